Context: an optimization exercise on an open-source flow, tuned for small area. The choices shown serve that exercise and are no tape-out recipe. Only simulation tests tie the RTL to the original design; equivalence was not proved. The runs stand in the order in which they began. Some may have run side by side, so a run need not build on the results above it, and the first need not be the original design. The series may have gaps, and a smaller design here may also do less where the tests do not look. Power figures rest on the tool's default switching activity, not on a simulated workload.

### design.v
`timescale 1ns / 1ps
module CRC32_64bKEEP(
  input             i_clk       ,
  input             i_rst       ,
  input             i_en        ,
  input  [7 :0]     i_data      ,
  input  [7 :0]     i_data_1    ,
  input  [7 :0]     i_data_2    ,
  input  [7 :0]     i_data_3    ,
  input  [7 :0]     i_data_4    ,
  input  [7 :0]     i_data_5    ,
  input  [7 :0]     i_data_6    ,
  input  [7 :0]     i_data_7    ,
  output [31:0]     o_crc_8     , 
  output [31:0]     o_crc_1     , 
  output [31:0]     o_crc_2     , 
  output [31:0]     o_crc_3     , 
  output [31:0]     o_crc_4     , 
  output [31:0]     o_crc_5     , 
  output [31:0]     o_crc_6     , 
  output [31:0]     o_crc_7       
);
    wire [7 :0] d[0:7];
    wire [31:0] c[0:7];
    wire [31:0] newcrc[0:7];
    reg  [31:0] ro_crc[0:7];
    assign o_crc_8 = ro_crc[7];
    assign o_crc_1 = ro_crc[0];
    assign o_crc_2 = ro_crc[1];
    assign o_crc_3 = ro_crc[2];
    assign o_crc_4 = ro_crc[3];
    assign o_crc_5 = ro_crc[4];
    assign o_crc_6 = ro_crc[5];
    assign o_crc_7 = ro_crc[6];
    assign d[0] = {i_data[0],i_data[1],i_data[2],i_data[3],i_data[4],i_data[5],i_data[6],i_data[7]}; 
    assign d[1] = {i_data_1[0],i_data_1[1],i_data_1[2],i_data_1[3],i_data_1[4],i_data_1[5],i_data_1[6],i_data_1[7]};
    assign d[2] = {i_data_2[0],i_data_2[1],i_data_2[2],i_data_2[3],i_data_2[4],i_data_2[5],i_data_2[6],i_data_2[7]};
    assign d[3] = {i_data_3[0],i_data_3[1],i_data_3[2],i_data_3[3],i_data_3[4],i_data_3[5],i_data_3[6],i_data_3[7]};
    assign d[4] = {i_data_4[0],i_data_4[1],i_data_4[2],i_data_4[3],i_data_4[4],i_data_4[5],i_data_4[6],i_data_4[7]};
    assign d[5] = {i_data_5[0],i_data_5[1],i_data_5[2],i_data_5[3],i_data_5[4],i_data_5[5],i_data_5[6],i_data_5[7]};
    assign d[6] = {i_data_6[0],i_data_6[1],i_data_6[2],i_data_6[3],i_data_6[4],i_data_6[5],i_data_6[6],i_data_6[7]};
    assign d[7] = {i_data_7[0],i_data_7[1],i_data_7[2],i_data_7[3],i_data_7[4],i_data_7[5],i_data_7[6],i_data_7[7]};
    assign c[0]  = 32'hffffffff;
genvar i ;
generate for(i = 0 ; i < 8 ; i = i + 1)
begin
    assign newcrc[i][0]  = i_en ? d[i][6] ^ d[i][0] ^ c[i][24] ^ c[i][30] : 'd0;
    assign newcrc[i][1]  = i_en ? d[i][7] ^ d[i][6] ^ d[i][1] ^ d[i][0] ^ c[i][24] ^ c[i][25] ^ c[i][30] ^ c[i][31]: 'd0;
    assign newcrc[i][2]  = i_en ? d[i][7] ^ d[i][6] ^ d[i][2] ^ d[i][1] ^ d[i][0] ^ c[i][24] ^ c[i][25] ^ c[i][26] ^ c[i][30] ^ c[i][31]: 'd0;
    assign newcrc[i][3]  = i_en ? d[i][7] ^ d[i][3] ^ d[i][2] ^ d[i][1] ^ c[i][25] ^ c[i][26] ^ c[i][27] ^ c[i][31]: 'd0;
    assign newcrc[i][4]  = i_en ? d[i][6] ^ d[i][4] ^ d[i][3] ^ d[i][2] ^ d[i][0] ^ c[i][24] ^ c[i][26] ^ c[i][27] ^ c[i][28] ^ c[i][30]: 'd0;
    assign newcrc[i][5]  = i_en ? d[i][7] ^ d[i][6] ^ d[i][5] ^ d[i][4] ^ d[i][3] ^ d[i][1] ^ d[i][0] ^ c[i][24] ^ c[i][25] ^ c[i][27] ^ c[i][28] ^ c[i][29] ^ c[i][30] ^ c[i][31]: 'd0;
    assign newcrc[i][6]  = i_en ? d[i][7] ^ d[i][6] ^ d[i][5] ^ d[i][4] ^ d[i][2] ^ d[i][1] ^ c[i][25] ^ c[i][26] ^ c[i][28] ^ c[i][29] ^ c[i][30] ^ c[i][31]: 'd0;
    assign newcrc[i][7]  = i_en ? d[i][7] ^ d[i][5] ^ d[i][3] ^ d[i][2] ^ d[i][0] ^ c[i][24] ^ c[i][26] ^ c[i][27] ^ c[i][29] ^ c[i][31]: 'd0;
    assign newcrc[i][8]  = i_en ? d[i][4] ^ d[i][3] ^ d[i][1] ^ d[i][0] ^ c[i][0] ^ c[i][24] ^ c[i][25] ^ c[i][27] ^ c[i][28]: 'd0;
    assign newcrc[i][9]  = i_en ? d[i][5] ^ d[i][4] ^ d[i][2] ^ d[i][1] ^ c[i][1] ^ c[i][25] ^ c[i][26] ^ c[i][28] ^ c[i][29]: 'd0;
    assign newcrc[i][10] = i_en ? d[i][5] ^ d[i][3] ^ d[i][2] ^ d[i][0] ^ c[i][2] ^ c[i][24] ^ c[i][26] ^ c[i][27] ^ c[i][29]: 'd0;
    assign newcrc[i][11] = i_en ? d[i][4] ^ d[i][3] ^ d[i][1] ^ d[i][0] ^ c[i][3] ^ c[i][24] ^ c[i][25] ^ c[i][27] ^ c[i][28]: 'd0;
    assign newcrc[i][12] = i_en ? d[i][6] ^ d[i][5] ^ d[i][4] ^ d[i][2] ^ d[i][1] ^ d[i][0] ^ c[i][4] ^ c[i][24] ^ c[i][25] ^ c[i][26] ^ c[i][28] ^ c[i][29] ^ c[i][30]: 'd0;
    assign newcrc[i][13] = i_en ? d[i][7] ^ d[i][6] ^ d[i][5] ^ d[i][3] ^ d[i][2] ^ d[i][1] ^ c[i][5] ^ c[i][25] ^ c[i][26] ^ c[i][27] ^ c[i][29] ^ c[i][30] ^ c[i][31]: 'd0;
    assign newcrc[i][14] = i_en ? d[i][7] ^ d[i][6] ^ d[i][4] ^ d[i][3] ^ d[i][2] ^ c[i][6] ^ c[i][26] ^ c[i][27] ^ c[i][28] ^ c[i][30] ^ c[i][31]: 'd0;
    assign newcrc[i][15] = i_en ? d[i][7] ^ d[i][5] ^ d[i][4] ^ d[i][3] ^ c[i][7] ^ c[i][27] ^ c[i][28] ^ c[i][29] ^ c[i][31]: 'd0;
    assign newcrc[i][16] = i_en ? d[i][5] ^ d[i][4] ^ d[i][0] ^ c[i][8] ^ c[i][24] ^ c[i][28] ^ c[i][29]: 'd0;
    assign newcrc[i][17] = i_en ? d[i][6] ^ d[i][5] ^ d[i][1] ^ c[i][9] ^ c[i][25] ^ c[i][29] ^ c[i][30]: 'd0;
    assign newcrc[i][18] = i_en ? d[i][7] ^ d[i][6] ^ d[i][2] ^ c[i][10] ^ c[i][26] ^ c[i][30] ^ c[i][31]: 'd0;
    assign newcrc[i][19] = i_en ? d[i][7] ^ d[i][3] ^ c[i][11] ^ c[i][27] ^ c[i][31]: 'd0;
    assign newcrc[i][20] = i_en ? d[i][4] ^ c[i][12] ^ c[i][28]: 'd0;
    assign newcrc[i][21] = i_en ? d[i][5] ^ c[i][13] ^ c[i][29]: 'd0;
    assign newcrc[i][22] = i_en ? d[i][0] ^ c[i][14] ^ c[i][24]: 'd0;
    assign newcrc[i][23] = i_en ? d[i][6] ^ d[i][1] ^ d[i][0] ^ c[i][15] ^ c[i][24] ^ c[i][25] ^ c[i][30]: 'd0;
    assign newcrc[i][24] = i_en ? d[i][7] ^ d[i][2] ^ d[i][1] ^ c[i][16] ^ c[i][25] ^ c[i][26] ^ c[i][31]: 'd0;
    assign newcrc[i][25] = i_en ? d[i][3] ^ d[i][2] ^ c[i][17] ^ c[i][26] ^ c[i][27]: 'd0;
    assign newcrc[i][26] = i_en ? d[i][6] ^ d[i][4] ^ d[i][3] ^ d[i][0] ^ c[i][18] ^ c[i][24] ^ c[i][27] ^ c[i][28] ^ c[i][30]: 'd0;
    assign newcrc[i][27] = i_en ? d[i][7] ^ d[i][5] ^ d[i][4] ^ d[i][1] ^ c[i][19] ^ c[i][25] ^ c[i][28] ^ c[i][29] ^ c[i][31]: 'd0;
    assign newcrc[i][28] = i_en ? d[i][6] ^ d[i][5] ^ d[i][2] ^ c[i][20] ^ c[i][26] ^ c[i][29] ^ c[i][30]: 'd0;
    assign newcrc[i][29] = i_en ? d[i][7] ^ d[i][6] ^ d[i][3] ^ c[i][21] ^ c[i][27] ^ c[i][30] ^ c[i][31]: 'd0;
    assign newcrc[i][30] = i_en ? d[i][7] ^ d[i][4] ^ c[i][22] ^ c[i][28] ^ c[i][31]: 'd0;
    assign newcrc[i][31] = i_en ? d[i][5] ^ c[i][23] ^ c[i][29]: 'd0;
    if(i > 0) begin
        assign c[i] = newcrc[i - 1];
    end
always@(posedge i_clk)
begin
  if(i_rst)
    ro_crc[i] <= 'd0;
  else 
    ro_crc[i] <= ~{
                  newcrc[i][0],newcrc[i][1],newcrc[i][2],newcrc[i][3],newcrc[i][4],newcrc[i][5],newcrc[i][6],newcrc[i][7],
                  newcrc[i][8],newcrc[i][9],newcrc[i][10],newcrc[i][11],newcrc[i][12],newcrc[i][13],newcrc[i][14],newcrc[i][15],
                  newcrc[i][16],newcrc[i][17],newcrc[i][18],newcrc[i][19],newcrc[i][20],newcrc[i][21],newcrc[i][22],newcrc[i][23],
                  newcrc[i][24],newcrc[i][25],newcrc[i][26],newcrc[i][27],newcrc[i][28],newcrc[i][29],newcrc[i][30],newcrc[i][31]
                  };
end
end
endgenerate
endmodule
`timescale 1ns / 1ps
module Hash_locating#(
    parameter       P_OUTPORT_WIDTH = 4     ,
    parameter       P_TABLE_DEPTH   = 16    ,
    parameter       P_MYTOR_ADDR    = 0     
)(
    input                           i_clk               ,
    input                           i_rst               ,
    input  [47:0]                   i_update_dest_mac   ,
    input  [P_OUTPORT_WIDTH - 1:0]  i_update_outport    ,
    input                           i_update_flag       ,
    input                           i_update_valid      ,
    input                           i_seek_valid        ,
    input  [47:0]                   i_seek_dest_mac     ,
    input  [2 :0]                   i_seek_id           ,
    output [P_OUTPORT_WIDTH - 1:0]  o_seek_outport      ,
    output [2 + 1 :0]               o_seek_id           ,
    output                          o_seek_flag         ,
    output                          o_seek_valid        
);
reg                             ri_seek_valid    ;
reg  [47:0]                     ri_seek_dest_mac ;
reg  [2 :0]                     ri_seek_id       ;
reg  [P_OUTPORT_WIDTH - 1:0]    ro_seek_outport ;
reg  [2 :0]                     ro_seek_id      ;
reg                             ro_seek_flag    ;
reg                             ro_seek_valid   ;
reg  [4*(48 + 1 + P_OUTPORT_WIDTH) - 1 : 0] mac_addr_table  [P_TABLE_DEPTH - 1 : 0];
reg  [2 : 0] mac_addr_num  [P_TABLE_DEPTH - 1 : 0];
integer i;
reg  [47:0]                     ri_update_dest_mac ;
reg  [P_OUTPORT_WIDTH - 1:0]    ri_update_outport  ;
reg                             ri_update_valid    ;
reg                             ri_update_flag     ; 
wire [31:0]     w_crc32_result  ;
wire [3 :0]     w_hash_addr     ;
wire [47:0]     w_crc_mac       ;
assign w_hash_addr = w_crc32_result[3 :0]   ;
assign w_crc_mac =  i_update_valid ? i_update_dest_mac : 
                    i_seek_valid ? i_seek_dest_mac : 'd0;
assign o_seek_outport  = ro_seek_outport ;
assign o_seek_id       = {ro_seek_id,ro_seek_flag};
assign o_seek_flag     = ro_seek_flag    ;
assign o_seek_valid    = ro_seek_valid   ;
CRC32_64bKEEP CRC32_64bKEEP_u0(
  .i_clk            (i_clk              ),
  .i_rst            (i_rst              ),
  .i_en             (i_update_valid || i_seek_valid),
  .i_data           (w_crc_mac[47:40]   ),
  .i_data_1         (w_crc_mac[39:32]   ),
  .i_data_2         (w_crc_mac[31:24]   ),
  .i_data_3         (w_crc_mac[23:16]   ),
  .i_data_4         (w_crc_mac[15: 8]   ),
  .i_data_5         (w_crc_mac[7 : 0]   ),
  .i_data_6         (8'd0),
  .i_data_7         (8'd0),
  .o_crc_8          (), 
  .o_crc_1          (), 
  .o_crc_2          (), 
  .o_crc_3          (), 
  .o_crc_4          (), 
  .o_crc_5          (), 
  .o_crc_6          (w_crc32_result             ), 
  .o_crc_7          ()  
);
always @(posedge i_clk) begin
    if(i_rst)
        ri_update_valid    <= 'd0;
    else if(i_update_valid)begin
        ri_update_dest_mac <= i_update_dest_mac     ;
        ri_update_outport  <= i_update_outport      ;
        ri_update_valid    <= i_update_valid        ;
        ri_update_flag     <= i_update_flag         ;
    end
    else begin
        ri_update_dest_mac <= ri_update_dest_mac    ;
        ri_update_outport  <= ri_update_outport     ;
        ri_update_valid    <= 0       ;
        ri_update_flag     <= ri_update_flag        ;
    end
end
always @(posedge i_clk) begin
    if(i_rst)begin
        for(i = 0; i < P_TABLE_DEPTH; i = i + 1)
            mac_addr_num[i] <= 'd0;
    end
    else if(ri_update_valid)
        mac_addr_num[w_hash_addr] <= mac_addr_num[w_hash_addr] + 1'd1;
    else
        mac_addr_num[w_hash_addr] <= mac_addr_num[w_hash_addr];
end
always @(posedge i_clk) begin
    if(i_rst)begin
        for(i = 0; i < P_TABLE_DEPTH; i = i + 1)
            mac_addr_table[i] <= 'd0;
    end
    else if(ri_update_valid)begin
        case(mac_addr_num[w_hash_addr])
            0 : mac_addr_table[w_hash_addr][0 +: (48 + 1 + P_OUTPORT_WIDTH)] <= {ri_update_outport,ri_update_flag,ri_update_dest_mac};
            1 : mac_addr_table[w_hash_addr][1*(48 + 1 + P_OUTPORT_WIDTH) +: (48 + 1 + P_OUTPORT_WIDTH)] <= {ri_update_outport,ri_update_flag,ri_update_dest_mac};
            2 : mac_addr_table[w_hash_addr][2*(48 + 1 + P_OUTPORT_WIDTH) +: (48 + 1 + P_OUTPORT_WIDTH)] <= {ri_update_outport,ri_update_flag,ri_update_dest_mac};
            3 : mac_addr_table[w_hash_addr][3*(48 + 1 + P_OUTPORT_WIDTH) +: (48 + 1 + P_OUTPORT_WIDTH)] <= {ri_update_outport,ri_update_flag,ri_update_dest_mac};
            default : mac_addr_table[w_hash_addr] <=  mac_addr_table[w_hash_addr];
        endcase
    end
    else
        mac_addr_table[w_hash_addr] <= mac_addr_table[w_hash_addr];
end
always @(posedge i_clk) begin
    if(i_rst)
        ri_seek_valid    <= 'd0;
    else if(i_seek_valid)begin
        ri_seek_valid    <= i_seek_valid   ;
        ri_seek_dest_mac <= i_seek_dest_mac;
        ri_seek_id       <= i_seek_id      ;        
    end
    else begin
        ri_seek_valid    <= 0               ;
        ri_seek_dest_mac <= ri_seek_dest_mac;
        ri_seek_id       <= ri_seek_id      ;   
    end
end
always @(posedge i_clk) begin
    if(i_rst)begin
        ro_seek_flag    <= 'd0;
        ro_seek_outport <= 'd0;
        ro_seek_id      <= 'd0;
        ro_seek_valid   <= 'd0;
    end
    else if(ri_seek_valid)begin
        if(mac_addr_table[w_hash_addr][0 +: 48] == ri_seek_dest_mac)begin
            ro_seek_flag    <= mac_addr_table[w_hash_addr][48 +: 1];
            ro_seek_outport <= mac_addr_table[w_hash_addr][48 + 1 +: P_OUTPORT_WIDTH];
            ro_seek_id      <= ri_seek_id;
            ro_seek_valid   <= 'd1;
        end
        else if(mac_addr_table[w_hash_addr][1 * (48 + 1 + P_OUTPORT_WIDTH)  +: 48] == ri_seek_dest_mac)begin
            ro_seek_flag    <= mac_addr_table[w_hash_addr][1 * (48 + 1 + P_OUTPORT_WIDTH) + 48 +: 1];
            ro_seek_outport <= mac_addr_table[w_hash_addr][1 * (48 + 1 + P_OUTPORT_WIDTH) + 48 + 1 +: P_OUTPORT_WIDTH];
            ro_seek_id      <= ri_seek_id;
            ro_seek_valid   <= 'd1;
        end
        else if(mac_addr_table[w_hash_addr][2 * (48 + 1 + P_OUTPORT_WIDTH)  +: 48] == ri_seek_dest_mac)begin
            ro_seek_flag    <= mac_addr_table[w_hash_addr][2 * (48 + 1 + P_OUTPORT_WIDTH) + 48 +: 1];
            ro_seek_outport <= mac_addr_table[w_hash_addr][2 * (48 + 1 + P_OUTPORT_WIDTH) + 48 + 1 +: P_OUTPORT_WIDTH];
            ro_seek_id      <= ri_seek_id;
            ro_seek_valid   <= 'd1;
        end
        else if(mac_addr_table[w_hash_addr][3 * (48 + 1 + P_OUTPORT_WIDTH)  +: 48] == ri_seek_dest_mac)begin
            ro_seek_flag    <= mac_addr_table[w_hash_addr][3 * (48 + 1 + P_OUTPORT_WIDTH) + 48 +: 1];
            ro_seek_outport <= mac_addr_table[w_hash_addr][3 * (48 + 1 + P_OUTPORT_WIDTH) + 48 + 1 +: P_OUTPORT_WIDTH];
            ro_seek_id      <= ri_seek_id;
            ro_seek_valid   <= 'd1;
        end
        else begin
            ro_seek_flag    <= 'd0;
            ro_seek_outport <= 'd0;
            ro_seek_id      <= 'd0;
            ro_seek_valid   <= 'd0;
        end
    end
    else begin
        ro_seek_flag    <= 'd0;
        ro_seek_outport <= 'd0;
        ro_seek_id      <= 'd0;
        ro_seek_valid   <= 'd0;
    end
end
endmodule
### run.sh
#!/bin/bash
# synth_recipe.tcl (not shown) runs the flow's synth.tcl, then flattens the netlist and writes it again
# the make line also repeats each setting of config.mk as NAME=value (left out here)
make -C /OpenROAD-flow-scripts/flow DESIGN_CONFIG=/design/flow/config.mk WORK_HOME=/design/flow/orfs CLKGATE_MAP_FILE= SYNTH_SCRIPT=/design/flow/synth_recipe.tcl finish
### config.mk
export PLATFORM = sky130hd
export DESIGN_NAME = Hash_locating
export DESIGN_NICKNAME = Hash_locating
export VERILOG_FILES = /design/flow/design.v
export SDC_FILE = /design/flow/constraint.sdc
export NUM_CORES = 4
export LEC_CHECK = 0
export CAP_MARGIN = 20
export CORE_MARGIN = 2
export CORE_UTILIZATION = 45
export PLACE_DENSITY = 0.6
export SLEW_MARGIN = 20
### constraint.sdc
create_clock -name core_clock -period 10.0 [get_ports {i_clk}]
set_input_delay 2.0000 -clock core_clock [delete_from_list [all_inputs] [get_ports {i_clk}]]
set_output_delay 2.0000 -clock core_clock [all_outputs]
set_load 0.01 [all_outputs]
==> results.yml, run 1 <==
status:
  status: "no timing/DRC/antenna violations"
detailed_routing:
  via_per_inst: 6.257
  drcViolationCount: 0
  route.layer.met1.wl_mm: 184.2
  highest_layer: "met5"
  wl_mm: 535.3
  ant_nets: 0
  vias: 94570
  drt_iter0_markers: 13000
  wl_met2_mm: 244.5
  wl_per_cell_microns: 35.42
  wl_met3_mm: 64.36
  drtPass1Iterations: 6
logic_synthesis:
  ys.flop_type: "edfxtp_1"
  ys_ff_latch: 3559
  syn_area_sq_um: 155800
  avgSynthCellArea_sq_um: 14.98
  seq_area_frac_synth: 0.6849
  synth_nets: 10520
  synthArstFlopShare: 0
  synthDistinctLibCells: 51
  yosysWarnings: 3
  syn_inst: 10410
  synth-edff-count: 3544
sta:
  whs_ns: 0.4588
  layout_setup_ws_ns: 3.269
  final_max_slew_viol_count: 0
  max_freq_mhz: 148.6
  rsz0062_at_grt: "no"
  finalClockSkew_ns: 0.05676
  period_minus_slack_ns: 6.731
  fin_crit_sh: 0.6731
  hold_viol: 0
  worst_pin_slew_ns: 1.311
  setup_tns_ns: 0
  setup_viol: 0
  slew_headroom: 0.1262
pwr:
  p_leak_nw: 58.64
  powerDensity_nw_per_um2: 276.2
  ir_drop_mv: 0.2097
cts:
  clock-sinks: 3559
  numCtsBuffers: 367
  cts_tree: "yes"
  htree_levels: 5
  ctsResizeCount: 0
  cts_root_buf: "clkbuf_16"
  post_cts_buffers: 0
  cts.clk_slew.worst_paths_ns: 0.07
  cts_buffer_depth: 4
  holdBufCountCts: 0
  clock_latency_ns: 0.98
placed_design:
  dp_hpwl_mm: 291.4
  io_buffers: 117
  gp_congestion: 0.9032
  pre_cts_ws_ns: 3.341
  placed_cells: 14440
setup_path:
  crit_cells: 12
  r2r-end: "ro_seek_id[0]"
  critPathArrivalTime_ns: 7.63
  crit_type: "reg2reg"
  r2r-start: "w_hash_addr[0]"
  startpoint: "w_hash_addr[0]"
  reg2reg_slack_ns: 3.27
  end_kind: "flip-flop"
  worst_r2r_path_depth: 12
  slowest_delay_ns: 1.03
  crit_path_start_kind: "flip-flop"
  critPathMaxFanout: 81
  slowest_stage: "nor4_1"
  crit_buf_inv: 3
  path_cells: "buf_12 > buf_4 > mux4_2 > mux4_2 > xnor2_1 > nand4_1 > nor4_1 > nand3_1 > nand3_1 > o21bai_1 > inv_1 > and2_1"
  required_ns: 10.90
  crit_family: "simple AND/OR/NAND/NOR gates"
floorplan:
  coreArea_sq_um: 345400
  die_y_microns: 592.5
  dieArea_sq_um: 351000
  rows: 216
  die_w_microns: 592.5
  num_io_pins: 118
  start_util: 0.4512
min_path:
  hold_class: "reg2reg"
  whs_endpoint: "ro_seek_id[0]"
  holdCritStartpoint: "ri_seek_id[0]"
  hold_depth: 1
final_layout:
  drive_gt1_frac: 0.1987
  stdcell_count: 15110
  fin_util: 0.5039
  syn_to_final_growth_pct: 11.70
  nets: 10350
  n_fill_cell: 28700
flow_run:
  maxCapViolCount: 0
grt:
  grt_start_max_net_pins: 122
  grt_pass1_wl_mm: 735.0
  antenna_found_initial: 11
  overflow: 0
  gr-usage-all-layers: 0.3027
  grt_pass1_vias: 94510
-- logic make-up (layout without fill, tap and decap cells) --
family                     count (synthesis)  in the layout  synth area share
AOI/OAI and AO/OA                        576            576           0.02611
xor gates and xnor gates                 456            456           0.02777
adders and majority gates                  5              5         0.0004015
buffers and inverters                    953           1070           0.02612
DFF                                     3559           3559            0.6849
muxes                                    953            953            0.1372
other                                      0             14                 0
and+or+nand+nor                         3903           3903           0.09752
-- stage by stage --
step           power, W  instance area, sq um
2_1_floorplan   0.02941                155800
3_3_place_gp    0.03435                162000
3_5_place_dp    0.03455                162000
4_1_cts         0.04780                173500
5_1_grt         0.04949                174000
6_report        0.04808                174100
-- metal layers --
| metal | GRT usage | up-vias |
|---|---|---|
| met3 | 0.07979 | 1243 |
| met5 | 0.002570 | - |
| met2 | 0.4651 | 5976 |
| met4 | 0.2053 | 8 |
| li1 | - | 37940 |
| met1 | 0.3777 | 49400 |
-- state kept, by name, indices dropped and copies added, names as in the netlist --
name,count
ri_seek_valid,1
ro_seek_flag,1
ro_seek_id,3
mac_addr_num,48
ri_seek_id,3
ri_update_valid,1
ri_update_outport,4
w_hash_addr,4
ro_seek_valid,1
ro_seek_outport,4
ri_update_dest_mac,48
ri_update_flag,1
mac_addr_table,3392
ri_seek_dest_mac,48
-- Yosys cell counts, drive strengths merged, types with 12 or more instances --
library cell	number	area, sq um
xnor2	370	3301
dfxtp	15	300.3
o22ai	15	93.84
a21o	16	120.1
edfxtp	3544	106400
clkbuf	530	1992
nor4	12	75.07
nand2	218	818.3
xor2	71	685.7
a21oi	217	1326
nand2b	70	437.9
nor2b	65	414.1
buf	413	2041
a22oi	295	2291
mux4	946	21310
nand4	48	300.3
nor2	3467	13010
xnor3	14	315.3
o21ai	12	60.06
-- how the worst max path moves through the flow --
stage / end
detailed placement: ro_seek_id[0]
global route: ro_seek_id[1]
floorplan: mac_addr_table[10][159]
global placement: ro_seek_id[1]
CTS: ro_seek_id[0]
finish: ro_seek_id[0]
-- power by group --
group	total, W	leakage, nW	switching, W	internal [W]
Sequential	0.0188	36.8	0.000520	0.0182
Combinational	0.0159	16.2	0.0103	0.00563
Clock	0.0134	5.59	0.00579	0.00762
-- layout by cell type (no fill, tap or decap), types with 15 or more instances in the layout --
| cell | instances |
|---|---|
| nand4_1 | 48 |
| a21oi_1 | 19 |
| mux4_2 | 946 |
| edfxtp_1 | 3544 |
| nand2_4 | 64 |
| nor2_1 | 3465 |
| a21o_1 | 16 |
| nor2b_1 | 60 |
| clkbuf_16 | 378 |
| clkinv_1 | 84 |
| buf_4 | 274 |
| o22ai_1 | 15 |
| xnor2_1 | 362 |
| bufinv_16 | 28 |
| a22oi_1 | 285 |
| nand2b_4 | 64 |
| nand2_1 | 154 |
| a21oi_2 | 198 |
| clkinv_2 | 57 |
| clkdlybuf4s50_1 | 115 |
| clkbuf_1 | 84 |
| xor2_1 | 64 |
-- layout make-up --
class / count / area, sq um / share of cell area
tap: 4578 / 5728 / 0.03291
inverter: 10 / 37.54 / 0.0002157
sequential: 3559 / 106700 / 0.6132
clock inverter: 189 / 1655 / 0.009510
timing repair buffer: 407 / 3518 / 0.02021
antenna: 14 / 35.03 / 0.0002013
clock buffer: 464 / 9802 / 0.05631
multi-input combinational: 5893 / 46540 / 0.2674
==> run 2: changes to the inputs <==
==> design.v (replaced) <==
`timescale 1ns / 1ps
module CRC32_64bKEEP(
  input  [47:0] i_mac ,
  output [3 :0] o_hash
);
  assign o_hash[0] = ^(i_mac & 48'h1b48df01d104) ^ 1'b1;
  assign o_hash[1] = ^(i_mac & 48'h3690be03a209) ^ 1'b1;
  assign o_hash[2] = ^(i_mac & 48'h6d207d074413);
  assign o_hash[3] = ^(i_mac & 48'hda40fa0e8826);
endmodule
`timescale 1ns / 1ps
module Hash_locating#(
    parameter       P_OUTPORT_WIDTH = 4     ,
    parameter       P_TABLE_DEPTH   = 16    ,
    parameter       P_MYTOR_ADDR    = 0
)(
    input                           i_clk               ,
    input                           i_rst               ,
    input  [47:0]                   i_update_dest_mac   ,
    input  [P_OUTPORT_WIDTH - 1:0]  i_update_outport    ,
    input                           i_update_flag       ,
    input                           i_update_valid      ,
    input                           i_seek_valid        ,
    input  [47:0]                   i_seek_dest_mac     ,
    input  [2 :0]                   i_seek_id           ,
    output [P_OUTPORT_WIDTH - 1:0]  o_seek_outport      ,
    output [2 + 1 :0]               o_seek_id           ,
    output                          o_seek_flag         ,
    output                          o_seek_valid
);
localparam W  = 44;                      
localparam PW = P_OUTPORT_WIDTH + 1;     
localparam SW = W + PW;                  
wire [3:0] w_hash_upd, w_hash_seek;
CRC32_64bKEEP crc_upd (.i_mac(i_update_dest_mac), .o_hash(w_hash_upd ));
CRC32_64bKEEP crc_seek(.i_mac(i_seek_dest_mac  ), .o_hash(w_hash_seek));
wire [3:0] w_bucket = i_update_valid ? w_hash_upd : w_hash_seek;
reg            ri_update_valid;
reg  [15:0]    ri_bsel;          
reg  [SW-1:0]  ri_update_entry;  
reg  [W-1:0]   ri_seek_key;      
reg  [2:0]     ri_seek_id;
reg            ri_seek_hit_ok;   
reg            ri_seek_zero;     
always @(posedge i_clk) begin
    ri_update_valid <= !i_rst && i_update_valid;
    ri_seek_hit_ok  <= !i_rst && i_seek_valid &&
                       (!i_update_valid || w_hash_upd == w_hash_seek);
    ri_seek_zero    <= !i_rst && i_seek_valid && i_seek_dest_mac == 48'd0;
    ri_bsel         <= 16'd1 << w_bucket;
    ri_update_entry <= {i_update_outport, i_update_flag,
                        i_update_dest_mac[47:12], i_update_dest_mac[7:0]};
    ri_seek_key     <= {i_seek_dest_mac[47:12], i_seek_dest_mac[7:0]};
    ri_seek_id      <= i_seek_id;
end
reg  [2:0]    r_num   [0:15];    
reg           r_full  [0:15];    
reg           r_wr_n  [0:15];    
wire [4*SW-1:0] w_bucket_data [0:15];
genvar gb, gs;
generate for (gb = 0; gb < 16; gb = gb + 1) begin : g_bucket
    wire w_upd = ri_update_valid && ri_bsel[gb];
    always @(posedge i_clk) begin
        if (i_rst) begin
            r_num[gb]  <= 3'd0;
            r_full[gb] <= 1'b0;
            r_wr_n[gb] <= 1'b1;
        end else if (w_upd) begin
            r_num[gb]  <= r_num[gb] + 3'd1;
            r_wr_n[gb] <= !(r_num[gb] + 3'd1 >= 3'd4);
            if (r_num[gb] == 3'd3)
                r_full[gb] <= 1'b1;
        end
    end
    for (gs = 0; gs < 4; gs = gs + 1) begin : g_slot
        reg  [SW-1:0] r_slot;
        wire w_at   = (r_num[gb][1:0] == gs);
        wire w_we   = w_upd && w_at && !r_num[gb][2];
        wire w_hold = !(w_upd && w_at && r_wr_n[gb]);
        always @(posedge i_clk)
            r_slot <= (r_slot & {SW{w_hold}}) | (ri_update_entry & {SW{w_we}});
        assign w_bucket_data[gb][gs*SW +: SW] = r_slot;
    end
end endgenerate
reg [4*SW-1:0] w_rd;
reg [2:0]      w_rd_num;
reg            w_rd_full;
integer k;
always @(*) begin
    w_rd      = {4*SW{1'b0}};
    w_rd_num  = 3'd0;
    w_rd_full = 1'b0;
    for (k = 0; k < 16; k = k + 1) begin
        w_rd      = w_rd      | ({4*SW{ri_bsel[k]}} & w_bucket_data[k]);
        w_rd_num  = w_rd_num  | ({3{ri_bsel[k]}} & r_num[k]);
        w_rd_full = w_rd_full | (ri_bsel[k] & r_full[k]);
    end
end
wire [3:0] w_valid, w_match;
wire [PW-1:0] w_pay [0:3];
generate for (gs = 0; gs < 4; gs = gs + 1) begin : g_cmp
    assign w_valid[gs] = w_rd_full || w_rd_num[2] || (w_rd_num[1:0] > gs);
    assign w_match[gs] = w_valid[gs] ? (w_rd[gs*SW +: W] == ri_seek_key) && ri_seek_hit_ok
                                     : ri_seek_zero;
    assign w_pay[gs]   = w_valid[gs] ? w_rd[gs*SW + W +: PW] : {PW{1'b0}};
end endgenerate
wire          w_hit = |w_match;
wire [PW-1:0] w_hit_pay = w_match[0] ? w_pay[0] :
                          w_match[1] ? w_pay[1] :
                          w_match[2] ? w_pay[2] :
                          w_match[3] ? w_pay[3] : {PW{1'b0}};
reg                          ro_seek_valid;
reg  [2:0]                   ro_seek_id;
reg  [PW-1:0]                ro_pay;
always @(posedge i_clk) begin
    if (i_rst || !w_hit) begin
        ro_seek_valid <= 1'b0;
        ro_seek_id    <= 3'd0;
        ro_pay        <= {PW{1'b0}};
    end else begin
        ro_seek_valid <= 1'b1;
        ro_seek_id    <= ri_seek_id;
        ro_pay        <= w_hit_pay;
    end
end
assign o_seek_outport = ro_pay[PW-1:1];
assign o_seek_flag    = ro_pay[0];
assign o_seek_id      = {ro_seek_id, ro_pay[0]};
assign o_seek_valid   = ro_seek_valid;
endmodule
==> config.mk (replaced) <==
export PLATFORM = sky130hd
export DESIGN_NAME = Hash_locating
export DESIGN_NICKNAME = Hash_locating
export VERILOG_FILES = /design/flow/design.v
export SDC_FILE = /design/flow/constraint.sdc
export NUM_CORES = 4
export LEC_CHECK = 0
export CAP_MARGIN = 10
export CORE_MARGIN = 2
export CORE_UTILIZATION = 65
export CTS_BUF_LIST = sky130_fd_sc_hd__clkbuf_16
export CTS_CLUSTER_DIAMETER = 80
export CTS_CLUSTER_SIZE = 25
export PLACE_DENSITY = 0.75
export SLEW_MARGIN = 10
==> results.yml, run 2 <==
setup_path:
  end_kind: "flip-flop"
  startpoint: "ri_bsel[6]"
  required_ns: 10.80
  crit_buf_inv: 2
  r2r-end: "ro_pay[2]"
  worst_r2r_path_depth: 12
  slowest_stage: "nor4_1"
  crit_path_start_kind: "flip-flop"
  crit_type: "reg2reg"
  r2r-start: "ri_bsel[6]"
  slowest_delay_ns: 1.03
  critPathArrivalTime_ns: 6.72
  crit_family: "simple AND/OR/NAND/NOR gates"
  reg2reg_slack_ns: 4.08
  critPathMaxFanout: 32
  path_cells: "buf_4 > buf_4 > a22o_1 > a221oi_1 > nand4_1 > xor2_1 > nor4_1 > nand4_1 > nor3_1 > nor3_1 > a21o_1 > a21oi_2"
cts:
  post_cts_buffers: 0
  clock-sinks: 3340
  holdBufCountCts: 0
  ctsResizeCount: 0
  numCtsBuffers: 154
  cts_tree: "yes"
  htree_levels: 4
  clock_latency_ns: 0.90
  cts_root_buf: "clkbuf_16"
  cts_buffer_depth: 3
  cts.clk_slew.worst_paths_ns: 0.10
logic_synthesis:
  synth-edff-count: 0
  synth_compound_gate_area_share: 0.3465
  synth_top_family_by_area: "compound AO/OA/AOI/OAI gates"
  synth.mux.area_fraction: 0.0001724
  syn_inst: 10700
  synthDistinctLibCells: 52
  syn_area_sq_um: 123400
  avgSynthCellArea_sq_um: 11.53
  synthArstFlopShare: 0
  yosys.area.top_type: "dfxtp_1"
  ys_ff_latch: 3340
  synth.most_common_cell: "a22o_1"
  yosys-top-cells-area: "dfxtp_1 (54%), a22o_1 (28%), a221oi_1 (4.7%)"
  synth_nets: 10900
  yosysWarnings: 4
  ys.flop_type: "dfxtp_1"
  synth_top_area_share: 0.5418
  seq_area_frac_synth: 0.5418
  synth_common_cells: "a22o_1 (3901), dfxtp_1 (3340), clkbuf_1 (944)"
  synthSimpleGateAreaFrac: 0.02836
  synth_xor_area_frac: 0.02001
  synth_fa_ha_area_frac: 0.009327
pwr:
  p_leak_nw: 49.19
  powerDensity_nw_per_um2: 248.4
  ir_drop_mv: 0.2385
final_layout:
  syn_to_final_growth_pct: 4.021
  layout_common_cells: "a22o_1 (3901), dfxtp_1 (3272), a221oi_1 (664)"
  largest_register_ffs: 3136
  stdcell_count: 12390
  drive_gt1_frac: 0.07176
  top_regs: "g_bucket.g_slot.r_slot: 3136 flops, ri_update_entry: 49 flops, r_num: 48 flops"
  n_fill_cell: 13820
  stdcell_area_sq_um: 128400
  top_register: "g_bucket.g_slot.r_slot"
  nets: 10060
  final_common_cell: "a22o_1"
floorplan:
  rows: 159
  start_util: 0.6558
  dieArea_sq_um: 193400
  coreArea_sq_um: 188200
  die_y_microns: 439.7
  num_io_pins: 118
  die_w_microns: 439.7
sta:
  fin_crit_sh: 0.5921
  hold_viol: 0
  setup_tns_ns: 0
  slew_headroom: -0.04620
  finalClockSkew_ns: 0.04744
  setup_viol: 0
  layout_setup_ws_ns: 4.079
  whs_ns: 0.4250
  max_freq_mhz: 168.9
  worst_pin_slew_ns: 1.567
  rsz0062_at_grt: "no"
  final_max_slew_viol_count: 16
  period_minus_slack_ns: 5.921
detailed_routing:
  wl_mm: 523.2
  drt_iter0_markers: 19360
  wl_per_cell_microns: 42.22
  vias: 105100
  via_per_inst: 8.480
  drtPass1Iterations: 12
  ant_nets: 0
  drcViolationCount: 0
min_path:
  holdCritStartpoint: "ri_seek_id[0]"
  whs_endpoint: "ro_seek_id[0]"
  hold_depth: 2
  hold_class: "reg2reg"
status:
  so.violations: "capacitance limit, slew limit"
  status: "failed layout checks"
grt:
  gr-usage-all-layers: 0.5185
  antenna_found_initial: 22
  grt_pass1_vias: 99560
  grt_pass1_wl_mm: 731.8
  grt_start_max_net_pins: 97
  overflow: 0
placed_design:
  io_buffers: 117
  gp_congestion: 0.9827
  placed_cells: 12200
  detailed_place.area_sq_um: 124200
  pre_cts_ws_ns: 4.725
  dp_hpwl_mm: 249.7
flow_run:
  maxCapViolCount: 3
## run 2: worst max-delay path by stage
| stage | endpoint | slack [ns] | cells past startpoint |
|---|---|---|---|
| 6_report | ro_pay[2] | 4.08 | 12 |
| 5_1_grt | ro_pay[2] | 4.28 | 12 |
| 4_1_cts | ro_pay[2] | 4.67 | 12 |
| 3_5_place_dp | ro_pay[2] | 4.73 | 12 |
| 3_3_place_gp | ri_bsel[1] | 4.65 | 10 |
| 2_1_floorplan | ri_bsel[0] | 6.38 | 9 |
## run 2: cell families (layout without fill, tap and decap cells)
kind of cell    after synthesis  after routing
xor+xnor                    282            282
other cells                   0             15
compound gates             4864           4864
simple gates                655            655
buf+inv                    1467            645
fa+ha+maj                    92             92
flops                      3340           3340
mux                           2              2
## run 2: cell type report
type,instances,area (sq um),area share
diodes,15,37.54,0.0002924
clock buffers,157,3929,0.03060
clock inverters,21,170.2,0.001326
inverters,76,285.3,0.002222
multi-input cells,5895,50400,0.3926
flip-flops and latches,3340,66990,0.5218
well taps,2495,3122,0.02432
repair buffers,391,3436,0.02676
## run 2: layer usage
layer  share of wire  wire (microns)  GRT usage
met1            0.34          177400     0.6534
met2            0.39          206100     0.7266
met3            0.17           88600     0.1806
met4           0.097           50920     0.3951
met5         0.00021             108          0
## run 2: power breakdown
group          leakage, nW  total, W  switching [W]  internal [W]
Clock                 2.03   0.00719        0.00432       0.00287
Sequential            27.2    0.0172        0.00178        0.0154
Combinational         20.0   0.00754        0.00498       0.00256
Total                 49.2    0.0319         0.0111        0.0208
## run 2: metrics by stage
step                      power [W]  utilization
final                       0.03189       0.6821
after global placement      0.02409       0.6600
after CTS                   0.03109       0.6818
after floorplan             0.02147            -
after detailed placement    0.02425       0.6601
after global routing        0.03225       0.6820
## run 2: worst register-to-register path: cells and delay by family (launching register included)
| kind | cells | cell delay, ns |
|---|---|---|
| simple gates | 5 | 2.83 |
| buf+inv | 2 | 1.11 |
| compound gates | 4 | 1.06 |
| flops | 1 | 0.73 |
| xor+xnor | 1 | 0.11 |
==> run 3: changes to the inputs <==
--- a/design.v
+++ b/design.v
@@ -35,80 +35,107 @@
 CRC32_64bKEEP crc_upd (.i_mac(i_update_dest_mac), .o_hash(w_hash_upd ));
 CRC32_64bKEEP crc_seek(.i_mac(i_seek_dest_mac  ), .o_hash(w_hash_seek));
 wire [3:0] w_bucket = i_update_valid ? w_hash_upd : w_hash_seek;
+reg            r_phase;
 reg            ri_update_valid;
 reg  [15:0]    ri_bsel;          
-reg  [SW-1:0]  ri_update_entry;  
+reg  [SW-1:0]  ri_update_wr_n;   
 reg  [W-1:0]   ri_seek_key;      
 reg  [2:0]     ri_seek_id;
 reg            ri_seek_hit_ok;   
 reg            ri_seek_zero;     
+wire [SW-1:0] w_entry = {i_update_outport, i_update_flag,
+                         i_update_dest_mac[47:12], i_update_dest_mac[7:0]};
+wire [W-1:0]  w_key   = {i_seek_dest_mac[47:12], i_seek_dest_mac[7:0]};
+always @(posedge i_clk) begin
+    if (i_rst)
+        r_phase <= 1'b0;
+    else
+        r_phase <= !r_phase;
+end
 always @(posedge i_clk) begin
     ri_update_valid <= !i_rst && i_update_valid;
     ri_seek_hit_ok  <= !i_rst && i_seek_valid &&
                        (!i_update_valid || w_hash_upd == w_hash_seek);
     ri_seek_zero    <= !i_rst && i_seek_valid && i_seek_dest_mac == 48'd0;
     ri_bsel         <= 16'd1 << w_bucket;
-    ri_update_entry <= {i_update_outport, i_update_flag,
-                        i_update_dest_mac[47:12], i_update_dest_mac[7:0]};
-    ri_seek_key     <= {i_seek_dest_mac[47:12], i_seek_dest_mac[7:0]};
+    ri_update_wr_n  <= ~(w_entry ^ {SW{r_phase}});
+    ri_seek_key     <= ~(w_key   ^ {W{r_phase}});
     ri_seek_id      <= i_seek_id;
 end
 reg  [2:0]    r_num   [0:15];    
 reg           r_full  [0:15];    
-reg           r_wr_n  [0:15];    
 wire [4*SW-1:0] w_bucket_data [0:15];
-genvar gb, gs;
+genvar gb, gs, gi;
 generate for (gb = 0; gb < 16; gb = gb + 1) begin : g_bucket
     wire w_upd = ri_update_valid && ri_bsel[gb];
     always @(posedge i_clk) begin
         if (i_rst) begin
             r_num[gb]  <= 3'd0;
             r_full[gb] <= 1'b0;
-            r_wr_n[gb] <= 1'b1;
         end else if (w_upd) begin
             r_num[gb]  <= r_num[gb] + 3'd1;
-            r_wr_n[gb] <= !(r_num[gb] + 3'd1 >= 3'd4);
             if (r_num[gb] == 3'd3)
                 r_full[gb] <= 1'b1;
         end
     end
     for (gs = 0; gs < 4; gs = gs + 1) begin : g_slot
         reg  [SW-1:0] r_slot;
-        wire w_at   = (r_num[gb][1:0] == gs);
-        wire w_we   = w_upd && w_at && !r_num[gb][2];
-        wire w_hold = !(w_upd && w_at && r_wr_n[gb]);
+        wire [SW-1:0] w_next;
+        wire w_we = w_upd && r_num[gb] == gs;
+        for (gi = 0; gi < SW; gi = gi + 1) begin : g_bit
+            Hash_hold_cell u_cell (
+                .i_q     (r_slot[gi]),
+                .i_we    (w_we),
+                .i_wr_n  (ri_update_wr_n[gi]),
+                .i_hold  (!w_we),
+                .o_next  (w_next[gi])
+            );
+        end
         always @(posedge i_clk)
-            r_slot <= (r_slot & {SW{w_hold}}) | (ri_update_entry & {SW{w_we}});
+            r_slot <= w_next;
         assign w_bucket_data[gb][gs*SW +: SW] = r_slot;
     end
 end endgenerate
-reg [4*SW-1:0] w_rd;
-reg [2:0]      w_rd_num;
-reg            w_rd_full;
-integer k;
-always @(*) begin
-    w_rd      = {4*SW{1'b0}};
-    w_rd_num  = 3'd0;
-    w_rd_full = 1'b0;
-    for (k = 0; k < 16; k = k + 1) begin
-        w_rd      = w_rd      | ({4*SW{ri_bsel[k]}} & w_bucket_data[k]);
-        w_rd_num  = w_rd_num  | ({3{ri_bsel[k]}} & r_num[k]);
-        w_rd_full = w_rd_full | (ri_bsel[k] & r_full[k]);
+localparam RW = 4*SW + 4;        
+wire [RW-1:0]   w_rd_all;
+wire [4*SW-1:0] w_rd      = w_rd_all[4*SW-1:0];
+wire [2:0]      w_rd_num  = w_rd_all[4*SW +: 3];
+wire            w_rd_full = w_rd_all[4*SW + 3];
+generate for (gi = 0; gi < RW; gi = gi + 1) begin : g_rd
+    wire [15:0] w_in;
+    for (gb = 0; gb < 16; gb = gb + 1) begin : g_in
+        if (gi < 4*SW)
+            assign w_in[gb] = w_bucket_data[gb][gi];
+        else if (gi < 4*SW + 3)
+            assign w_in[gb] = r_num[gb][gi - 4*SW];
+        else
+            assign w_in[gb] = r_full[gb];
     end
-end
+    wire [5:0] w_grp_n;
+    for (gs = 0; gs < 5; gs = gs + 1) begin : g_grp
+        Hash_aoi222 u_aoi (
+            .i_a0(ri_bsel[3*gs]),   .i_b0(w_in[3*gs]),
+            .i_a1(ri_bsel[3*gs+1]), .i_b1(w_in[3*gs+1]),
+            .i_a2(ri_bsel[3*gs+2]), .i_b2(w_in[3*gs+2]),
+            .o_y_n(w_grp_n[gs])
+        );
+    end
+    assign w_grp_n[5] = !(ri_bsel[15] && w_in[15]);
+    assign w_rd_all[gi] = !(&w_grp_n);
+end endgenerate
 wire [3:0] w_valid, w_match;
-wire [PW-1:0] w_pay [0:3];
 generate for (gs = 0; gs < 4; gs = gs + 1) begin : g_cmp
     assign w_valid[gs] = w_rd_full || w_rd_num[2] || (w_rd_num[1:0] > gs);
     assign w_match[gs] = w_valid[gs] ? (w_rd[gs*SW +: W] == ri_seek_key) && ri_seek_hit_ok
                                      : ri_seek_zero;
-    assign w_pay[gs]   = w_valid[gs] ? w_rd[gs*SW + W +: PW] : {PW{1'b0}};
 end endgenerate
 wire          w_hit = |w_match;
-wire [PW-1:0] w_hit_pay = w_match[0] ? w_pay[0] :
-                          w_match[1] ? w_pay[1] :
-                          w_match[2] ? w_pay[2] :
-                          w_match[3] ? w_pay[3] : {PW{1'b0}};
+wire [1:0]    w_first = w_match[0] ? 2'd0 :
+                        w_match[1] ? 2'd1 :
+                        w_match[2] ? 2'd2 : 2'd3;
+wire [PW-1:0] w_first_pay   = w_rd[w_first*SW + W +: PW];
+wire          w_first_valid = w_valid[w_first];
+wire [PW-1:0] w_hit_pay     = w_first_valid ? w_first_pay ^ {PW{r_phase}} : {PW{1'b0}};
 reg                          ro_seek_valid;
 reg  [2:0]                   ro_seek_id;
 reg  [PW-1:0]                ro_pay;
@@ -128,3 +155,20 @@
 assign o_seek_id      = {ro_seek_id, ro_pay[0]};
 assign o_seek_valid   = ro_seek_valid;
 endmodule
+module Hash_hold_cell(
+    input  i_q    ,
+    input  i_we   ,
+    input  i_wr_n ,
+    input  i_hold ,
+    output o_next
+);
+assign o_next = !((i_q || i_we) && (i_wr_n || i_hold));
+endmodule
+module Hash_aoi222(
+    input  i_a0, input i_b0,
+    input  i_a1, input i_b1,
+    input  i_a2, input i_b2,
+    output o_y_n
+);
+assign o_y_n = !(i_a0 && i_b0 || i_a1 && i_b1 || i_a2 && i_b2);
+endmodule
--- a/config.mk
+++ b/config.mk
@@ -7,9 +7,11 @@
 export LEC_CHECK = 0
 export CAP_MARGIN = 10
 export CORE_MARGIN = 2
-export CORE_UTILIZATION = 65
+export CORE_UTILIZATION = 55
 export CTS_BUF_LIST = sky130_fd_sc_hd__clkbuf_16
 export CTS_CLUSTER_DIAMETER = 80
 export CTS_CLUSTER_SIZE = 25
-export PLACE_DENSITY = 0.75
+export PLACE_DENSITY = 0.65
 export SLEW_MARGIN = 10
+export SYNTH_HIERARCHICAL = 1
+export SYNTH_MINIMUM_KEEP_SIZE = 0
==> results.yml, run 3 <==
floorplan:
  die_y_microns: 444.5
  dieArea_sq_um: 197600
  num_io_pins: 118
  rows: 161
  die_w_microns: 444.5
  start_util: 0.5541
  coreArea_sq_um: 192600
status:
  status: "no timing/DRC/antenna violations"
detailed_routing:
  ant_nets: 0
  drcViolationCount: 0
  drt_iter0_markers: 17620
  wl_mm: 446.8
  vias: 96620
  wl_per_cell_microns: 36.86
  drtPass1Iterations: 13
  via_per_inst: 7.972
grt:
  grt_start_max_net_pins: 121
  grt_pass1_wl_mm: 638.6
  grt_pass1_vias: 91800
  overflow: 0
  antenna_found_initial: 23
  gr-usage-all-layers: 0.4327
setup_path:
  slowest_delay_ns: 1.07
  path_cells: "buf_4 > buf_4 > a222oi_1 > nand3_1 > a211oi_1 > xnor2_1 > nor4_1 > nand4_1 > nor3_1 > buf_4 > a311oi_1 > a21oi_1 > o21ai_1 > a21oi_1"
  crit_type: "reg2reg"
  crit_cells: 14
  end_kind: "flip-flop"
  r2r-end: "ro_pay[4]"
  crit_path_start_kind: "flip-flop"
  crit_buf_inv: 3
  path_common_cell: "buf_4"
  startpoint: "ri_bsel[7]"
  crit_family: "simple AND/OR/NAND/NOR gates"
  slowest_stage: "nor4_1"
  r2r-start: "ri_bsel[7]"
  crit_path_end: "ro_pay[4]"
  critPathArrivalTime_ns: 7.02
  reg2reg_slack_ns: 3.77
  required_ns: 10.79
  worst_r2r_path_depth: 14
  critPathMaxFanout: 38
logic_synthesis:
  yosys.area.top_type: "dfxtp_1"
  syn_inst: 9099
  synth.most_common_cell: "dfxtp_1"
  seq_area_frac_synth: 0.6237
  yosys-top-cells-area: "dfxtp_1 (62%), o22ai_1 (18%), a222oi_1 (9.4%)"
  avgSynthCellArea_sq_um: 11.73
  synth_nets: 9287
  yosysWarnings: 9
  synthDistinctLibCells: 45
  synth_top_area_share: 0.6237
  ys.flop_type: "dfxtp_1"
  synthArstFlopShare: 0
  synth-edff-count: 0
  syn_area_sq_um: 106700
  ys_ff_latch: 3325
  synth_common_cells: "dfxtp_1 (3325), o22ai_1 (3137), a222oi_1 (1000)"
cts:
  cts_buffer_depth: 3
  clock_latency_ns: 0.88
  cts_tree: "yes"
  numCtsBuffers: 154
  ctsResizeCount: 0
  holdBufCountCts: 0
  post_cts_buffers: 0
  htree_levels: 4
  cts.clk_slew.worst_paths_ns: 0.10
  cts_root_buf: "clkbuf_16"
  clock-sinks: 3325
sta:
  period_minus_slack_ns: 6.230
  final_max_slew_viol_count: 0
  setup_viol: 0
  slew_headroom: 0.03144
  rsz0062_at_grt: "no"
  worst_pin_slew_ns: 1.451
  finalClockSkew_ns: 0.04517
  hold_viol: 0
  max_freq_mhz: 160.5
  fin_crit_sh: 0.6230
  setup_tns_ns: 0
final_layout:
  top_register: "g_bucket.g_slot.r_slot"
  regArea_sq_um: 66760
  multi_input_area_sq_um: 39520
  nets: 9729
  layout_common_cells: "dfxtp_1 (3257), o22ai_1 (3137), a222oi_1 (1000)"
  largest_register_ffs: 3136
  drive_gt1_frac: 0.06774
  top_regs: "g_bucket.g_slot.r_slot: 3136 flops, ri_update_wr_n: 49 flops, r_num: 48 flops"
  final_common_cell: "dfxtp_1"
  n_fill_cell: 15850
  syn_to_final_growth_pct: 10.11
placed_design:
  dp_hpwl_mm: 248.3
  io_buffers: 117
  gp_congestion: 0.9501
pwr:
  finalPower_w: 0.04432
  ir_drop_mv: 0.2728
  powerDensity_nw_per_um2: 377.1
  p_leak_nw: 44.59
flow_run:
  maxCapViolCount: 0
min_path:
  hold_class: "reg2reg"
-- run 3: per-stage QoR --
stage	util	std cells	setup slack, ns	area [sq um]	hold slack [ns]
finish	0.6102	12120	3.770	117500	0.4462
global route	0.6101	12110	4.103	117500	0.4571
CTS	0.6100	12110	4.290	117500	0.4488
detailed placement	0.5875	11910	4.350	113100	0.4299
global placement	0.5875	11910	4.317	113100	0.4184
floorplan	-	9099	2.596	106700	0.4057
-- run 3: how the worst min path moves through the flow --
stage,from,to,slack [ns],depth (start not counted)
after floorplan,ri_seek_id[0],ro_seek_id[0],0.41,1
after global routing,g_bucket[7].g_slot[2].r_slot[19],g_bucket[7].g_slot[2].r_slot[19],0.46,1
after detailed placement,ri_seek_id[1],ro_seek_id[1],0.43,1
after CTS,g_bucket[10].g_slot[1].r_slot[32],g_bucket[10].g_slot[1].r_slot[32],0.45,1
after global placement,ri_seek_id[1],ro_seek_id[1],0.42,1
final,g_bucket[8].g_slot[0].r_slot[28],g_bucket[8].g_slot[0].r_slot[28],0.45,1
-- run 3: logic make-up (layout without fill, tap and decap cells) --
family	Yosys count	count (layout)	share of synthesized area
buf+inv	208	690	0.007984
compound gates	4412	4412	0.2958
flops	3325	3325	0.6237
other cells	0	13	0
mux	5	5	0.0005276
xor+xnor	362	362	0.03194
simple gates	707	707	0.03066
fa+ha+maj	80	80	0.009380
-- run 3: layer usage --
layer | up-vias | track usage | share of wire
met2 | 7320 | 0.6223 | 0.42
met1 | 48050 | 0.5472 | 0.36
met4 | 18 | 0.3149 | 0.084
met5 | - | 0 | 0.00027
li1 | 39760 | - | -
met3 | 1468 | 0.1363 | 0.14
-- run 3: final cells by class --
| class | count | area share |
|---|---|---|
| clock inverters | 33 | 0.002257 |
| flip-flops and latches | 3325 | 0.5681 |
| clock buffers | 163 | 0.03471 |
| repair buffers | 359 | 0.02709 |
| inverters | 135 | 0.004312 |
| well taps | 2526 | 0.02690 |
| diodes | 13 | 0.0002768 |
| multi-input cells | 5566 | 0.3363 |
-- run 3: per-module statistics from Yosys, one instance, submodules excluded --
module / cells inside / flops+latches / copies in the design
Hash_aoi222: 1 / 0 / 1000
Hash_locating: 4889 / 3325 / 1
CRC32_64bKEEP: 37 / 0 / 2
Hash_hold_cell: 1 / 0 / 3136
-- run 3: worst reg2reg max path: cells and delay by family, from the launching register on --
kind	cells	cell delay, ns
AO/OA/AOI/OAI	6	1.45
XOR/XNOR	1	0.16
buffers and inverters	3	1.42
flip-flops	1	0.87
AND/OR/NAND/NOR	4	2.27
-- run 3: where the power goes --
group,internal (W),switching (W)
sequential,0.0158,0.00240
combinational,0.00729,0.0116
clock,0.00299,0.00424
total,0.0261,0.0182
==> run 4: changes to the inputs <==
--- a/config.mk
+++ b/config.mk
@@ -5,13 +5,13 @@
 export SDC_FILE = /design/flow/constraint.sdc
 export NUM_CORES = 4
 export LEC_CHECK = 0
-export CAP_MARGIN = 10
+export CAP_MARGIN = 20
 export CORE_MARGIN = 2
 export CORE_UTILIZATION = 55
 export CTS_BUF_LIST = sky130_fd_sc_hd__clkbuf_16
 export CTS_CLUSTER_DIAMETER = 80
 export CTS_CLUSTER_SIZE = 25
 export PLACE_DENSITY = 0.65
-export SLEW_MARGIN = 10
+export SLEW_MARGIN = 20
 export SYNTH_HIERARCHICAL = 1
 export SYNTH_MINIMUM_KEEP_SIZE = 0
==> results.yml, run 4 <==
logic_synthesis:
  seq_area_frac_synth: 0.6237
  synth_nets: 9287
  syn_inst: 9099
  synthArstFlopShare: 0
  ys_ff_latch: 3325
  synth_common_cells: "dfxtp_1 (3325), o22ai_1 (3137), a222oi_1 (1000)"
  synth.most_common_cell: "dfxtp_1"
  synth-edff-count: 0
  yosysWarnings: 9
  avgSynthCellArea_sq_um: 11.73
  synth_top_area_share: 0.6237
  syn_area_sq_um: 106700
  ys.flop_type: "dfxtp_1"
  yosys.area.top_type: "dfxtp_1"
  yosys-top-cells-area: "dfxtp_1 (62%), o22ai_1 (18%), a222oi_1 (9.4%)"
  synthDistinctLibCells: 45
pwr:
  ir_drop_mv: 0.3422
  powerDensity_nw_per_um2: 376.9
  p_leak_nw: 44.66
  finalPower_w: 0.04437
detailed_routing:
  vias: 96790
  wl_mm: 447.6
  drcViolationCount: 0
  wl_per_cell_microns: 36.91
  ant_nets: 0
  via_per_inst: 7.981
  drtPass1Iterations: 10
  drt_iter0_markers: 17450
setup_path:
  critPathMaxFanout: 38
  r2r-start: "ri_bsel[7]"
  worst_r2r_path_depth: 14
  required_ns: 10.78
  reg2reg_slack_ns: 3.90
  critPathArrivalTime_ns: 6.88
  crit_path_start_kind: "flip-flop"
  crit_type: "reg2reg"
  crit_path_end: "ro_pay[4]"
  startpoint: "ri_bsel[7]"
  r2r-end: "ro_pay[4]"
  end_kind: "flip-flop"
cts:
  holdBufCountCts: 0
  clock-sinks: 3325
  ctsResizeCount: 0
  numCtsBuffers: 153
  cts_buffer_depth: 3
  clock_latency_ns: 0.88
  cts_root_buf: "clkbuf_16"
  post_cts_buffers: 0
  cts.clk_slew.worst_paths_ns: 0.10
  htree_levels: 4
  cts_tree: "yes"
final_layout:
  final_common_cell: "dfxtp_1"
  nets: 9737
  top_register: "g_bucket.g_slot.r_slot"
  top_regs: "g_bucket.g_slot.r_slot: 3136 flops, ri_update_wr_n: 49 flops, r_num: 48 flops"
  layout_common_cells: "dfxtp_1 (3254), o22ai_1 (3137), a222oi_1 (1000)"
  drive_gt1_frac: 0.06894
  syn_to_final_growth_pct: 10.31
  largest_register_ffs: 3136
sta:
  setup_viol: 0
  worst_pin_slew_ns: 1.301
  finalClockSkew_ns: 0.03800
  max_freq_mhz: 164.0
  hold_viol: 0
  slew_headroom: 0.1312
  whs_ns: 0.4464
  rsz0062_at_grt: "no"
  period_minus_slack_ns: 6.096
  fin_crit_sh: 0.6096
  setup_tns_ns: 0
  final_max_slew_viol_count: 0
status:
  status: "no timing/DRC/antenna violations"
placed_design:
  io_buffers: 117
  dp_hpwl_mm: 248.4
  gp_congestion: 0.9501
floorplan:
  die_w_microns: 444.5
  dieArea_sq_um: 197600
  rows: 161
  coreArea_sq_um: 192600
  die_y_microns: 444.5
  num_io_pins: 118
  start_util: 0.5541
flow_run:
  maxCapViolCount: 0
grt:
  grt_pass1_vias: 92190
  antenna_found_initial: 20
  overflow: 0
  gr-usage-all-layers: 0.4337
  grt_start_max_net_pins: 121
  grt_pass1_wl_mm: 640.4
min_path:
  hold_class: "reg2reg"
run 4: changes by cell type in the layout (fill, tap and decap cells not counted), moves of 4 or more:
cell	change
inv_1	-4
inv_4	+5
inv_2	-7
buf_12	+8
run 4: worst min path at each step:
stage,startpoint,endpoint,slack (ns),cells after the start
floorplan,ri_seek_id[0],ro_seek_id[0],0.41,1
global placement,ri_seek_id[1],ro_seek_id[1],0.42,1
detailed placement,ri_seek_id[1],ro_seek_id[1],0.43,1
CTS,g_bucket[12].g_slot[1].r_slot[29],g_bucket[12].g_slot[1].r_slot[29],0.45,1
global route,g_bucket[13].g_slot[0].r_slot[45],g_bucket[13].g_slot[0].r_slot[45],0.46,1
finish,g_bucket[12].g_slot[1].r_slot[43],g_bucket[12].g_slot[1].r_slot[43],0.45,1
run 4: worst max-delay path, stage by stage (launching register included):
cell and delay, ns:
dfxtp_4 0.87, buf_4 0.61, buf_4 0.55, a222oi_1 0.14, nand3_1 0.21, a211oi_2 0.07, xnor2_1 0.16, nor4_1 0.84
nand4_1 0.54, nor3_1 0.70, buf_4 0.23, a311oi_1 0.05, a21oi_1 0.44, o21ai_1 0.33, a21oi_1 0.25
run 4: Yosys stat by module (local to each module, per instance):
module,times used,cell area [sq um]
Hash_hold_cell,3136,6.256
Hash_locating,1,76200
Hash_aoi222,1000,10.01
CRC32_64bKEEP,2,442.9
run 4: through the flow:
step / worst slack [ns] / area (sq um) / util / instances
2_1_floorplan: 2.596 / 106700 / - / 9099
5_1_grt: 4.043 / 117700 / 0.6111 / 12120
6_report: 3.904 / 117700 / 0.6113 / 12130
3_5_place_dp: 4.298 / 113200 / 0.5876 / 11910
3_3_place_gp: 4.317 / 113100 / 0.5875 / 11910
4_1_cts: 4.241 / 117500 / 0.6102 / 12110
run 4: layout make-up:
| type | count | area, sq um |
|---|---|---|
| clock buffers | 162 | 4054 |
| well taps | 2526 | 3161 |
| clock inverters | 32 | 285.3 |
| fillers | 15720 | 74860 |
| multi-input cells | 5566 | 39530 |
| diodes | 13 | 32.53 |
| inverters | 135 | 520.5 |
| repair buffers | 368 | 3371 |
| flip-flops and latches | 3325 | 66770 |
run 4: kinds of logic (layout without fill, tap and decap cells):
logic type | count (synthesis) | count (layout) | share of synthesized area
compound gates | 4412 | 4412 | 0.2958
xor+xnor | 362 | 362 | 0.03194
fa+ha+maj | 80 | 80 | 0.009380
buf+inv | 208 | 697 | 0.007984
flops | 3325 | 3325 | 0.6237
mux | 5 | 5 | 0.0005276
other cells | 0 | 13 | 0
simple gates | 707 | 707 | 0.03066
run 4: layer usage:
layer | vias up | wire length [microns] | global-route usage
met3 | 1470 | 62230 | 0.1295
met2 | 7402 | 186200 | 0.6243
li1 | 39740 | - | -
met5 | - | 74 | 0
met1 | 48160 | 162800 | 0.5531
met4 | 12 | 36320 | 0.3142
run 4: power by group:
group,internal [W],switching [W]
sequential,0.0158,0.00236
combinational,0.00730,0.0116
clock,0.00301,0.00423
==> run 5: changes to the inputs <==
==> flow/run.sh (new file) <==
#!/bin/bash
# The standard layout (standard.sh: ORFS from the standard synthesis to the
# final DEF), with one change: the input and output ports are buffered with
# the smallest buffer, sky130_fd_sc_hd__buf_1, instead of the cell
# buffer_ports picks by default. make's full output goes to standard.log here;
# each ORFS step also keeps its own log under orfs/logs/.
set -uo pipefail
export BUFFER_PORTS_ARGS="-buffer_cell sky130_fd_sc_hd__buf_1"
bash standard.sh > standard.log 2>&1
==> standard.sh (new file) <==
#!/bin/bash
# synth_recipe.tcl (not shown) runs the flow's synth.tcl, then flattens the netlist and writes it again
# the make line also repeats each setting of config.mk as NAME=value (left out here)
make -C /OpenROAD-flow-scripts/flow DESIGN_CONFIG=/design/flow/config.mk WORK_HOME=/design/flow/orfs CLKGATE_MAP_FILE= SYNTH_SCRIPT=/design/flow/synth_recipe.tcl "${@:-finish}"
removed: run.sh
==> results.yml, run 5 <==
sta:
  finalClockSkew_ns: 0.03367
  setup_viol: 0
  max_freq_mhz: 169.1
  fin_crit_sh: 0.5915
  worst_pin_slew_ns: 1.362
  slew_headroom: 0.09095
  rsz0062_at_grt: "no"
  period_minus_slack_ns: 5.915
  hold_viol: 0
  final_max_slew_viol_count: 0
  setup_tns_ns: 0
  layout_setup_ws_ns: 4.085
final_layout:
  layout_common_cells: "dfxtp_1 (3255), o22ai_1 (3137), a222oi_1 (1000)"
  largest_register_ffs: 3136
  regArea_sq_um: 66760
  drive_gt1_frac: 0.06950
  final_common_cell: "dfxtp_1"
  syn_to_final_growth_pct: 9.471
  n_fill_cell: 15810
  stdcell_area_sq_um: 116800
  top_regs: "g_bucket.g_slot.r_slot: 3136 flops, ri_update_wr_n: 49 flops, r_num: 48 flops"
  top_register: "g_bucket.g_slot.r_slot"
  nets: 9756
  multi_input_area_sq_um: 39530
flow_run:
  maxCapViolCount: 0
grt:
  gr-usage-all-layers: 0.4407
  overflow: 0
  grt_pass1_vias: 92610
  grt_start_max_net_pins: 106
  grt_pass1_wl_mm: 647.4
  antenna_found_initial: 11
detailed_routing:
  vias: 97780
  wl_mm: 456.2
  ant_nets: 0
  drcViolationCount: 0
  drt_iter0_markers: 19010
  wl_per_cell_microns: 37.59
  highest_layer: "met5"
  via_per_inst: 8.058
  route.layer.met1.wl_mm: 165.0
  wl_met2_mm: 186.8
  wl_met3_mm: 65.17
  drtPass1Iterations: 10
pwr:
  ir_drop_mv: 0.3225
  p_leak_nw: 44.38
  powerDensity_nw_per_um2: 378.0
setup_path:
  critPathArrivalTime_ns: 6.65
  r2r-start: "ri_bsel[7]"
  crit_buf_inv: 2
  critPathMaxFanout: 60
  crit_type: "reg2reg"
  slowest_delay_ns: 1.14
  crit_family: "simple AND/OR/NAND/NOR gates"
  required_ns: 10.73
  crit_path_end: "ro_pay[0]"
  worst_r2r_path_depth: 13
  startpoint: "ri_bsel[7]"
  r2r-end: "ro_pay[0]"
  end_kind: "flip-flop"
  crit_path_start_kind: "flip-flop"
  crit_cells: 13
  path_cells: "buf_4 > buf_4 > a222oi_1 > nand3_1 > a211oi_1 > xor2_1 > nand4_1 > or4_1 > o31ai_4 > nand2_2 > a2111oi_0 > or4_1 > a21oi_1"
  reg2reg_slack_ns: 4.08
  slowest_stage: "dfxtp_4"
logic_synthesis:
  ys_ff_latch: 3325
  synth_nets: 9287
  synth.most_common_cell: "dfxtp_1"
  synth_compound_gate_area_share: 0.2958
  avgSynthCellArea_sq_um: 11.73
  synthArstFlopShare: 0
  syn_inst: 9099
  ys.flop_type: "dfxtp_1"
  synth_fa_ha_area_frac: 0.009380
  yosys-top-cells-area: "dfxtp_1 (62%), o22ai_1 (18%), a222oi_1 (9.4%)"
  synthSimpleGateAreaFrac: 0.03066
  synthDistinctLibCells: 45
  synth_common_cells: "dfxtp_1 (3325), o22ai_1 (3137), a222oi_1 (1000)"
  yosys.area.top_type: "dfxtp_1"
  yosysWarnings: 9
  synth.mux.area_fraction: 0.0005276
  synth_xor_area_frac: 0.03194
  seq_area_frac_synth: 0.6237
  synth-edff-count: 0
  synth_top_area_share: 0.6237
  syn_area_sq_um: 106700
  synth_top_family_by_area: "compound AO/OA/AOI/OAI gates"
cts:
  htree_levels: 4
  holdBufCountCts: 0
  clock_latency_ns: 0.88
  ctsResizeCount: 0
  cts_buffer_depth: 3
  clock-sinks: 3325
  cts.clk_slew.worst_paths_ns: 0.10
  post_cts_buffers: 0
  cts_root_buf: "clkbuf_16"
  numCtsBuffers: 153
  cts_tree: "yes"
placed_design:
  gp_congestion: 0.9556
  detailed_place.area_sq_um: 112600
  io_buffers: 117
  dp_hpwl_mm: 248.6
  pre_cts_ws_ns: 4.467
floorplan:
  die_w_microns: 444.5
  coreArea_sq_um: 192600
  die_y_microns: 444.5
  num_io_pins: 118
  start_util: 0.5541
  dieArea_sq_um: 197600
  rows: 161
min_path:
  hold_depth: 1
  hold_class: "reg2reg"
status:
  status: "no timing/DRC/antenna violations"
==> run 5: cell counts after synthesis <==
Identical to the previous run, type by type.
==> run 5: per-stage QoR <==
stage | std cells | hold slack (ns) | utilization | total power [W]
finish | 12140 | 0.4472 | 0.6066 | 0.04416
global placement | 11940 | 0.4083 | 0.5843 | 0.03590
floorplan | 9099 | 0.4057 | - | 0.02932
CTS | 12120 | 0.4483 | 0.6062 | 0.04302
global route | 12120 | 0.4566 | 0.6065 | 0.04527
detailed placement | 11940 | 0.4147 | 0.5845 | 0.03617
==> run 5: cell families after synthesis <==
group / count (synthesis)
adders and majority gates: 80
AOI/OAI and AO/OA: 4412
xor gates and xnor gates: 362
DFF: 3325
and+or+nand+nor: 707
muxes: 5
buffers and inverters: 208
==> run 5: routing by layer <==
layer | up-vias | track usage
met5 | - | 0.009768
met4 | 9 | 0.3226
met3 | 1613 | 0.1277
met2 | 7786 | 0.6288
met1 | 48560 | 0.5670
li1 | 39810 | -
==> run 5: area by class of cell <==
cell class,count,share of cell area
clock buffers,160,0.03427
repair buffers,387,0.02275
diodes,12,0.0002570
clock inverters,24,0.001478
flip-flops and latches,3325,0.5714
inverters,135,0.004391
multi-input cells,5566,0.3384
well taps,2526,0.02705
==> run 5: how the worst min path moves through the flow <==
stage	startpoint	to	slack (ns)
6_report	g_bucket[13].g_slot[2].r_slot[46]	g_bucket[13].g_slot[2].r_slot[46]	0.45
5_1_grt	g_bucket[13].g_slot[0].r_slot[35]	g_bucket[13].g_slot[0].r_slot[35]	0.46
4_1_cts	g_bucket[9].g_slot[2].r_slot[14]	g_bucket[9].g_slot[2].r_slot[14]	0.45
3_5_place_dp	ri_seek_id[2]	ro_seek_id[2]	0.41
3_3_place_gp	ri_seek_id[2]	ro_seek_id[2]	0.41
2_1_floorplan	ri_seek_id[0]	ro_seek_id[0]	0.41
==> run 5: per-module statistics from Yosys, one instance, submodules excluded <==
| module | flip-flops and latches | area [sq um] | copies in the design |
|---|---|---|---|
| Hash_locating | 3325 | 76200 | 1 |
| Hash_aoi222 | 0 | 10.01 | 1000 |
| CRC32_64bKEEP | 0 | 442.9 | 2 |
| Hash_hold_cell | 0 | 6.256 | 3136 |
==> run 5: report_power, final <==
group / leakage, nW / internal (W) / switching (W)
clock network: 2.11 / 0.00292 / 0.00421
registers: 27.9 / 0.0158 / 0.00230
logic: 14.3 / 0.00725 / 0.0116
==> run 6: changes to the inputs <==
==> flow/run.sh (replaced) <==
#!/bin/bash
# The standard layout (standard.sh: ORFS from the standard synthesis to the
# final DEF), with two changes:
#  - the input and output ports are buffered with the smallest buffer,
#    sky130_fd_sc_hd__buf_1, instead of the cell buffer_ports picks by default;
#  - after global routing, ORFS's power recovery (repair_timing
#    -recover_power) may downsize cells on paths with positive slack.
# make's full output goes to standard.log here; each ORFS step also keeps its
# own log under orfs/logs/.
set -uo pipefail
export BUFFER_PORTS_ARGS="-buffer_cell sky130_fd_sc_hd__buf_1"
export RECOVER_POWER=100
bash standard.sh > standard.log 2>&1
--- a/config.mk
+++ b/config.mk
@@ -5,13 +5,13 @@
 export SDC_FILE = /design/flow/constraint.sdc
 export NUM_CORES = 4
 export LEC_CHECK = 0
-export CAP_MARGIN = 20
+export CAP_MARGIN = 10
 export CORE_MARGIN = 2
 export CORE_UTILIZATION = 55
 export CTS_BUF_LIST = sky130_fd_sc_hd__clkbuf_16
 export CTS_CLUSTER_DIAMETER = 80
 export CTS_CLUSTER_SIZE = 25
 export PLACE_DENSITY = 0.65
-export SLEW_MARGIN = 20
+export SLEW_MARGIN = 10
 export SYNTH_HIERARCHICAL = 1
 export SYNTH_MINIMUM_KEEP_SIZE = 0
==> results.yml, run 6 <==
status:
  status: "failed layout checks"
  so.violations: "capacitance limit, slew limit"
detailed_routing:
  drcViolationCount: 0
  drt_iter0_markers: 18550
  via_per_inst: 8.042
  ant_nets: 0
  vias: 97590
  wl_mm: 455.7
  wl_per_cell_microns: 37.55
  drtPass1Iterations: 9
grt:
  antenna_found_initial: 15
  grt_start_max_net_pins: 106
  gr-usage-all-layers: 0.4402
  overflow: 0
  grt_pass1_wl_mm: 646.4
  grt_pass1_vias: 92700
sta:
  whs_ns: 0.4457
  finalClockSkew_ns: 0.04201
  period_minus_slack_ns: 8.153
  final_max_slew_viol_count: 4295
  setup_viol: 0
  rsz0062_at_grt: "no"
  max_freq_mhz: 122.7
  worst_pin_slew_ns: 4.098
  hold_viol: 0
  setup_tns_ns: 0
  fin_crit_sh: 0.8153
  slew_headroom: -1.732
floorplan:
  dieArea_sq_um: 197600
  start_util: 0.5541
  die_w_microns: 444.5
  coreArea_sq_um: 192600
  num_io_pins: 118
  rows: 161
  die_y_microns: 444.5
pwr:
  power_leader: "combinational cells"
  finalPower_w: 0.04415
  power.combinational.total_w: 0.0189
  internal_power_w: 0.02603
  p_comb_frac: 0.427
  p_leak_nw: 43.94
  ir_drop_mv: 0.2829
  powerDensity_nw_per_um2: 379.7
  p_clk_w: 0.00713
  switching_power_w: 0.01812
  p_seq_frac: 0.411
  swShare: 0.4104
  clkPwrFrac: 0.161
  seq_power_w: 0.0182
final_layout:
  drive_gt1_frac: 0.05011
  final_common_cell: "dfxtp_1"
  n_fill_cell: 15900
  top_regs: "g_bucket.g_slot.r_slot: 3136 flops, ri_update_wr_n: 49 flops, r_num: 48 flops"
  stdcell_area_sq_um: 116300
  syn_to_final_growth_pct: 8.954
  largest_register_ffs: 3136
  fin_util: 0.6038
  layout_common_cells: "dfxtp_1 (3261), o22ai_1 (3137), a222oi_1 (1000)"
  top_register: "g_bucket.g_slot.r_slot"
  nets: 9753
cts:
  cts_root_buf: "clkbuf_16"
  ctsResizeCount: 0
  htree_levels: 4
  cts_tree: "yes"
  holdBufCountCts: 0
  cts.clk_slew.worst_paths_ns: 0.10
  post_cts_buffers: 0
  cts_buffer_depth: 3
  numCtsBuffers: 153
  clock-sinks: 3325
  clock_latency_ns: 0.89
setup_path:
  reg2reg_slack_ns: 1.85
  critPathArrivalTime_ns: 8.90
  crit_path_start_kind: "flip-flop"
  critPathMaxFanout: 50
  crit_buf_inv: 3
  required_ns: 10.75
  r2r-end: "g_bucket[5].g_slot[2].r_slot[25]"
  path_cells: "clkbuf_1 > nand2_1 > nor2_1 > nand2_2 > clkbuf_1 > inv_1 > o22ai_1"
  worst_r2r_path_depth: 7
  end_kind: "flip-flop"
  r2r-start: "ri_update_valid"
  crit_cells: 7
  slowest_stage: "clkbuf_1"
  crit_type: "reg2reg"
  path_common_cell: "clkbuf_1"
  slowest_delay_ns: 2.54
  startpoint: "ri_update_valid"
  crit_family: "buffers and inverters"
  crit_path_end: "g_bucket[5].g_slot[2].r_slot[25]"
flow_run:
  maxCapViolCount: 101
logic_synthesis:
  ys.flop_type: "dfxtp_1"
  synth-edff-count: 0
  syn_inst: 9099
  ys_ff_latch: 3325
  yosys-top-cells-area: "dfxtp_1 (62%), o22ai_1 (18%), a222oi_1 (9.4%)"
  synth.most_common_cell: "dfxtp_1"
  seq_area_frac_synth: 0.6237
  synthArstFlopShare: 0
  synthDistinctLibCells: 45
  avgSynthCellArea_sq_um: 11.73
  yosys.area.top_type: "dfxtp_1"
  syn_area_sq_um: 106700
  yosysWarnings: 9
  synth_nets: 9287
  synth_common_cells: "dfxtp_1 (3325), o22ai_1 (3137), a222oi_1 (1000)"
  synth_top_area_share: 0.6237
min_path:
  hold_depth: 1
  holdCritStartpoint: "g_bucket[4].g_slot[3].r_slot[30]"
  hold_class: "reg2reg"
  whs_endpoint: "g_bucket[4].g_slot[3].r_slot[30]"
placed_design:
  detailed_place.area_sq_um: 112500
  dp_hpwl_mm: 248.4
  io_buffers: 117
  gp_congestion: 0.9556
==> run 6: kinds of logic (layout without fill, tap and decap cells) <==
group | count (synthesis) | in the layout | share of synthesized area
buffers and inverters | 208 | 708 | 0.007984
other | 0 | 11 | 0
adder cells (fa/ha/maj) | 80 | 80 | 0.009380
flip-flops | 3325 | 3325 | 0.6237
AO/OA/AOI/OAI | 4412 | 4412 | 0.2958
multiplexers | 5 | 5 | 0.0005276
XOR/XNOR | 362 | 362 | 0.03194
AND/OR/NAND/NOR | 707 | 707 | 0.03066
==> run 6: metrics by stage <==
| step | cells | setup WS (ns) |
|---|---|---|
| after floorplan | 9099 | 2.596 |
| after global placement | 11940 | 4.392 |
| after detailed placement | 11940 | 4.484 |
| after CTS | 12130 | 4.413 |
| after global routing | 12130 | 2.096 |
| final | 12140 | 1.847 |
==> run 6: how the worst max path moves through the flow <==
| stage | start | to | slack (ns) | depth (start not counted) |
|---|---|---|---|---|
| 2_1_floorplan | ri_bsel[10] | g_bucket[10].g_slot[3].r_slot[0] | 2.60 | 3 |
| 3_3_place_gp | ri_bsel[7] | ro_pay[4] | 4.39 | 13 |
| 3_5_place_dp | ri_bsel[7] | ro_pay[1] | 4.48 | 13 |
| 4_1_cts | ri_bsel[7] | ro_pay[2] | 4.41 | 13 |
==> run 6: per-module statistics from Yosys (local to each module, per instance) <==
module | cells | flip-flops and latches
Hash_locating | 4889 | 3325
Hash_hold_cell | 1 | 0
Hash_aoi222 | 1 | 0
CRC32_64bKEEP | 37 | 0
==> run 6: power groups by stage <==
stage	sequential (W)	combinational (W)	clock [W]
4_1_cts	0.0180	0.0179	0.00710
3_5_place_dp	0.0183	0.0179	0
3_3_place_gp	0.0182	0.0177	0
2_1_floorplan	0.0183	0.0110	0
==> run 6: layout make-up <==
| class | instances | area (sq um) | share of cell area |
|---|---|---|---|
| timing repair buffer | 384 | 2213 | 0.01904 |
| clock inverter | 30 | 211.5 | 0.001819 |
| antenna | 11 | 27.53 | 0.0002367 |
| sequential | 3325 | 66740 | 0.5740 |
| tap | 2526 | 3161 | 0.02718 |
| multi-input combinational | 5566 | 39430 | 0.3391 |
| inverter | 135 | 506.7 | 0.004358 |
| clock buffer | 159 | 3979 | 0.03422 |
==> run 6: per-layer routing <==
metal | part of all wire | vias up | GRT usage
met5 | 0.00013 | - | 0
li1 | - | 39780 | -
met4 | 0.085 | 10 | 0.3176
met1 | 0.36 | 48440 | 0.5625
met3 | 0.15 | 1639 | 0.1348
met2 | 0.41 | 7724 | 0.6305
==> run 7: changes to the inputs <==
--- a/design.v
+++ b/design.v
@@ -73,7 +73,9 @@
             r_num[gb]  <= 3'd0;
             r_full[gb] <= 1'b0;
         end else if (w_upd) begin
-            r_num[gb]  <= r_num[gb] + 3'd1;
+            r_num[gb]  <= {r_num[gb][2] ^ (r_num[gb][1] & r_num[gb][0]),
+                           r_num[gb][1] ^ r_num[gb][0],
+                           !r_num[gb][0]};
             if (r_num[gb] == 3'd3)
                 r_full[gb] <= 1'b1;
         end
==> flow/run.sh (replaced) <==
#!/bin/bash
set -uo pipefail
export BUFFER_PORTS_ARGS="-buffer_cell sky130_fd_sc_hd__buf_1"
export CTS_ARGS="-sink_clustering_enable -repair_clock_nets -dont_use_dummy_load -sink_clustering_size 25 -sink_clustering_max_diameter 80 -buf_list sky130_fd_sc_hd__clkbuf_16"
bash standard.sh > standard.log 2>&1
--- a/config.mk
+++ b/config.mk
@@ -5,13 +5,13 @@
 export SDC_FILE = /design/flow/constraint.sdc
 export NUM_CORES = 4
 export LEC_CHECK = 0
-export CAP_MARGIN = 10
+export CAP_MARGIN = 20
 export CORE_MARGIN = 2
 export CORE_UTILIZATION = 55
 export CTS_BUF_LIST = sky130_fd_sc_hd__clkbuf_16
 export CTS_CLUSTER_DIAMETER = 80
 export CTS_CLUSTER_SIZE = 25
 export PLACE_DENSITY = 0.65
-export SLEW_MARGIN = 10
+export SLEW_MARGIN = 20
 export SYNTH_HIERARCHICAL = 1
 export SYNTH_MINIMUM_KEEP_SIZE = 0
==> results.yml, run 7 <==
floorplan:
  dieArea_sq_um: 198900
  die_y_microns: 445.9
  rows: 162
  num_io_pins: 118
  die_w_microns: 445.9
  coreArea_sq_um: 194600
  start_util: 0.5520
setup_path:
  crit_type: "reg2reg"
  critPathArrivalTime_ns: 7.30
  required_ns: 10.72
  crit_path_start_kind: "flip-flop"
  end_kind: "flip-flop"
  critPathMaxFanout: 51
placed_design:
  gp_congestion: 0.9605
  pre_cts_ws_ns: 4.226
  io_buffers: 117
  dp_hpwl_mm: 267.8
detailed_routing:
  drtPass1Iterations: 12
  wl_mm: 465.3
  wl_per_cell_microns: 38.09
  drcViolationCount: 0
  ant_nets: 0
  via_per_inst: 8.095
  drt_iter0_markers: 18980
  vias: 98880
sta:
  final_max_slew_viol_count: 0
  layout_setup_ws_ns: 3.418
  worst_pin_slew_ns: 1.321
  finalClockSkew_ns: 0.05061
  setup_tns_ns: 0
  slew_headroom: 0.1180
  hold_viol: 0
  fin_crit_sh: 0.6582
  setup_viol: 0
  period_minus_slack_ns: 6.582
  max_freq_mhz: 151.9
  rsz0062_at_grt: "no"
cts:
  clock_latency_ns: 0.87
  holdBufCountCts: 0
  cts_tree: "yes"
  htree_levels: 4
  cts.clk_slew.worst_paths_ns: 0.10
  numCtsBuffers: 154
  cts_root_buf: "clkbuf_16"
  clock-sinks: 3325
  cts_buffer_depth: 3
  ctsResizeCount: 0
  post_cts_buffers: 0
logic_synthesis:
  synthArstFlopShare: 0
  synth-edff-count: 0
  syn_area_sq_um: 107400
  yosys-top-cells-area: "dfxtp_1 (62%), o22ai_1 (18%), a222oi_1 (9.3%)"
  seq_area_frac_synth: 0.6197
  avgSynthCellArea_sq_um: 11.71
  synth_top_area_share: 0.6197
  syn_inst: 9170
  yosys.area.top_type: "dfxtp_1"
  synthDistinctLibCells: 65
  ys_ff_latch: 3325
  yosysWarnings: 9
  ys.flop_type: "dfxtp_1"
  synth.most_common_cell: "dfxtp_1"
  synth_common_cells: "dfxtp_1 (3325), o22ai_1 (3136), a222oi_1 (1000)"
  synth_nets: 9358
min_path:
  hold_class: "reg2reg"
final_layout:
  largest_register_ffs: 3136
  top_register: "g_bucket.g_slot.r_slot"
  final_common_cell: "dfxtp_1"
  nets: 9837
  top_regs: "g_bucket.g_slot.r_slot: 3136 flops, ri_update_wr_n: 49 flops, r_num: 48 flops"
  syn_to_final_growth_pct: 9.137
  layout_common_cells: "dfxtp_1 (3253), o22ai_1 (3136), a222oi_1 (1000)"
  drive_gt1_frac: 0.07194
  fin_util: 0.6025
grt:
  grt_start_max_net_pins: 121
  overflow: 0
  antenna_found_initial: 31
  gr-usage-all-layers: 0.4488
  grt_pass1_vias: 92640
  grt_pass1_wl_mm: 659.8
pwr:
  powerDensity_nw_per_um2: 385.1
  ir_drop_mv: 0.3146
  p_leak_nw: 43.89
  finalPower_w: 0.04515
flow_run:
  maxCapViolCount: 0
status:
  status: "no timing/DRC/antenna violations"
run 7: cell types whose count changed after synthesis, moves of 43 or more:
cell      before  now
a31o_2         0   47
and4_1         1   95
xnor2_1      305  205
a21oi_1      113   70
nand4_1       84  156
nand3_1      177  104
a211oi_1     110   62
and3_1         2   51
run 7: path summary, 6_finish.rpt:
kind                                          start                           endpoint  slack [ns]  cells after the start
setup / recovery                        ri_bsel[11]                          ro_pay[4]        3.42                     12
hold / removal    g_bucket[15].g_slot[1].r_slot[36]  g_bucket[15].g_slot[1].r_slot[36]        0.44                      1
setup reg to reg                        ri_bsel[11]                          ro_pay[4]        3.42                     12
hold reg to reg   g_bucket[15].g_slot[1].r_slot[36]  g_bucket[15].g_slot[1].r_slot[36]        0.44                      1
run 7: final cells by class:
cell class,count,area (sq um)
Sequential cell,3325,66730
Fill cell,16100,77350
Antenna cell,27,67.56
Multi-Input combinational cell,5651,40240
Timing Repair Buffer,393,2681
Clock buffer,154,3854
Inverter,124,480.5
Tap cell,2542,3181
run 7: logic make-up (layout without fill, tap and decap cells):
group,Yosys count,count (layout),share of synthesized area
XOR/XNOR,279,279,0.02496
adder cells (fa/ha/maj),80,80,0.009318
AO/OA/AOI/OAI,4410,4410,0.2940
AND/OR/NAND/NOR,877,877,0.04380
other,0,27,0
multiplexers,5,5,0.0005241
flip-flops,3325,3325,0.6197
buffers and inverters,194,671,0.007688
run 7: report_power, final:
part	total (W)	internal (W)	switching, W
clock	0.00687	0.00276	0.00411
combinational	0.0203	0.00730	0.0130
sequential	0.0180	0.0158	0.00214
total	0.0451	0.0259	0.0192
run 7: per-layer routing:
metal | GRT usage | wire length [microns] | vias up
met5 | 0 | 94 | -
met4 | 0.3424 | 40930 | 14
met3 | 0.1423 | 65890 | 1622
met2 | 0.6350 | 191900 | 7826
met1 | 0.5692 | 166500 | 49070
li1 | - | - | 40350
run 7: metrics by stage:
stage / instance area, sq um / cells / hold WS, ns
after floorplan: 107400 / 9170 / 0.4057
after global placement: 113100 / 12030 / 0.4108
after detailed placement: 113200 / 12030 / 0.4222
after CTS: 117100 / 12180 / 0.4426
after global routing: 117200 / 12200 / 0.4497
final: 117200 / 12220 / 0.4410
run 7: worst max-delay path, cell delays in order, from the launching register on:
cell       delay (ns)
dfxtp_4          0.81
buf_4            0.38
buf_4            0.72
a222oi_1         0.21
nand3_1          0.40
a211oi_1         0.17
xnor2_1          0.20
a2111oi_2        0.87
nand4_1          0.86
o32ai_1          0.76
o41ai_1          0.17
a211o_1          0.39
nor4_1           0.40
run 7: per-module statistics from Yosys, one instance, submodules excluded:
module	flops+latches	cell area, sq um	cells
Hash_locating	3325	76910	4960
Hash_aoi222	0	10.01	1
Hash_hold_cell	0	6.256	1
CRC32_64bKEEP	0	442.9	37

==> static timing again, ports no longer ideal <==
No port has a modelled driver above. Below, the same layouts with a new extraction and two added sets of constraints.
Step 1, drivers: a clkbuf_16 drives i_clk and a buf_2 each remaining input, both assumed.
Step 2 adds t to the input delays and takes it off the output delays; t is the mean of the earliest and latest rising clock arrival at the registers after step 1. Input paths then give back, and output paths get back, about the clock's delay inside the block.
a / b / c = ideal / step 1 / step 2; a / b = the first two.
run | t, ns | slack for setup (ns) | worst setup path at the end | clock arrival spread, ns | pins driven straight from the clock port
run 1 | 1.062 | 3.269 / 3.269 / 3.269 | register to register | 0.057 / 0.057 | 1
run 2 | 0.981 | 4.079 / 4.079 / 4.079 | register to register | 0.051 / 0.051 | 1
run 3 | 0.954 | 3.770 / 3.770 / 3.770 | register to register | 0.047 / 0.047 | 1
run 4 | 0.954 | 3.904 / 3.904 / 3.904 | register to register | 0.041 / 0.041 | 1
run 5 | 0.958 | 4.085 / 4.085 / 4.085 | register to register | 0.035 / 0.035 | 1
run 6 | 0.959 | 1.847 / 1.847 / 1.847 | register to register | 0.042 / 0.042 | 1
run 7 | 0.941 | 3.418 / 3.418 / 3.418 | register to register | 0.052 / 0.052 | 1
